This design comes from an exercise in tuning for small area on the open sky130 flow, not from production work.
Only simulation tests tie the RTL to the original design; equivalence was not proved.
Runs are listed by start time; runs that overlapped did not see each other's results, and the first one shown may already differ from the original design.
Not every run is shown, and edits may drop behaviour that the tests do not exercise.
Power is estimated from default activity; no workload was simulated.

## config.mk

```make
export PLATFORM = sky130hd
export DESIGN_NAME = PE
export DESIGN_NICKNAME = PE
export VERILOG_FILES = /design/flow/design.v
export SDC_FILE = /design/flow/constraint.sdc
export NUM_CORES = 4
export LEC_CHECK = 0
export CAP_MARGIN = 20
export CORE_MARGIN = 2
export CORE_UTILIZATION = 60
export SETUP_SLACK_MARGIN = 0.5
export SLEW_MARGIN = 20
```

## constraint.sdc

```tcl
create_clock -name core_clock -period 16.0 [get_ports {clock}]
set_input_delay 3.2000 -clock core_clock [delete_from_list [all_inputs] [get_ports {clock}]]
set_output_delay 3.2000 -clock core_clock [all_outputs]
set_load 0.01 [all_outputs]
```

## design.v

```verilog
module RAdd #(parameter W = 8) (
  input  [W-1:0] a,
  input  [W-1:0] b,
  input          ci,
  output [W-1:0] s,
  output         co
);
  wire [W:0] c;
  assign c[0] = ci;
  genvar i;
  generate
    for (i = 0; i < W; i = i + 1) begin : bit_
      assign s[i] = a[i] ^ b[i] ^ c[i];
      assign c[i+1] = (a[i] & b[i]) | (c[i] & (a[i] ^ b[i]));
    end
  endgenerate
  assign co = c[W];
endmodule
module FRoundPack(
  input         sign,
  input  [8:0]  E,
  input  [23:0] M,
  input         g,
  input         s,
  input  [2:0]  rm,
  output [31:0] out
);
  wire rne = rm == 3'h0;
  wire rdn = rm == 3'h2;
  wire rup = rm == 3'h3;
  wire rmm = rm == 3'h4;
  wire rod = rm == 3'h6;
  wire inexact = g | s;
  wire inc = (rne & g & (s | M[0])) | (rdn & sign & inexact) | (rup & ~sign & inexact) | (rmm & g);
  wire [23:0] Mo = {M[23:1], M[0] | (rod & inexact)};
  wire [23:0] Mi;
  wire        Mc;
  RAdd #(24) inc_ (.a(Mo), .b(24'd0), .ci(inc), .s(Mi), .co(Mc));
  wire [1:0]  v = {Mc, Mi[23]};
  wire [9:0]  adj = (v == 2'd0) ? 10'h3ff : (v == 2'd1) ? 10'h000 : 10'h001;
  wire [9:0]  top;
  wire        tc;
  RAdd #(10) exp_ (.a({1'b0, E}), .b(adj), .ci(1'b0), .s(top), .co(tc));
  wire ovf = top[9] | top[8] | (&top[7:0]);
  wire toInf = rne | rmm | (rdn & sign) | (rup & ~sign);
  assign out = ovf ? (toInf ? {sign, 8'hff, 23'd0} : {sign, 8'hfe, 23'h7fffff}) : {sign, top[7:0], Mi[22:0]};
endmodule
module FAddRaw(
  input  [31:0] a,
  input  [31:0] b,
  input         op,
  input  [2:0]  rm,
  output [37:0] raw
);
  wire sa = a[31];
  wire sb = b[31] ^ op;
  wire [7:0] ea = a[30:23];
  wire [7:0] eb = b[30:23];
  wire fa_nz = |a[22:0];
  wire fb_nz = |b[22:0];
  wire a_nan = (&ea) & fa_nz;
  wire b_nan = (&eb) & fb_nz;
  wire a_inf = (&ea) & ~fa_nz;
  wire b_inf = (&eb) & ~fb_nz;
  wire nan = a_nan | b_nan | (a_inf & b_inf & (sa ^ sb));
  wire inf = a_inf | b_inf;
  wire inf_sign = a_inf ? sa : sb;
  wire swap = b[30:0] > a[30:0];
  wire        sL = swap ? sb : sa;
  wire        sS = swap ? sa : sb;
  wire [30:0] xL = swap ? b[30:0] : a[30:0];
  wire [30:0] xS = swap ? a[30:0] : b[30:0];
  wire        nL = |xL[30:23];
  wire        nS = |xS[30:23];
  wire [7:0]  EL = {xL[30:24], xL[23] | ~nL};
  wire [7:0]  ES = {xS[30:24], xS[23] | ~nS};
  wire [23:0] mL = {nL, xL[22:0]};
  wire [23:0] mS = {nS, xS[22:0]};
  wire [7:0]  d = EL - ES;
  wire        far = d > 8'd26;
  wire [26:0] sh = far ? 27'd0 : ({mS, 3'b000} >> d[4:0]);
  reg  [4:0]  tz;
  integer i;
  always @(*) begin
    tz = 5'd0;
    for (i = 23; i >= 0; i = i - 1)
      if (mS[i]) tz = i[4:0];
  end
  wire        sticky = (|mS) & ({3'd0, tz} + 8'd3 < d);
  wire        effSub = sL ^ sS;
  wire [27:0] L = {1'b0, mL, 3'b000};
  wire [27:0] S = {1'b0, sh[26:1], sh[0] | sticky};
  wire [27:0] sum = L + (S ^ {28{effSub}}) + {27'd0, effSub};
  wire        zero = sum == 28'd0;
  reg  [4:0]  lz;
  always @(*) begin
    lz = 5'd27;
    for (i = 0; i <= 26; i = i + 1)
      if (sum[i]) lz = 5'd26 - i[4:0];
  end
  wire [7:0]  ELm1 = EL - 8'd1;
  wire [4:0]  nsh = ({3'd0, lz} > ELm1) ? ELm1[4:0] : lz;
  wire [26:0] nrm = sum[26:0] << nsh;
  wire        carry = sum[27];
  wire [23:0] M = carry ? sum[27:4] : nrm[26:3];
  wire        g = carry ? sum[3] : nrm[2];
  wire        s = carry ? (|sum[2:0]) : (|nrm[1:0]);
  wire [8:0]  E = zero ? 9'd1 : carry ? {1'b0, EL} + 9'd1 : {1'b0, EL} - {4'd0, nsh};
  wire        sign = inf ? inf_sign : zero ? (effSub ? (rm == 3'h2) : sL) : sL;
  assign raw = {nan, inf, sign, E, M, g, s};
endmodule
module FAddRound(
  input  [37:0] raw,
  input  [2:0]  rm,
  output [31:0] out
);
  wire [31:0] fin;
  FRoundPack rp (.sign(raw[35]), .E(raw[34:26]), .M(raw[25:2]), .g(raw[1]), .s(raw[0]), .rm(rm), .out(fin));
  assign out = raw[37] ? 32'h7fc00000 : raw[36] ? {raw[35], 8'hff, 23'd0} : fin;
endmodule
module FUnpackNorm(
  input  [31:0] a,
  output [23:0] m,
  output [9:0]  e
);
  wire [7:0] ea = a[30:23];
  wire       sub = ea == 8'd0;
  reg  [4:0] lz;
  integer i;
  always @(*) begin
    lz = 5'd0;
    for (i = 0; i <= 22; i = i + 1)
      if (a[i]) lz = 5'd22 - i[4:0];
  end
  wire [22:0] fs = a[22:0] << lz;
  assign m = sub ? {fs, 1'b0} : {1'b1, a[22:0]};
  assign e = sub ? -{5'd0, lz} : {2'd0, ea};
endmodule
module FMulRaw(
  input  [31:0] a,
  input  [31:0] b,
  input  [9:0]  ea_n,
  input  [9:0]  eb_n,
  input  [47:0] p,
  output [40:0] raw
);
  wire [7:0] ea = a[30:23];
  wire [7:0] eb = b[30:23];
  wire fa_nz = |a[22:0];
  wire fb_nz = |b[22:0];
  wire a_nan = (&ea) & fa_nz;
  wire b_nan = (&eb) & fb_nz;
  wire a_inf = (&ea) & ~fa_nz;
  wire b_inf = (&eb) & ~fb_nz;
  wire a_zero = (ea == 8'd0) & ~fa_nz;
  wire b_zero = (eb == 8'd0) & ~fb_nz;
  wire nan = a_nan | b_nan | (a_inf & b_zero) | (a_zero & b_inf);
  wire inf = a_inf | b_inf;
  wire zero = a_zero | b_zero;
  wire sign = a[31] ^ b[31];
  wire [9:0] es, E0;
  wire c0, c1;
  RAdd #(10) e1_ (.a(ea_n), .b(eb_n), .ci(1'b0), .s(es), .co(c0));
  RAdd #(10) e2_ (.a(es), .b(10'h381), .ci(1'b0), .s(E0), .co(c1));
  assign raw = {nan, inf, zero, sign, E0, p[47:22], |p[21:0]};
endmodule
module FMulRound(
  input  [40:0] raw,
  input  [2:0]  rm,
  output [31:0] out
);
  wire        sign = raw[37];
  wire [9:0]  E0 = raw[36:27];
  wire [25:0] pt = raw[26:1];
  wire        st = raw[0];
  wire        hi = pt[25];
  wire [9:0]  E;
  wire        ec;
  RAdd #(10) eh_ (.a(E0), .b(10'd0), .ci(hi), .s(E), .co(ec));
  wire [23:0] M = hi ? pt[25:2] : pt[24:1];
  wire        g = hi ? pt[1] : pt[0];
  wire        s = st | (hi & pt[0]);
  wire        tiny = E[9] | (E == 10'd0);
  wire [9:0]  sd;
  wire        sc;
  RAdd #(10) sd_ (.a(~E), .b(10'd1), .ci(1'b1), .s(sd), .co(sc));
  wire [4:0]  sdc = (sd[9:5] != 5'd0 || sd[4:0] > 5'd26) ? 5'd26 : sd[4:0];
  wire [24:0] X = {M, g};
  wire [24:0] Xs = X >> sdc;
  reg  [4:0]  tz;
  integer i;
  always @(*) begin
    tz = 5'd0;
    for (i = 24; i >= 0; i = i - 1)
      if (X[i]) tz = i[4:0];
  end
  wire        lost = (|X) & (tz < sdc);
  wire [23:0] Md = tiny ? Xs[24:1] : M;
  wire        gd = tiny ? Xs[0] : g;
  wire        sdn = tiny ? (s | lost) : s;
  wire [8:0]  Ed = tiny ? 9'd1 : (E[8] ? 9'h1ff : E[8:0]);
  wire [31:0] fin;
  FRoundPack rp (.sign(sign), .E(Ed), .M(Md), .g(gd), .s(sdn), .rm(rm), .out(fin));
  assign out = raw[40] ? 32'h7fc00000 : raw[39] ? {sign, 8'hff, 23'd0} : raw[38] ? {sign, 31'd0} : fin;
endmodule
module MulUnit(
  input         clock,
  input         reset,
  input         rs1,
  input         rs2,
  input         use_in,
  input         u1,
  input  [2:0]  r1,
  input  [31:0] pre_a,
  input  [31:0] pre_b,
  output [31:0] res
);
  reg [31:0] oa, ob, aa, ab;
  reg [40:0] R;
  reg [31:0] N, Y, Mr;
  wire [23:0] ma, mb;
  wire [9:0]  ea, eb;
  FUnpackNorm una (.a(aa), .m(ma), .e(ea));
  FUnpackNorm unb (.a(ab), .m(mb), .e(eb));
  wire [23:0] xl = use_in ? oa[23:0] : ma;
  wire [23:0] yl = use_in ? ob[23:0] : mb;
  wire [7:0]  ex = oa[31:24] * ob[7:0] + oa[7:0] * ob[31:24];
  wire [47:0] p = xl * yl + {16'd0, use_in ? ex : 8'd0, 24'd0};
  wire [31:0] pint = p[31:0];
  wire [40:0] fr;
  FMulRaw fmr (.a(aa), .b(ab), .ea_n(ea), .eb_n(eb), .p(p), .raw(fr));
  wire zf = rs1 | rs2;
  wire zi = reset | rs1;
  wire [40:0] fraw = zf ? {3'b001, 38'd0} : fr;
  wire [31:0] iraw = zi ? 32'd0 : pint;
  wire [31:0] mo = reset ? 32'd0 : N;
  wire [31:0] fres;
  FMulRound rr (.raw(R), .rm(r1), .out(fres));
  always @(posedge clock) begin
    oa <= pre_a;
    ob <= pre_b;
    aa <= oa;
    ab <= ob;
    R  <= use_in ? {9'd0, iraw} : fraw;
    N  <= u1 ? R[31:0] : mo;
    Y  <= u1 ? mo : fres;
    Mr <= Y;
  end
  assign res = rs1 ? 32'd0 : Mr;
endmodule
module AddUnit(
  input         clock,
  input         reset,
  input         rs1,
  input         rs2,
  input         use_in,
  input         u1,
  input  [2:0]  rm_in,
  input  [2:0]  r1,
  input         op_in,
  input  [31:0] pre_a,
  input  [31:0] pre_b,
  output [31:0] res
);
  reg [31:0] oa, ob, aa, ab;
  reg [37:0] R;
  reg [31:0] N, Y, Mr;
  wire [37:0] fr;
  FAddRaw far (.a(aa), .b(ab), .op(op_in), .rm(rm_in), .raw(fr));
  wire [31:0] isum = oa + (ob ^ {32{op_in}}) + {31'd0, op_in};
  wire zf = rs1 | rs2;
  wire zi = reset | rs1;
  wire zsign = op_in & (rm_in == 3'h2);
  wire [37:0] fraw = zf ? {2'b00, zsign, 9'd1, 26'd0} : fr;
  wire [31:0] iraw = zi ? 32'd0 : isum;
  wire [31:0] mo = reset ? 32'd0 : N;
  wire [31:0] fres;
  FAddRound rr (.raw(R), .rm(r1), .out(fres));
  always @(posedge clock) begin
    oa <= pre_a;
    ob <= pre_b;
    aa <= oa;
    ab <= ob;
    R  <= use_in ? {6'd0, iraw} : fraw;
    N  <= u1 ? R[31:0] : mo;
    Y  <= u1 ? mo : fres;
    Mr <= Y;
  end
  assign res = rs1 ? 32'd0 : Mr;
endmodule
module PE(
  input         clock,
  input         reset,
  input  [31:0] io_Xi_0,
  input  [31:0] io_Yi_0,
  input  [31:0] io_Xi_1,
  input  [31:0] io_Yi_1,
  input  [31:0] io_aggr_0,
  input  [31:0] io_aggr_1,
  input  [31:0] io_aggr_2,
  input  [31:0] io_aggr_3,
  input  [1:0]  io_m_0_sel,
  input  [1:0]  io_m_1_sel,
  input  [1:0]  io_m_2_sel,
  input  [1:0]  io_m_3_sel,
  input  [1:0]  io_m_4_sel,
  input  [1:0]  io_m_5_sel,
  input  [1:0]  io_m_6_sel,
  input  [1:0]  io_m_7_sel,
  input  [1:0]  io_m_8_sel,
  input  [1:0]  io_m_9_sel,
  input         io_addsub_0_op,
  input         io_addsub_1_op,
  input  [2:0]  io_rounding,
  input         io_tininess,
  input         io_use_int,
  output [31:0] io_out_0,
  output [31:0] io_out_1
);
  reg [31:0] Xi_0, Yi_0, Xi_1, Yi_1, aggr_0, aggr_1, aggr_2, aggr_3;
  reg        rs1, rs2, u1;
  reg [2:0]  r1;
  reg [31:0] pre_0, pre_1, pre_2, pre_3, pre_4, pre_5, pre_6, pre_7, pre_8, pre_9;
  reg [31:0] o_8, o_9, q_8, q_9;
  wire [31:0] A0, A1, M0, M1;
  function [31:0] mux3;
    input [1:0]  sel;
    input [31:0] in0;
    input [31:0] in1;
    input [31:0] in2;
    begin
      case (sel)
        2'd0: mux3 = in0;
        2'd1: mux3 = in1;
        2'd2: mux3 = in2;
        default: mux3 = 32'd0;
      endcase
    end
  endfunction
  always @(posedge clock) begin
    Xi_0 <= io_Xi_0;
    Yi_0 <= io_Yi_0;
    Xi_1 <= io_Xi_1;
    Yi_1 <= io_Yi_1;
    aggr_0 <= io_aggr_0;
    aggr_1 <= io_aggr_1;
    aggr_2 <= io_aggr_2;
    aggr_3 <= io_aggr_3;
    rs1 <= reset;
    rs2 <= rs1;
    u1 <= io_use_int;
    r1 <= io_rounding;
    pre_0 <= mux3(io_m_0_sel, Xi_0, A0, 32'd0);
    pre_1 <= mux3(io_m_1_sel, Yi_0, A0, 32'd0);
    pre_2 <= mux3(io_m_2_sel, Xi_1, A1, 32'd0);
    pre_3 <= mux3(io_m_3_sel, Yi_1, A1, 32'd0);
    pre_4 <= mux3(io_m_4_sel, Xi_0, M0, aggr_0);
    pre_5 <= mux3(io_m_5_sel, Yi_0, M1, aggr_1);
    pre_6 <= mux3(io_m_6_sel, Xi_1, M1, aggr_2);
    pre_7 <= mux3(io_m_7_sel, Yi_1, 32'd0, aggr_3);
    pre_8 <= mux3(io_m_8_sel, A0, M0, 32'd0);
    pre_9 <= mux3(io_m_9_sel, A1, M1, 32'd0);
    o_8 <= pre_8;
    o_9 <= pre_9;
    q_8 <= o_8;
    q_9 <= o_9;
  end
  MulUnit mul0 (.clock(clock), .reset(reset), .rs1(rs1), .rs2(rs2), .use_in(io_use_int), .u1(u1),
    .r1(r1), .pre_a(pre_0), .pre_b(pre_1), .res(M0));
  MulUnit mul1 (.clock(clock), .reset(reset), .rs1(rs1), .rs2(rs2), .use_in(io_use_int), .u1(u1),
    .r1(r1), .pre_a(pre_2), .pre_b(pre_3), .res(M1));
  AddUnit add0 (.clock(clock), .reset(reset), .rs1(rs1), .rs2(rs2), .use_in(io_use_int), .u1(u1),
    .rm_in(io_rounding), .r1(r1), .op_in(io_addsub_0_op), .pre_a(pre_4), .pre_b(pre_5), .res(A0));
  AddUnit add1 (.clock(clock), .reset(reset), .rs1(rs1), .rs2(rs2), .use_in(io_use_int), .u1(u1),
    .rm_in(io_rounding), .r1(r1), .op_in(io_addsub_1_op), .pre_a(pre_6), .pre_b(pre_7), .res(A1));
  wire zo = rs1 | rs2;
  assign io_out_0 = zo ? 32'd0 : q_8;
  assign io_out_1 = zo ? 32'd0 : q_9;
endmodule
```

## run.sh

```bash
#!/bin/bash
# synth_recipe.tcl (not shown) runs the flow's synth.tcl, then flattens the netlist and writes it again
# the make line also repeats each setting of config.mk as NAME=value (left out here)
make -C /OpenROAD-flow-scripts/flow DESIGN_CONFIG=/design/flow/config.mk WORK_HOME=/design/flow/orfs CLKGATE_MAP_FILE= SYNTH_SCRIPT=/design/flow/synth_recipe.tcl finish
```

==> results of run 1 <==
## through the flow
step / instances / instance area, µm²
2_1_floorplan: 13700 / 122000
3_3_place_gp: 16300 / 129000
3_5_place_dp: 16300 / 129000
4_1_cts: 16600 / 135000
5_1_grt: 16700 / 136000
6_report: 16700 / 136000
## worst paths after layout
| check | endpoint | slack [ps] | depth (start not counted) |
|---|---|---|---|
| setup / recovery | add1.R[34] | 1230 | 71 |
| hold reg to reg | o_8[9] | 280 | 0 |
| setup reg to reg | add1.R[34] | 1230 | 71 |
| hold / removal | o_8[9] | 280 | 0 |
## sequential cells by signal, summed over array words and instances (netlist names), 38 cells and up
name	cells
mul0.R	41
add0.R	38
mul1.R	41
add1.R	38
## critical path, delay by kind of cell, from the launching register on
kind | cells | cell delay, ps
AND/OR/NAND/NOR | 17 | 3100
XOR/XNOR | 2 | 340
AO/OA/AOI/OAI | 38 | 7480
adder cells (fa/ha/maj) | 9 | 2700
buffers and inverters | 5 | 570
flip-flops | 1 | 390
## area by class of cell
class                   instances  area share
multi-input cells            9775       0.586
inverters                    1475      0.0409
clock inverters               109      0.0110
well taps                    2672      0.0246
clock buffers                 204      0.0334
repair buffers                669      0.0434
diodes                         13    0.000240
repair inverters                1   0.0000369
flip-flops and latches       1764       0.260
## kinds of logic after synthesis
| family | after synthesis | synth area share |
|---|---|---|
| simple gates | 4234 | 0.155 |
| compound gates | 2334 | 0.121 |
| buf+inv | 2133 | 0.0668 |
| fa+ha+maj | 1938 | 0.265 |
| flops | 1764 | 0.288 |
| mux | 867 | 0.0739 |
| xor+xnor | 399 | 0.0288 |
| other cells | 1 | 0.0000306 |
## power groups by stage
stage,clock (µW),combinational (µW),sequential (µW)
after global routing,4480,15300,5870
after floorplan,0,9320,5460
after global placement,0,13400,5890
after detailed placement,0,13600,5900
final,4280,14300,5850
after CTS,4300,13700,5820
## repair_timing
action                                  in CTS  in global routing
gates resized for setup                      0                 35
buffers inserted                             0                 15
endpoints found under the setup margin       0                 83
## per-layer routing
layer  GRT usage  part of all wire  vias up
li1            -                 -    45700
met5           0           0.00020        -
met1       0.521              0.38    50300
met2       0.628              0.44     6070
met4       0.251             0.074       14
met3      0.0975              0.11     1405
## layout by cell type (no fill, tap or decap), drive strengths merged, types with 38 or more instances in the layout
master	count
or3	51
mux2i	763
nand4	74
nor3	217
fa	1094
nor2b	161
o22ai	85
o21a	60
a22oi	57
o31ai	45
o211ai	70
or2	38
inv	1483
a21o	69
nor4	73
o21bai	53
dfxtp	1764
a31oi	56
and3	73
xnor2	268
clkinv	64
clkbuf	205
a22o	112
nand2	1639
and2	339
ha	844
o21ai	719
xor2	130
nor2	1242
nand2b	112
a21oi	578
mux2	83
nand3	140
a211oi	115
clkdlybuf4s50	331
buf	337
==> results.cfg, run 1 <==
[timing]
setup_viol = 0
final.setup.tns_ps = 0
worst_clock_skew_ps = 58.7
grt_setup_unrepaired = true
holdWs_ps = 279
setup_slack_ps = 1230
post-route-period-util = 0.923
period_minus_slack_ps = 14770
maxSlewHeadroom = 0.210
timing.fmax_mhz = 67.7
worst_pin_slew_ps = 1170
drv_slew = 0
hold_viol = 0

[synthesis]
ys_seq_area_frac = 0.288
synth.most_common_cell = dfxtp_1
synthTopCellsByArea = dfxtp_1 (29%), fa_1 (18%), ha_1 (8.6%)
syn_inst = 13700
yosysTopAreaCellShare = 0.288
synth_area_per_cell_um2 = 8.95
synth_enable_flop_cells = 0
async_reset_ff_frac = 0
yosysUniqueCellTypes = 115
synthesis.area_um2 = 122000
yosysWarnings = 6
synth_flop_cell = dfxtp_1
synth.top_cells.by_count = dfxtp_1 (1764), nand2_1 (1637), inv_1 (1455)
ys_seq_elements = 1764
synth_top_area_cell = dfxtp_1

[worst_setup_path]
worstReg2RegStart = add1.aa[26]
cp-start-kind = flop
startpoint = add1.aa[26]
max_stage_delay_ps = 510
crit_fanout = 14
path_class = flop to flop
end_kind = flop
slowest_stage = ha_1
cp.arrival_ps = 15460
crit_required_ps = 16690

[floorplan]
die_y_um = 456
die_area_um2 = 208000
core_area_um2 = 203000
die_w_um = 456
ioPinCount = 349
initial_core_util = 0.604
std_cell_rows = 165

[cells_and_area]
fin_util = 0.670
fillers = 16200
syn2layout_area_growth_pct = 10.9
multi_input_area_um2 = 79500
drive_gt1_frac = 0.0678
final_nets = 16100
seqCellArea_um2 = 35300

[global_route]
grtUsageTotal = 0.409
antenna_found_initial = 23
grt_start_max_net_pins = 99
grt_pass1_wl_um = 642000
grt-ovfl-total = 0
grt_pass1_vias = 103000

[clock_network]
clk_pin_slew_ps = 70
cts.htree.levels = 4
cts_root_buf = clkbuf_16
ctsHoldBuffers = 0
numCtsBuffers = 168
clk-insertion-delay-late_ps = 840
cts.path.max_buffers = 3
cts_tree = done
clock_sinks = 1764

[drt]
drtIter0Drc = 11700
vias = 104000
vias_per_cell = 6.21
firstDrtPassIters = 9
drc = 0
avgRoutedWirePerCell_um = 26.0
postRouteAntennaNets = 0
routed_wirelength_um = 434000

[power_and_ir_drop]
finalPower_uw = 24400
ir_drop_mv = 0.182
switching_share = 0.477
p_sw_uw = 11600
pwr-share-clk = 0.176
power_frac_comb = 0.585
p_per_area_nw_per_um2 = 180
power.internal_uw = 12700
power_frac_seq = 0.240
p_leak_uw = 0.0605

[place]
gp_congestion = 1.03
dp_hpwl_um = 339000
portBuffers = 347
pre_cts_slack_ps = 992

[worst_hold_path]
holdCritStartpoint = pre_8[9]
min_path_type = flop to flop

[job]
cap_violations = 0

[outcome]
status = finished clean
==> inputs of run 2 (changes only) <==
--- a/design.v
+++ b/design.v
@@ -47,11 +47,7 @@
 endmodule
-module FAddRaw(
+module FAddPrep(
   input  [31:0] a,
   input  [31:0] b,
-  input         op,
-  input  [2:0]  rm,
-  output [37:0] raw
+  output [64:0] prep
 );
-  wire sa = a[31];
-  wire sb = b[31] ^ op;
   wire [7:0] ea = a[30:23];
@@ -64,8 +60,6 @@
   wire b_inf = (&eb) & ~fb_nz;
-  wire nan = a_nan | b_nan | (a_inf & b_inf & (sa ^ sb));
-  wire inf = a_inf | b_inf;
-  wire inf_sign = a_inf ? sa : sb;
-  wire swap = b[30:0] > a[30:0];
-  wire        sL = swap ? sb : sa;
-  wire        sS = swap ? sa : sb;
+  wire [30:0] df;
+  wire        ge;
+  RAdd #(31) cmp_ (.a(a[30:0]), .b(~b[30:0]), .ci(1'b1), .s(df), .co(ge));
+  wire        swap = ~ge;
   wire [30:0] xL = swap ? b[30:0] : a[30:0];
@@ -78,3 +72,5 @@
   wire [23:0] mS = {nS, xS[22:0]};
-  wire [7:0]  d = EL - ES;
+  wire [7:0]  d;
+  wire        dc;
+  RAdd #(8) dif_ (.a(EL), .b(~ES), .ci(1'b1), .s(d), .co(dc));
   wire        far = d > 8'd26;
@@ -89,8 +85,27 @@
   wire        sticky = (|mS) & ({3'd0, tz} + 8'd3 < d);
-  wire        effSub = sL ^ sS;
-  wire [27:0] L = {1'b0, mL, 3'b000};
-  wire [27:0] S = {1'b0, sh[26:1], sh[0] | sticky};
-  wire [27:0] sum = L + (S ^ {28{effSub}}) + {27'd0, effSub};
+  wire [26:0] S = {sh[26:1], sh[0] | sticky};
+  assign prep = {a_nan | b_nan, a_inf, b_inf, a[31], b[31], swap, EL, mL, S};
+endmodule
+module FAddRaw(
+  input  [64:0] prep,
+  input         op,
+  input  [2:0]  rm,
+  input  [27:0] sum,
+  output        effSub,
+  output [38:0] raw
+);
+  wire        sa = prep[61];
+  wire        sb = prep[60] ^ op;
+  wire        swap = prep[59];
+  wire [7:0]  EL = prep[58:51];
+  wire        a_inf = prep[63];
+  wire        b_inf = prep[62];
+  assign effSub = sa ^ sb;
+  wire        sL = swap ? sb : sa;
+  wire        nan = prep[64] | (a_inf & b_inf & effSub);
+  wire        inf = a_inf | b_inf;
+  wire        inf_sign = a_inf ? sa : sb;
   wire        zero = sum == 28'd0;
   reg  [4:0]  lz;
+  integer i;
   always @(*) begin
@@ -109,6 +124,6 @@
   wire        sign = inf ? inf_sign : zero ? (effSub ? (rm == 3'h2) : sL) : sL;
-  assign raw = {nan, inf, sign, E, M, g, s};
+  assign raw = {nan, inf, 1'b0, sign, E, M, g, s};
 endmodule
 module FAddRound(
-  input  [37:0] raw,
+  input  [38:0] raw,
   input  [2:0]  rm,
@@ -118,29 +133,8 @@
   FRoundPack rp (.sign(raw[35]), .E(raw[34:26]), .M(raw[25:2]), .g(raw[1]), .s(raw[0]), .rm(rm), .out(fin));
-  assign out = raw[37] ? 32'h7fc00000 : raw[36] ? {raw[35], 8'hff, 23'd0} : fin;
+  assign out = raw[38] ? 32'h7fc00000 : raw[37] ? {raw[35], 8'hff, 23'd0} : raw[36] ? {raw[35], 31'd0} : fin;
 endmodule
-module FUnpackNorm(
-  input  [31:0] a,
-  output [23:0] m,
-  output [9:0]  e
-);
-  wire [7:0] ea = a[30:23];
-  wire       sub = ea == 8'd0;
-  reg  [4:0] lz;
-  integer i;
-  always @(*) begin
-    lz = 5'd0;
-    for (i = 0; i <= 22; i = i + 1)
-      if (a[i]) lz = 5'd22 - i[4:0];
-  end
-  wire [22:0] fs = a[22:0] << lz;
-  assign m = sub ? {fs, 1'b0} : {1'b1, a[22:0]};
-  assign e = sub ? -{5'd0, lz} : {2'd0, ea};
-endmodule
-module FMulRaw(
+module FMulPrep(
   input  [31:0] a,
   input  [31:0] b,
-  input  [9:0]  ea_n,
-  input  [9:0]  eb_n,
-  input  [47:0] p,
-  output [40:0] raw
+  output [60:0] prep
 );
@@ -150,2 +144,4 @@
   wire fb_nz = |b[22:0];
+  wire a_sub = ea == 8'd0;
+  wire b_sub = eb == 8'd0;
   wire a_nan = (&ea) & fa_nz;
@@ -154,4 +150,4 @@
   wire b_inf = (&eb) & ~fb_nz;
-  wire a_zero = (ea == 8'd0) & ~fa_nz;
-  wire b_zero = (eb == 8'd0) & ~fb_nz;
+  wire a_zero = a_sub & ~fa_nz;
+  wire b_zero = b_sub & ~fb_nz;
   wire nan = a_nan | b_nan | (a_inf & b_zero) | (a_zero & b_inf);
@@ -159,8 +155,25 @@
   wire zero = a_zero | b_zero;
+  wire tiny = a_sub & b_sub;
   wire sign = a[31] ^ b[31];
-  wire [9:0] es, E0;
+  wire sel = b_sub & ~a_sub;
+  wire [22:0] nf = sel ? b[22:0] : a[22:0];
+  wire [7:0]  ne = sel ? eb : ea;
+  wire        nsub = sel ? b_sub : a_sub;
+  wire [22:0] fo = sel ? a[22:0] : b[22:0];
+  wire [7:0]  oe = sel ? ea : eb;
+  reg  [4:0]  lz;
+  integer i;
+  always @(*) begin
+    lz = 5'd0;
+    for (i = 0; i <= 22; i = i + 1)
+      if (nf[i]) lz = 5'd22 - i[4:0];
+  end
+  wire [22:0] fs = nf << lz;
+  wire [22:0] fn = nsub ? {fs[21:0], 1'b0} : nf;
+  wire [9:0]  en = nsub ? -{5'd0, lz} : {2'd0, ne};
+  wire [9:0]  es, E0;
   wire c0, c1;
-  RAdd #(10) e1_ (.a(ea_n), .b(eb_n), .ci(1'b0), .s(es), .co(c0));
+  RAdd #(10) e1_ (.a(en), .b({2'd0, oe}), .ci(1'b0), .s(es), .co(c0));
   RAdd #(10) e2_ (.a(es), .b(10'h381), .ci(1'b0), .s(E0), .co(c1));
-  assign raw = {nan, inf, zero, sign, E0, p[47:22], |p[21:0]};
+  assign prep = {nan, inf, zero, tiny, sign, tiny ? 10'h300 : E0, fn, fo};
 endmodule
@@ -176,5 +189,5 @@
   wire        hi = pt[25];
-  wire [9:0]  E;
-  wire        ec;
-  RAdd #(10) eh_ (.a(E0), .b(10'd0), .ci(hi), .s(E), .co(ec));
+  wire [9:0]  E = hi ? E0 + 10'd1 : E0;
+  wire        tiny = E[9] | (E == 10'd0);
+  wire [9:0]  sd = hi ? -E0 : 10'd1 - E0;
   wire [23:0] M = hi ? pt[25:2] : pt[24:1];
@@ -182,6 +195,2 @@
   wire        s = st | (hi & pt[0]);
-  wire        tiny = E[9] | (E == 10'd0);
-  wire [9:0]  sd;
-  wire        sc;
-  RAdd #(10) sd_ (.a(~E), .b(10'd1), .ci(1'b1), .s(sd), .co(sc));
   wire [4:0]  sdc = (sd[9:5] != 5'd0 || sd[4:0] > 5'd26) ? 5'd26 : sd[4:0];
@@ -217,19 +226,19 @@
 );
-  reg [31:0] oa, ob, aa, ab;
+  reg [31:0] oa, ob;
+  reg [60:0] A;
   reg [40:0] R;
   reg [31:0] N, Y, Mr;
-  wire [23:0] ma, mb;
-  wire [9:0]  ea, eb;
-  FUnpackNorm una (.a(aa), .m(ma), .e(ea));
-  FUnpackNorm unb (.a(ab), .m(mb), .e(eb));
-  wire [23:0] xl = use_in ? oa[23:0] : ma;
-  wire [23:0] yl = use_in ? ob[23:0] : mb;
-  wire [7:0]  ex = oa[31:24] * ob[7:0] + oa[7:0] * ob[31:24];
-  wire [47:0] p = xl * yl + {16'd0, use_in ? ex : 8'd0, 24'd0};
+  wire [60:0] prep;
+  FMulPrep fmp (.a(oa), .b(ob), .prep(prep));
+  wire [23:0] xl = use_in ? oa[23:0] : {1'b1, A[45:23]};
+  wire [23:0] yl = use_in ? ob[23:0] : {1'b1, A[22:0]};
+  wire [7:0]  xh = use_in ? oa[31:24] : 8'd0;
+  wire [7:0]  yh = use_in ? ob[31:24] : 8'd0;
+  wire [47:0] p;
+  MulTree mt (.x(xl), .y(yl), .xh(xh), .yh(yh), .p(p));
   wire [31:0] pint = p[31:0];
-  wire [40:0] fr;
-  FMulRaw fmr (.a(aa), .b(ab), .ea_n(ea), .eb_n(eb), .p(p), .raw(fr));
+  wire [40:0] fr = {A[60:58], A[56:46], p[47:22], (|p[21:0]) | A[57]};
   wire zf = rs1 | rs2;
   wire zi = reset | rs1;
-  wire [40:0] fraw = zf ? {3'b001, 38'd0} : fr;
+  wire [40:0] fraw = zf ? {4'b0010, fr[36:0]} : fr;
   wire [31:0] iraw = zi ? 32'd0 : pint;
@@ -241,4 +250,3 @@
     ob <= pre_b;
-    aa <= oa;
-    ab <= ob;
+    A  <= prep;
     R  <= use_in ? {9'd0, iraw} : fraw;
@@ -264,8 +272,15 @@
 );
-  reg [31:0] oa, ob, aa, ab;
-  reg [37:0] R;
+  reg [31:0] oa, ob;
+  reg [64:0] A;
+  reg [38:0] R;
   reg [31:0] N, Y, Mr;
-  wire [37:0] fr;
-  FAddRaw far (.a(aa), .b(ab), .op(op_in), .rm(rm_in), .raw(fr));
-  wire [31:0] isum = oa + (ob ^ {32{op_in}}) + {31'd0, op_in};
+  wire [64:0] prep;
+  FAddPrep fap (.a(oa), .b(ob), .prep(prep));
+  wire        effSub;
+  wire [38:0] fr;
+  wire [31:0] x = use_in ? oa : {4'd0, A[50:27], 3'd0};
+  wire [31:0] y = use_in ? ob : {5'd0, A[26:0]};
+  wire        inv = use_in ? op_in : effSub;
+  wire [31:0] sum = x + (y ^ {32{inv}}) + {31'd0, inv};
+  FAddRaw far (.prep(A), .op(op_in), .rm(rm_in), .sum(sum[27:0]), .effSub(effSub), .raw(fr));
   wire zf = rs1 | rs2;
@@ -273,4 +288,4 @@
   wire zsign = op_in & (rm_in == 3'h2);
-  wire [37:0] fraw = zf ? {2'b00, zsign, 9'd1, 26'd0} : fr;
-  wire [31:0] iraw = zi ? 32'd0 : isum;
+  wire [38:0] fraw = zf ? {3'b001, zsign, fr[34:0]} : fr;
+  wire [31:0] iraw = zi ? 32'd0 : sum;
   wire [31:0] mo = reset ? 32'd0 : N;
@@ -281,5 +296,4 @@
     ob <= pre_b;
-    aa <= oa;
-    ab <= ob;
-    R  <= use_in ? {6'd0, iraw} : fraw;
+    A  <= prep;
+    R  <= use_in ? {7'd0, iraw} : fraw;
     N  <= u1 ? R[31:0] : mo;
@@ -379 +393,811 @@
 endmodule
+module MulTree(
+  input  [23:0] x,
+  input  [23:0] y,
+  input  [7:0]  xh,
+  input  [7:0]  yh,
+  output [47:0] p
+);
+  wire [26:0] yy = {2'b00, y, 1'b0};
+  wire [25:0] x1 = {2'b00, x};
+  wire [25:0] x2 = {1'b0, x, 1'b0};
+  wire one0 = yy[0] ^ yy[1];
+  wire two0 = (yy[2] & ~yy[1] & ~yy[0]) | (~yy[2] & yy[1] & yy[0]);
+  wire neg0 = yy[2];
+  wire [25:0] r0 = (({26{one0}} & x1) | ({26{two0}} & x2)) ^ {26{neg0}};
+  wire one1 = yy[2] ^ yy[3];
+  wire two1 = (yy[4] & ~yy[3] & ~yy[2]) | (~yy[4] & yy[3] & yy[2]);
+  wire neg1 = yy[4];
+  wire [25:0] r1 = (({26{one1}} & x1) | ({26{two1}} & x2)) ^ {26{neg1}};
+  wire one2 = yy[4] ^ yy[5];
+  wire two2 = (yy[6] & ~yy[5] & ~yy[4]) | (~yy[6] & yy[5] & yy[4]);
+  wire neg2 = yy[6];
+  wire [25:0] r2 = (({26{one2}} & x1) | ({26{two2}} & x2)) ^ {26{neg2}};
+  wire one3 = yy[6] ^ yy[7];
+  wire two3 = (yy[8] & ~yy[7] & ~yy[6]) | (~yy[8] & yy[7] & yy[6]);
+  wire neg3 = yy[8];
+  wire [25:0] r3 = (({26{one3}} & x1) | ({26{two3}} & x2)) ^ {26{neg3}};
+  wire one4 = yy[8] ^ yy[9];
+  wire two4 = (yy[10] & ~yy[9] & ~yy[8]) | (~yy[10] & yy[9] & yy[8]);
+  wire neg4 = yy[10];
+  wire [25:0] r4 = (({26{one4}} & x1) | ({26{two4}} & x2)) ^ {26{neg4}};
+  wire one5 = yy[10] ^ yy[11];
+  wire two5 = (yy[12] & ~yy[11] & ~yy[10]) | (~yy[12] & yy[11] & yy[10]);
+  wire neg5 = yy[12];
+  wire [25:0] r5 = (({26{one5}} & x1) | ({26{two5}} & x2)) ^ {26{neg5}};
+  wire one6 = yy[12] ^ yy[13];
+  wire two6 = (yy[14] & ~yy[13] & ~yy[12]) | (~yy[14] & yy[13] & yy[12]);
+  wire neg6 = yy[14];
+  wire [25:0] r6 = (({26{one6}} & x1) | ({26{two6}} & x2)) ^ {26{neg6}};
+  wire one7 = yy[14] ^ yy[15];
+  wire two7 = (yy[16] & ~yy[15] & ~yy[14]) | (~yy[16] & yy[15] & yy[14]);
+  wire neg7 = yy[16];
+  wire [25:0] r7 = (({26{one7}} & x1) | ({26{two7}} & x2)) ^ {26{neg7}};
+  wire one8 = yy[16] ^ yy[17];
+  wire two8 = (yy[18] & ~yy[17] & ~yy[16]) | (~yy[18] & yy[17] & yy[16]);
+  wire neg8 = yy[18];
+  wire [25:0] r8 = (({26{one8}} & x1) | ({26{two8}} & x2)) ^ {26{neg8}};
+  wire one9 = yy[18] ^ yy[19];
+  wire two9 = (yy[20] & ~yy[19] & ~yy[18]) | (~yy[20] & yy[19] & yy[18]);
+  wire neg9 = yy[20];
+  wire [25:0] r9 = (({26{one9}} & x1) | ({26{two9}} & x2)) ^ {26{neg9}};
+  wire one10 = yy[20] ^ yy[21];
+  wire two10 = (yy[22] & ~yy[21] & ~yy[20]) | (~yy[22] & yy[21] & yy[20]);
+  wire neg10 = yy[22];
+  wire [25:0] r10 = (({26{one10}} & x1) | ({26{two10}} & x2)) ^ {26{neg10}};
+  wire one11 = yy[22] ^ yy[23];
+  wire two11 = (yy[24] & ~yy[23] & ~yy[22]) | (~yy[24] & yy[23] & yy[22]);
+  wire neg11 = yy[24];
+  wire [25:0] r11 = (({26{one11}} & x1) | ({26{two11}} & x2)) ^ {26{neg11}};
+  wire one12 = yy[24] ^ yy[25];
+  wire two12 = (yy[26] & ~yy[25] & ~yy[24]) | (~yy[26] & yy[25] & yy[24]);
+  wire neg12 = yy[26];
+  wire [25:0] r12 = (({26{one12}} & x1) | ({26{two12}} & x2)) ^ {26{neg12}};
+  wire t1 = ~r1[25] ^ r2[23];
+  wire t2 = ~r1[25] & r2[23];
+  wire t3 = r2[24] ^ r3[22] ^ r4[20];
+  wire t4 = (r2[24] & r3[22]) | (r4[20] & (r2[24] ^ r3[22]));
+  wire t5 = r5[18] ^ r6[16] ^ r7[14];
+  wire t6 = (r5[18] & r6[16]) | (r7[14] & (r5[18] ^ r6[16]));
+  wire t7 = ~r2[25] ^ r3[23] ^ r4[21];
+  wire t8 = (~r2[25] & r3[23]) | (r4[21] & (~r2[25] ^ r3[23]));
+  wire t9 = r5[19] ^ r6[17] ^ r7[15];
+  wire t10 = (r5[19] & r6[17]) | (r7[15] & (r5[19] ^ r6[17]));
+  wire t11 = r8[13] ^ r9[11] ^ r10[9];
+  wire t12 = (r8[13] & r9[11]) | (r10[9] & (r8[13] ^ r9[11]));
+  wire t13 = r3[24] ^ r4[22] ^ r5[20];
+  wire t14 = (r3[24] & r4[22]) | (r5[20] & (r3[24] ^ r4[22]));
+  wire t15 = r6[18] ^ r7[16] ^ r8[14];
+  wire t16 = (r6[18] & r7[16]) | (r8[14] & (r6[18] ^ r7[16]));
+  wire t17 = r9[12] ^ r10[10] ^ r11[8];
+  wire t18 = (r9[12] & r10[10]) | (r11[8] & (r9[12] ^ r10[10]));
+  wire t19 = r12[6] ^ (xh[0] & y[6]) ^ (x[6] & yh[0]);
+  wire t20 = (r12[6] & (xh[0] & y[6])) | ((x[6] & yh[0]) & (r12[6] ^ (xh[0] & y[6])));
+  wire t21 = (xh[1] & y[5]) ^ (x[5] & yh[1]);
+  wire t22 = (xh[1] & y[5]) & (x[5] & yh[1]);
+  wire t23 = ~r3[25] ^ r4[23] ^ r5[21];
+  wire t24 = (~r3[25] & r4[23]) | (r5[21] & (~r3[25] ^ r4[23]));
+  wire t25 = r6[19] ^ r7[17] ^ r8[15];
+  wire t26 = (r6[19] & r7[17]) | (r8[15] & (r6[19] ^ r7[17]));
+  wire t27 = r9[13] ^ r10[11] ^ r11[9];
+  wire t28 = (r9[13] & r10[11]) | (r11[9] & (r9[13] ^ r10[11]));
+  wire t29 = r12[7] ^ (xh[0] & y[7]) ^ (x[7] & yh[0]);
+  wire t30 = (r12[7] & (xh[0] & y[7])) | ((x[7] & yh[0]) & (r12[7] ^ (xh[0] & y[7])));
+  wire t31 = (xh[1] & y[6]) ^ (x[6] & yh[1]) ^ (xh[2] & y[5]);
+  wire t32 = ((xh[1] & y[6]) & (x[6] & yh[1])) | ((xh[2] & y[5]) & ((xh[1] & y[6]) ^ (x[6] & yh[1])));
+  wire t33 = (x[5] & yh[2]) ^ (xh[3] & y[4]) ^ (x[4] & yh[3]);
+  wire t34 = ((x[5] & yh[2]) & (xh[3] & y[4])) | ((x[4] & yh[3]) & ((x[5] & yh[2]) ^ (xh[3] & y[4])));
+  wire t35 = r0[24] ^ r1[22] ^ r2[20];
+  wire t36 = (r0[24] & r1[22]) | (r2[20] & (r0[24] ^ r1[22]));
+  wire t37 = r3[18] ^ r4[16];
+  wire t38 = r3[18] & r4[16];
+  wire t39 = ~r0[25] ^ r1[23] ^ r2[21];
+  wire t40 = (~r0[25] & r1[23]) | (r2[21] & (~r0[25] ^ r1[23]));
+  wire t41 = r3[19] ^ r4[17] ^ r5[15];
+  wire t42 = (r3[19] & r4[17]) | (r5[15] & (r3[19] ^ r4[17]));
+  wire t43 = r6[13] ^ r7[11] ^ r8[9];
+  wire t44 = (r6[13] & r7[11]) | (r8[9] & (r6[13] ^ r7[11]));
+  wire t45 = r9[7] ^ r10[5];
+  wire t46 = r9[7] & r10[5];
+  wire t47 = r1[24] ^ r2[22] ^ r3[20];
+  wire t48 = (r1[24] & r2[22]) | (r3[20] & (r1[24] ^ r2[22]));
+  wire t49 = r4[18] ^ r5[16] ^ r6[14];
+  wire t50 = (r4[18] & r5[16]) | (r6[14] & (r4[18] ^ r5[16]));
+  wire t51 = r7[12] ^ r8[10] ^ r9[8];
+  wire t52 = (r7[12] & r8[10]) | (r9[8] & (r7[12] ^ r8[10]));
+  wire t53 = r10[6] ^ r11[4] ^ r12[2];
+  wire t54 = (r10[6] & r11[4]) | (r12[2] & (r10[6] ^ r11[4]));
+  wire t55 = (xh[0] & y[2]) ^ (x[2] & yh[0]) ^ (xh[1] & y[1]);
+  wire t56 = ((xh[0] & y[2]) & (x[2] & yh[0])) | ((xh[1] & y[1]) & ((xh[0] & y[2]) ^ (x[2] & yh[0])));
+  wire t57 = r3[21] ^ r4[19] ^ r5[17];
+  wire t58 = (r3[21] & r4[19]) | (r5[17] & (r3[21] ^ r4[19]));
+  wire t59 = r6[15] ^ r7[13] ^ r8[11];
+  wire t60 = (r6[15] & r7[13]) | (r8[11] & (r6[15] ^ r7[13]));
+  wire t61 = r9[9] ^ r10[7] ^ r11[5];
+  wire t62 = (r9[9] & r10[7]) | (r11[5] & (r9[9] ^ r10[7]));
+  wire t63 = r12[3] ^ (xh[0] & y[3]) ^ (x[3] & yh[0]);
+  wire t64 = (r12[3] & (xh[0] & y[3])) | ((x[3] & yh[0]) & (r12[3] ^ (xh[0] & y[3])));
+  wire t65 = (xh[1] & y[2]) ^ (x[2] & yh[1]) ^ (xh[2] & y[1]);
+  wire t66 = ((xh[1] & y[2]) & (x[2] & yh[1])) | ((xh[2] & y[1]) & ((xh[1] & y[2]) ^ (x[2] & yh[1])));
+  wire t67 = (x[1] & yh[2]) ^ (xh[3] & y[0]);
+  wire t68 = (x[1] & yh[2]) & (xh[3] & y[0]);
+  wire t69 = r8[12] ^ r9[10] ^ r10[8];
+  wire t70 = (r8[12] & r9[10]) | (r10[8] & (r8[12] ^ r9[10]));
+  wire t71 = r11[6] ^ r12[4] ^ (xh[0] & y[4]);
+  wire t72 = (r11[6] & r12[4]) | ((xh[0] & y[4]) & (r11[6] ^ r12[4]));
+  wire t73 = (x[4] & yh[0]) ^ (xh[1] & y[3]) ^ (x[3] & yh[1]);
+  wire t74 = ((x[4] & yh[0]) & (xh[1] & y[3])) | ((x[3] & yh[1]) & ((x[4] & yh[0]) ^ (xh[1] & y[3])));
+  wire t75 = (xh[2] & y[2]) ^ (x[2] & yh[2]) ^ (xh[3] & y[1]);
+  wire t76 = ((xh[2] & y[2]) & (x[2] & yh[2])) | ((xh[3] & y[1]) & ((xh[2] & y[2]) ^ (x[2] & yh[2])));
+  wire t77 = (x[1] & yh[3]) ^ (xh[4] & y[0]) ^ (x[0] & yh[4]);
+  wire t78 = ((x[1] & yh[3]) & (xh[4] & y[0])) | ((x[0] & yh[4]) & ((x[1] & yh[3]) ^ (xh[4] & y[0])));
+  wire t79 = 1'b1 ^ t2 ^ t3;
+  wire t80 = (1'b1 & t2) | (t3 & (1'b1 ^ t2));
+  wire t81 = r11[7] ^ r12[5] ^ (xh[0] & y[5]);
+  wire t82 = (r11[7] & r12[5]) | ((xh[0] & y[5]) & (r11[7] ^ r12[5]));
+  wire t83 = (x[5] & yh[0]) ^ (xh[1] & y[4]) ^ (x[4] & yh[1]);
+  wire t84 = ((x[5] & yh[0]) & (xh[1] & y[4])) | ((x[4] & yh[1]) & ((x[5] & yh[0]) ^ (xh[1] & y[4])));
+  wire t85 = (xh[2] & y[3]) ^ (x[3] & yh[2]) ^ (xh[3] & y[2]);
+  wire t86 = ((xh[2] & y[3]) & (x[3] & yh[2])) | ((xh[3] & y[2]) & ((xh[2] & y[3]) ^ (x[3] & yh[2])));
+  wire t87 = (x[2] & yh[3]) ^ (xh[4] & y[1]) ^ (x[1] & yh[4]);
+  wire t88 = ((x[2] & yh[3]) & (xh[4] & y[1])) | ((x[1] & yh[4]) & ((x[2] & yh[3]) ^ (xh[4] & y[1])));
+  wire t89 = (xh[5] & y[0]) ^ (x[0] & yh[5]) ^ t4;
+  wire t90 = ((xh[5] & y[0]) & (x[0] & yh[5])) | (t4 & ((xh[5] & y[0]) ^ (x[0] & yh[5])));
+  wire t91 = t6 ^ t7 ^ t9;
+  wire t92 = (t6 & t7) | (t9 & (t6 ^ t7));
+  wire t93 = (xh[2] & y[4]) ^ (x[4] & yh[2]) ^ (xh[3] & y[3]);
+  wire t94 = ((xh[2] & y[4]) & (x[4] & yh[2])) | ((xh[3] & y[3]) & ((xh[2] & y[4]) ^ (x[4] & yh[2])));
+  wire t95 = (x[3] & yh[3]) ^ (xh[4] & y[2]) ^ (x[2] & yh[4]);
+  wire t96 = ((x[3] & yh[3]) & (xh[4] & y[2])) | ((x[2] & yh[4]) & ((x[3] & yh[3]) ^ (xh[4] & y[2])));
+  wire t97 = (xh[5] & y[1]) ^ (x[1] & yh[5]) ^ (xh[6] & y[0]);
+  wire t98 = ((xh[5] & y[1]) & (x[1] & yh[5])) | ((xh[6] & y[0]) & ((xh[5] & y[1]) ^ (x[1] & yh[5])));
+  wire t99 = (x[0] & yh[6]) ^ 1'b1 ^ t8;
+  wire t100 = ((x[0] & yh[6]) & 1'b1) | (t8 & ((x[0] & yh[6]) ^ 1'b1));
+  wire t101 = t10 ^ t12 ^ t13;
+  wire t102 = (t10 & t12) | (t13 & (t10 ^ t12));
+  wire t103 = t15 ^ t17 ^ t19;
+  wire t104 = (t15 & t17) | (t19 & (t15 ^ t17));
+  wire t105 = (xh[4] & y[3]) ^ (x[3] & yh[4]) ^ (xh[5] & y[2]);
+  wire t106 = ((xh[4] & y[3]) & (x[3] & yh[4])) | ((xh[5] & y[2]) & ((xh[4] & y[3]) ^ (x[3] & yh[4])));
+  wire t107 = (x[2] & yh[5]) ^ (xh[6] & y[1]) ^ (x[1] & yh[6]);
+  wire t108 = ((x[2] & yh[5]) & (xh[6] & y[1])) | ((x[1] & yh[6]) & ((x[2] & yh[5]) ^ (xh[6] & y[1])));
+  wire t109 = (xh[7] & y[0]) ^ (x[0] & yh[7]) ^ t14;
+  wire t110 = ((xh[7] & y[0]) & (x[0] & yh[7])) | (t14 & ((xh[7] & y[0]) ^ (x[0] & yh[7])));
+  wire t111 = t16 ^ t18 ^ t20;
+  wire t112 = (t16 & t18) | (t20 & (t16 ^ t18));
+  wire t113 = t22 ^ t23 ^ t25;
+  wire t114 = (t22 & t23) | (t25 & (t22 ^ t23));
+  wire t115 = t27 ^ t29 ^ t31;
+  wire t116 = (t27 & t29) | (t31 & (t27 ^ t29));
+  wire t117 = r4[24] ^ r5[22] ^ r6[20];
+  wire t118 = (r4[24] & r5[22]) | (r6[20] & (r4[24] ^ r5[22]));
+  wire t119 = r7[18] ^ r8[16] ^ r9[14];
+  wire t120 = (r7[18] & r8[16]) | (r9[14] & (r7[18] ^ r8[16]));
+  wire t121 = r10[12] ^ r11[10] ^ r12[8];
+  wire t122 = (r10[12] & r11[10]) | (r12[8] & (r10[12] ^ r11[10]));
+  wire t123 = 1'b1 ^ t24 ^ t26;
+  wire t124 = (1'b1 & t24) | (t26 & (1'b1 ^ t24));
+  wire t125 = t28 ^ t30;
+  wire t126 = t28 & t30;
+  wire t127 = ~r4[25] ^ r5[23];
+  wire t128 = ~r4[25] & r5[23];
+  wire t129 = r0[16] ^ r1[14];
+  wire t130 = r0[16] & r1[14];
+  wire t131 = r0[17] ^ r1[15];
+  wire t132 = r0[17] & r1[15];
+  wire t133 = r0[18] ^ r1[16] ^ r2[14];
+  wire t134 = (r0[18] & r1[16]) | (r2[14] & (r0[18] ^ r1[16]));
+  wire t135 = r3[12] ^ r4[10];
+  wire t136 = r3[12] & r4[10];
+  wire t137 = r0[19] ^ r1[17] ^ r2[15];
+  wire t138 = (r0[19] & r1[17]) | (r2[15] & (r0[19] ^ r1[17]));
+  wire t139 = r3[13] ^ r4[11];
+  wire t140 = r3[13] & r4[11];
+  wire t141 = r0[20] ^ r1[18] ^ r2[16];
+  wire t142 = (r0[20] & r1[18]) | (r2[16] & (r0[20] ^ r1[18]));
+  wire t143 = r3[14] ^ r4[12] ^ r5[10];
+  wire t144 = (r3[14] & r4[12]) | (r5[10] & (r3[14] ^ r4[12]));
+  wire t145 = r6[8] ^ r7[6];
+  wire t146 = r6[8] & r7[6];
+  wire t147 = r0[21] ^ r1[19] ^ r2[17];
+  wire t148 = (r0[21] & r1[19]) | (r2[17] & (r0[21] ^ r1[19]));
+  wire t149 = r3[15] ^ r4[13] ^ r5[11];
+  wire t150 = (r3[15] & r4[13]) | (r5[11] & (r3[15] ^ r4[13]));
+  wire t151 = r6[9] ^ r7[7];
+  wire t152 = r6[9] & r7[7];
+  wire t153 = r0[22] ^ r1[20] ^ r2[18];
+  wire t154 = (r0[22] & r1[20]) | (r2[18] & (r0[22] ^ r1[20]));
+  wire t155 = r3[16] ^ r4[14] ^ r5[12];
+  wire t156 = (r3[16] & r4[14]) | (r5[12] & (r3[16] ^ r4[14]));
+  wire t157 = r6[10] ^ r7[8] ^ r8[6];
+  wire t158 = (r6[10] & r7[8]) | (r8[6] & (r6[10] ^ r7[8]));
+  wire t159 = r9[4] ^ r10[2];
+  wire t160 = r9[4] & r10[2];
+  wire t161 = r0[23] ^ r1[21] ^ r2[19];
+  wire t162 = (r0[23] & r1[21]) | (r2[19] & (r0[23] ^ r1[21]));
+  wire t163 = r3[17] ^ r4[15] ^ r5[13];
+  wire t164 = (r3[17] & r4[15]) | (r5[13] & (r3[17] ^ r4[15]));
+  wire t165 = r6[11] ^ r7[9] ^ r8[7];
+  wire t166 = (r6[11] & r7[9]) | (r8[7] & (r6[11] ^ r7[9]));
+  wire t167 = r9[5] ^ r10[3];
+  wire t168 = r9[5] & r10[3];
+  wire t169 = r5[14] ^ r6[12] ^ r7[10];
+  wire t170 = (r5[14] & r6[12]) | (r7[10] & (r5[14] ^ r6[12]));
+  wire t171 = r8[8] ^ r9[6] ^ r10[4];
+  wire t172 = (r8[8] & r9[6]) | (r10[4] & (r8[8] ^ r9[6]));
+  wire t173 = r11[2] ^ r12[0] ^ neg12;
+  wire t174 = (r11[2] & r12[0]) | (neg12 & (r11[2] ^ r12[0]));
+  wire t175 = (xh[0] & y[0]) ^ (x[0] & yh[0]) ^ t35;
+  wire t176 = ((xh[0] & y[0]) & (x[0] & yh[0])) | (t35 & ((xh[0] & y[0]) ^ (x[0] & yh[0])));
+  wire t177 = r11[3] ^ r12[1] ^ (xh[0] & y[1]);
+  wire t178 = (r11[3] & r12[1]) | ((xh[0] & y[1]) & (r11[3] ^ r12[1]));
+  wire t179 = (x[1] & yh[0]) ^ (xh[1] & y[0]) ^ (x[0] & yh[1]);
+  wire t180 = ((x[1] & yh[0]) & (xh[1] & y[0])) | ((x[0] & yh[1]) & ((x[1] & yh[0]) ^ (xh[1] & y[0])));
+  wire t181 = 1'b1 ^ t36 ^ t38;
+  wire t182 = (1'b1 & t36) | (t38 & (1'b1 ^ t36));
+  wire t183 = t39 ^ t41 ^ t43;
+  wire t184 = (t39 & t41) | (t43 & (t39 ^ t41));
+  wire t185 = (x[1] & yh[1]) ^ (xh[2] & y[0]) ^ (x[0] & yh[2]);
+  wire t186 = ((x[1] & yh[1]) & (xh[2] & y[0])) | ((x[0] & yh[2]) & ((x[1] & yh[1]) ^ (xh[2] & y[0])));
+  wire t187 = 1'b1 ^ t40 ^ t42;
+  wire t188 = (1'b1 & t40) | (t42 & (1'b1 ^ t40));
+  wire t189 = t44 ^ t46 ^ t47;
+  wire t190 = (t44 & t46) | (t47 & (t44 ^ t46));
+  wire t191 = t49 ^ t51 ^ t53;
+  wire t192 = (t49 & t51) | (t53 & (t49 ^ t51));
+  wire t193 = (x[0] & yh[3]) ^ t1 ^ t48;
+  wire t194 = ((x[0] & yh[3]) & t1) | (t48 & ((x[0] & yh[3]) ^ t1));
+  wire t195 = t50 ^ t52 ^ t54;
+  wire t196 = (t50 & t52) | (t54 & (t50 ^ t52));
+  wire t197 = t56 ^ t57 ^ t59;
+  wire t198 = (t56 & t57) | (t59 & (t56 ^ t57));
+  wire t199 = t61 ^ t63 ^ t65;
+  wire t200 = (t61 & t63) | (t65 & (t61 ^ t63));
+  wire t201 = t5 ^ t58 ^ t60;
+  wire t202 = (t5 & t58) | (t60 & (t5 ^ t58));
+  wire t203 = t62 ^ t64 ^ t66;
+  wire t204 = (t62 & t64) | (t66 & (t62 ^ t64));
+  wire t205 = t68 ^ t69 ^ t71;
+  wire t206 = (t68 & t69) | (t71 & (t68 ^ t69));
+  wire t207 = t73 ^ t75 ^ t77;
+  wire t208 = (t73 & t75) | (t77 & (t73 ^ t75));
+  wire t209 = t11 ^ t70 ^ t72;
+  wire t210 = (t11 & t70) | (t72 & (t11 ^ t70));
+  wire t211 = t74 ^ t76 ^ t78;
+  wire t212 = (t74 & t76) | (t78 & (t74 ^ t76));
+  wire t213 = t80 ^ t81 ^ t83;
+  wire t214 = (t80 & t81) | (t83 & (t80 ^ t81));
+  wire t215 = t85 ^ t87 ^ t89;
+  wire t216 = (t85 & t87) | (t89 & (t85 ^ t87));
+  wire t217 = t21 ^ t82 ^ t84;
+  wire t218 = (t21 & t82) | (t84 & (t21 ^ t82));
+  wire t219 = t86 ^ t88 ^ t90;
+  wire t220 = (t86 & t88) | (t90 & (t86 ^ t88));
+  wire t221 = t92 ^ t93 ^ t95;
+  wire t222 = (t92 & t93) | (t95 & (t92 ^ t93));
+  wire t223 = t97 ^ t99 ^ t101;
+  wire t224 = (t97 & t99) | (t101 & (t97 ^ t99));
+  wire t225 = t33 ^ t94 ^ t96;
+  wire t226 = (t33 & t94) | (t96 & (t33 ^ t94));
+  wire t227 = t98 ^ t100 ^ t102;
+  wire t228 = (t98 & t100) | (t102 & (t98 ^ t100));
+  wire t229 = t104 ^ t105 ^ t107;
+  wire t230 = (t104 & t105) | (t107 & (t104 ^ t105));
+  wire t231 = t109 ^ t111 ^ t113;
+  wire t232 = (t109 & t111) | (t113 & (t109 ^ t111));
+  wire t233 = t32 ^ t34 ^ t106;
+  wire t234 = (t32 & t34) | (t106 & (t32 ^ t34));
+  wire t235 = t108 ^ t110 ^ t112;
+  wire t236 = (t108 & t110) | (t112 & (t108 ^ t110));
+  wire t237 = t114 ^ t116 ^ t117;
+  wire t238 = (t114 & t116) | (t117 & (t114 ^ t116));
+  wire t239 = t119 ^ t121 ^ t123;
+  wire t240 = (t119 & t121) | (t123 & (t119 ^ t121));
+  wire t241 = r6[21] ^ r7[19] ^ r8[17];
+  wire t242 = (r6[21] & r7[19]) | (r8[17] & (r6[21] ^ r7[19]));
+  wire t243 = r9[15] ^ r10[13] ^ r11[11];
+  wire t244 = (r9[15] & r10[13]) | (r11[11] & (r9[15] ^ r10[13]));
+  wire t245 = r12[9] ^ t118 ^ t120;
+  wire t246 = (r12[9] & t118) | (t120 & (r12[9] ^ t118));
+  wire t247 = t122 ^ t124 ^ t126;
+  wire t248 = (t122 & t124) | (t126 & (t122 ^ t124));
+  wire t249 = r5[24] ^ r6[22] ^ r7[20];
+  wire t250 = (r5[24] & r6[22]) | (r7[20] & (r5[24] ^ r6[22]));
+  wire t251 = r8[18] ^ r9[16] ^ r10[14];
+  wire t252 = (r8[18] & r9[16]) | (r10[14] & (r8[18] ^ r9[16]));
+  wire t253 = r11[12] ^ r12[10];
+  wire t254 = r11[12] & r12[10];
+  wire t255 = ~r5[25] ^ r6[23] ^ r7[21];
+  wire t256 = (~r5[25] & r6[23]) | (r7[21] & (~r5[25] ^ r6[23]));
+  wire t257 = r0[10] ^ r1[8];
+  wire t258 = r0[10] & r1[8];
+  wire t259 = r0[11] ^ r1[9];
+  wire t260 = r0[11] & r1[9];
+  wire t261 = r0[12] ^ r1[10] ^ r2[8];
+  wire t262 = (r0[12] & r1[10]) | (r2[8] & (r0[12] ^ r1[10]));
+  wire t263 = r3[6] ^ r4[4];
+  wire t264 = r3[6] & r4[4];
+  wire t265 = r0[13] ^ r1[11] ^ r2[9];
+  wire t266 = (r0[13] & r1[11]) | (r2[9] & (r0[13] ^ r1[11]));
+  wire t267 = r3[7] ^ r4[5];
+  wire t268 = r3[7] & r4[5];
+  wire t269 = r0[14] ^ r1[12] ^ r2[10];
+  wire t270 = (r0[14] & r1[12]) | (r2[10] & (r0[14] ^ r1[12]));
+  wire t271 = r3[8] ^ r4[6] ^ r5[4];
+  wire t272 = (r3[8] & r4[6]) | (r5[4] & (r3[8] ^ r4[6]));
+  wire t273 = r6[2] ^ r7[0];
+  wire t274 = r6[2] & r7[0];
+  wire t275 = r0[15] ^ r1[13] ^ r2[11];
+  wire t276 = (r0[15] & r1[13]) | (r2[11] & (r0[15] ^ r1[13]));
+  wire t277 = r3[9] ^ r4[7] ^ r5[5];
+  wire t278 = (r3[9] & r4[7]) | (r5[5] & (r3[9] ^ r4[7]));
+  wire t279 = r6[3] ^ r7[1];
+  wire t280 = r6[3] & r7[1];
+  wire t281 = r2[12] ^ r3[10] ^ r4[8];
+  wire t282 = (r2[12] & r3[10]) | (r4[8] & (r2[12] ^ r3[10]));
+  wire t283 = r5[6] ^ r6[4] ^ r7[2];
+  wire t284 = (r5[6] & r6[4]) | (r7[2] & (r5[6] ^ r6[4]));
+  wire t285 = r8[0] ^ neg8 ^ t129;
+  wire t286 = (r8[0] & neg8) | (t129 & (r8[0] ^ neg8));
+  wire t287 = r2[13] ^ r3[11] ^ r4[9];
+  wire t288 = (r2[13] & r3[11]) | (r4[9] & (r2[13] ^ r3[11]));
+  wire t289 = r5[7] ^ r6[5] ^ r7[3];
+  wire t290 = (r5[7] & r6[5]) | (r7[3] & (r5[7] ^ r6[5]));
+  wire t291 = r8[1] ^ t130 ^ t131;
+  wire t292 = (r8[1] & t130) | (t131 & (r8[1] ^ t130));
+  wire t293 = r5[8] ^ r6[6] ^ r7[4];
+  wire t294 = (r5[8] & r6[6]) | (r7[4] & (r5[8] ^ r6[6]));
+  wire t295 = r8[2] ^ r9[0] ^ neg9;
+  wire t296 = (r8[2] & r9[0]) | (neg9 & (r8[2] ^ r9[0]));
+  wire t297 = t132 ^ t133 ^ t135;
+  wire t298 = (t132 & t133) | (t135 & (t132 ^ t133));
+  wire t299 = r5[9] ^ r6[7] ^ r7[5];
+  wire t300 = (r5[9] & r6[7]) | (r7[5] & (r5[9] ^ r6[7]));
+  wire t301 = r8[3] ^ r9[1] ^ t134;
+  wire t302 = (r8[3] & r9[1]) | (t134 & (r8[3] ^ r9[1]));
+  wire t303 = t136 ^ t137 ^ t139;
+  wire t304 = (t136 & t137) | (t139 & (t136 ^ t137));
+  wire t305 = r8[4] ^ r9[2] ^ r10[0];
+  wire t306 = (r8[4] & r9[2]) | (r10[0] & (r8[4] ^ r9[2]));
+  wire t307 = neg10 ^ t138 ^ t140;
+  wire t308 = (neg10 & t138) | (t140 & (neg10 ^ t138));
+  wire t309 = t141 ^ t143 ^ t145;
+  wire t310 = (t141 & t143) | (t145 & (t141 ^ t143));
+  wire t311 = r8[5] ^ r9[3] ^ r10[1];
+  wire t312 = (r8[5] & r9[3]) | (r10[1] & (r8[5] ^ r9[3]));
+  wire t313 = t142 ^ t144 ^ t146;
+  wire t314 = (t142 & t144) | (t146 & (t142 ^ t144));
+  wire t315 = t147 ^ t149 ^ t151;
+  wire t316 = (t147 & t149) | (t151 & (t147 ^ t149));
+  wire t317 = r11[0] ^ neg11 ^ t148;
+  wire t318 = (r11[0] & neg11) | (t148 & (r11[0] ^ neg11));
+  wire t319 = t150 ^ t152 ^ t153;
+  wire t320 = (t150 & t152) | (t153 & (t150 ^ t152));
+  wire t321 = t155 ^ t157 ^ t159;
+  wire t322 = (t155 & t157) | (t159 & (t155 ^ t157));
+  wire t323 = r11[1] ^ t154 ^ t156;
+  wire t324 = (r11[1] & t154) | (t156 & (r11[1] ^ t154));
+  wire t325 = t158 ^ t160 ^ t161;
+  wire t326 = (t158 & t160) | (t161 & (t158 ^ t160));
+  wire t327 = t163 ^ t165 ^ t167;
+  wire t328 = (t163 & t165) | (t167 & (t163 ^ t165));
+  wire t329 = t37 ^ t162 ^ t164;
+  wire t330 = (t37 & t162) | (t164 & (t37 ^ t162));
+  wire t331 = t166 ^ t168 ^ t169;
+  wire t332 = (t166 & t168) | (t169 & (t166 ^ t168));
+  wire t333 = t171 ^ t173 ^ t175;
+  wire t334 = (t171 & t173) | (t175 & (t171 ^ t173));
+  wire t335 = t45 ^ t170 ^ t172;
+  wire t336 = (t45 & t170) | (t172 & (t45 ^ t170));
+  wire t337 = t174 ^ t176 ^ t177;
+  wire t338 = (t174 & t176) | (t177 & (t174 ^ t176));
+  wire t339 = t179 ^ t181 ^ t183;
+  wire t340 = (t179 & t181) | (t183 & (t179 ^ t181));
+  wire t341 = t55 ^ t178 ^ t180;
+  wire t342 = (t55 & t178) | (t180 & (t55 ^ t178));
+  wire t343 = t182 ^ t184 ^ t185;
+  wire t344 = (t182 & t184) | (t185 & (t182 ^ t184));
+  wire t345 = t187 ^ t189 ^ t191;
+  wire t346 = (t187 & t189) | (t191 & (t187 ^ t189));
+  wire t347 = t67 ^ t186 ^ t188;
+  wire t348 = (t67 & t186) | (t188 & (t67 ^ t186));
+  wire t349 = t190 ^ t192 ^ t193;
+  wire t350 = (t190 & t192) | (t193 & (t190 ^ t192));
+  wire t351 = t195 ^ t197 ^ t199;
+  wire t352 = (t195 & t197) | (t199 & (t195 ^ t197));
+  wire t353 = t79 ^ t194 ^ t196;
+  wire t354 = (t79 & t194) | (t196 & (t79 ^ t194));
+  wire t355 = t198 ^ t200 ^ t201;
+  wire t356 = (t198 & t200) | (t201 & (t198 ^ t200));
+  wire t357 = t203 ^ t205 ^ t207;
+  wire t358 = (t203 & t205) | (t207 & (t203 ^ t205));
+  wire t359 = t91 ^ t202 ^ t204;
+  wire t360 = (t91 & t202) | (t204 & (t91 ^ t202));
+  wire t361 = t206 ^ t208 ^ t209;
+  wire t362 = (t206 & t208) | (t209 & (t206 ^ t208));
+  wire t363 = t211 ^ t213 ^ t215;
+  wire t364 = (t211 & t213) | (t215 & (t211 ^ t213));
+  wire t365 = t103 ^ t210 ^ t212;
+  wire t366 = (t103 & t210) | (t212 & (t103 ^ t210));
+  wire t367 = t214 ^ t216 ^ t217;
+  wire t368 = (t214 & t216) | (t217 & (t214 ^ t216));
+  wire t369 = t219 ^ t221 ^ t223;
+  wire t370 = (t219 & t221) | (t223 & (t219 ^ t221));
+  wire t371 = t115 ^ t218 ^ t220;
+  wire t372 = (t115 & t218) | (t220 & (t115 ^ t218));
+  wire t373 = t222 ^ t224 ^ t225;
+  wire t374 = (t222 & t224) | (t225 & (t222 ^ t224));
+  wire t375 = t227 ^ t229 ^ t231;
+  wire t376 = (t227 & t229) | (t231 & (t227 ^ t229));
+  wire t377 = t125 ^ t226 ^ t228;
+  wire t378 = (t125 & t226) | (t228 & (t125 ^ t226));
+  wire t379 = t230 ^ t232 ^ t233;
+  wire t380 = (t230 & t232) | (t233 & (t230 ^ t232));
+  wire t381 = t235 ^ t237 ^ t239;
+  wire t382 = (t235 & t237) | (t239 & (t235 ^ t237));
+  wire t383 = t127 ^ t234 ^ t236;
+  wire t384 = (t127 & t234) | (t236 & (t127 ^ t234));
+  wire t385 = t238 ^ t240 ^ t241;
+  wire t386 = (t238 & t240) | (t241 & (t238 ^ t240));
+  wire t387 = t243 ^ t245 ^ t247;
+  wire t388 = (t243 & t245) | (t247 & (t243 ^ t245));
+  wire t389 = 1'b1 ^ t128 ^ t242;
+  wire t390 = (1'b1 & t128) | (t242 & (1'b1 ^ t128));
+  wire t391 = t244 ^ t246 ^ t248;
+  wire t392 = (t244 & t246) | (t248 & (t244 ^ t246));
+  wire t393 = t249 ^ t251 ^ t253;
+  wire t394 = (t249 & t251) | (t253 & (t249 ^ t251));
+  wire t395 = r8[19] ^ r9[17] ^ r10[15];
+  wire t396 = (r8[19] & r9[17]) | (r10[15] & (r8[19] ^ r9[17]));
+  wire t397 = r11[13] ^ r12[11] ^ t250;
+  wire t398 = (r11[13] & r12[11]) | (t250 & (r11[13] ^ r12[11]));
+  wire t399 = t252 ^ t254 ^ t255;
+  wire t400 = (t252 & t254) | (t255 & (t252 ^ t254));
+  wire t401 = r6[24] ^ r7[22] ^ r8[20];
+  wire t402 = (r6[24] & r7[22]) | (r8[20] & (r6[24] ^ r7[22]));
+  wire t403 = r9[18] ^ r10[16] ^ r11[14];
+  wire t404 = (r9[18] & r10[16]) | (r11[14] & (r9[18] ^ r10[16]));
+  wire t405 = r12[12] ^ 1'b1 ^ t256;
+  wire t406 = (r12[12] & 1'b1) | (t256 & (r12[12] ^ 1'b1));
+  wire t407 = ~r6[25] ^ r7[23] ^ r8[21];
+  wire t408 = (~r6[25] & r7[23]) | (r8[21] & (~r6[25] ^ r7[23]));
+  wire t409 = r9[19] ^ r10[17] ^ r11[15];
+  wire t410 = (r9[19] & r10[17]) | (r11[15] & (r9[19] ^ r10[17]));
+  wire t411 = r7[24] ^ r8[22] ^ r9[20];
+  wire t412 = (r7[24] & r8[22]) | (r9[20] & (r7[24] ^ r8[22]));
+  wire t413 = r10[18] ^ r11[16];
+  wire t414 = r10[18] & r11[16];
+  wire t415 = ~r7[25] ^ r8[23] ^ r9[21];
+  wire t416 = (~r7[25] & r8[23]) | (r9[21] & (~r7[25] ^ r8[23]));
+  wire t417 = r8[24] ^ r9[22];
+  wire t418 = r8[24] & r9[22];
+  wire t419 = r0[6] ^ r1[4];
+  wire t420 = r0[6] & r1[4];
+  wire t421 = r0[7] ^ r1[5];
+  wire t422 = r0[7] & r1[5];
+  wire t423 = r0[8] ^ r1[6] ^ r2[4];
+  wire t424 = (r0[8] & r1[6]) | (r2[4] & (r0[8] ^ r1[6]));
+  wire t425 = r3[2] ^ r4[0];
+  wire t426 = r3[2] & r4[0];
+  wire t427 = r0[9] ^ r1[7] ^ r2[5];
+  wire t428 = (r0[9] & r1[7]) | (r2[5] & (r0[9] ^ r1[7]));
+  wire t429 = r3[3] ^ r4[1];
+  wire t430 = r3[3] & r4[1];
+  wire t431 = r2[6] ^ r3[4] ^ r4[2];
+  wire t432 = (r2[6] & r3[4]) | (r4[2] & (r2[6] ^ r3[4]));
+  wire t433 = r5[0] ^ neg5 ^ t257;
+  wire t434 = (r5[0] & neg5) | (t257 & (r5[0] ^ neg5));
+  wire t435 = r2[7] ^ r3[5] ^ r4[3];
+  wire t436 = (r2[7] & r3[5]) | (r4[3] & (r2[7] ^ r3[5]));
+  wire t437 = r5[1] ^ t258 ^ t259;
+  wire t438 = (r5[1] & t258) | (t259 & (r5[1] ^ t258));
+  wire t439 = r5[2] ^ r6[0] ^ neg6;
+  wire t440 = (r5[2] & r6[0]) | (neg6 & (r5[2] ^ r6[0]));
+  wire t441 = t260 ^ t261 ^ t263;
+  wire t442 = (t260 & t261) | (t263 & (t260 ^ t261));
+  wire t443 = r5[3] ^ r6[1] ^ t262;
+  wire t444 = (r5[3] & r6[1]) | (t262 & (r5[3] ^ r6[1]));
+  wire t445 = t264 ^ t265 ^ t267;
+  wire t446 = (t264 & t265) | (t267 & (t264 ^ t265));
+  wire t447 = neg7 ^ t266 ^ t268;
+  wire t448 = (neg7 & t266) | (t268 & (neg7 ^ t266));
+  wire t449 = t269 ^ t271 ^ t273;
+  wire t450 = (t269 & t271) | (t273 & (t269 ^ t271));
+  wire t451 = t270 ^ t272 ^ t274;
+  wire t452 = (t270 & t272) | (t274 & (t270 ^ t272));
+  wire t453 = t275 ^ t277 ^ t279;
+  wire t454 = (t275 & t277) | (t279 & (t275 ^ t277));
+  wire t455 = t276 ^ t278 ^ t280;
+  wire t456 = (t276 & t278) | (t280 & (t276 ^ t278));
+  wire t457 = t281 ^ t283 ^ t285;
+  wire t458 = (t281 & t283) | (t285 & (t281 ^ t283));
+  wire t459 = t282 ^ t284 ^ t286;
+  wire t460 = (t282 & t284) | (t286 & (t282 ^ t284));
+  wire t461 = t287 ^ t289 ^ t291;
+  wire t462 = (t287 & t289) | (t291 & (t287 ^ t289));
+  wire t463 = t288 ^ t290 ^ t292;
+  wire t464 = (t288 & t290) | (t292 & (t288 ^ t290));
+  wire t465 = t293 ^ t295 ^ t297;
+  wire t466 = (t293 & t295) | (t297 & (t293 ^ t295));
+  wire t467 = t294 ^ t296 ^ t298;
+  wire t468 = (t294 & t296) | (t298 & (t294 ^ t296));
+  wire t469 = t299 ^ t301 ^ t303;
+  wire t470 = (t299 & t301) | (t303 & (t299 ^ t301));
+  wire t471 = t300 ^ t302 ^ t304;
+  wire t472 = (t300 & t302) | (t304 & (t300 ^ t302));
+  wire t473 = t305 ^ t307 ^ t309;
+  wire t474 = (t305 & t307) | (t309 & (t305 ^ t307));
+  wire t475 = t306 ^ t308 ^ t310;
+  wire t476 = (t306 & t308) | (t310 & (t306 ^ t308));
+  wire t477 = t311 ^ t313 ^ t315;
+  wire t478 = (t311 & t313) | (t315 & (t311 ^ t313));
+  wire t479 = t312 ^ t314 ^ t316;
+  wire t480 = (t312 & t314) | (t316 & (t312 ^ t314));
+  wire t481 = t317 ^ t319 ^ t321;
+  wire t482 = (t317 & t319) | (t321 & (t317 ^ t319));
+  wire t483 = t318 ^ t320 ^ t322;
+  wire t484 = (t318 & t320) | (t322 & (t318 ^ t320));
+  wire t485 = t323 ^ t325 ^ t327;
+  wire t486 = (t323 & t325) | (t327 & (t323 ^ t325));
+  wire t487 = t324 ^ t326 ^ t328;
+  wire t488 = (t324 & t326) | (t328 & (t324 ^ t326));
+  wire t489 = t329 ^ t331 ^ t333;
+  wire t490 = (t329 & t331) | (t333 & (t329 ^ t331));
+  wire t491 = t330 ^ t332 ^ t334;
+  wire t492 = (t330 & t332) | (t334 & (t330 ^ t332));
+  wire t493 = t335 ^ t337 ^ t339;
+  wire t494 = (t335 & t337) | (t339 & (t335 ^ t337));
+  wire t495 = t336 ^ t338 ^ t340;
+  wire t496 = (t336 & t338) | (t340 & (t336 ^ t338));
+  wire t497 = t341 ^ t343 ^ t345;
+  wire t498 = (t341 & t343) | (t345 & (t341 ^ t343));
+  wire t499 = t342 ^ t344 ^ t346;
+  wire t500 = (t342 & t344) | (t346 & (t342 ^ t344));
+  wire t501 = t347 ^ t349 ^ t351;
+  wire t502 = (t347 & t349) | (t351 & (t347 ^ t349));
+  wire t503 = t348 ^ t350 ^ t352;
+  wire t504 = (t348 & t350) | (t352 & (t348 ^ t350));
+  wire t505 = t353 ^ t355 ^ t357;
+  wire t506 = (t353 & t355) | (t357 & (t353 ^ t355));
+  wire t507 = t354 ^ t356 ^ t358;
+  wire t508 = (t354 & t356) | (t358 & (t354 ^ t356));
+  wire t509 = t359 ^ t361 ^ t363;
+  wire t510 = (t359 & t361) | (t363 & (t359 ^ t361));
+  wire t511 = t360 ^ t362 ^ t364;
+  wire t512 = (t360 & t362) | (t364 & (t360 ^ t362));
+  wire t513 = t365 ^ t367 ^ t369;
+  wire t514 = (t365 & t367) | (t369 & (t365 ^ t367));
+  wire t515 = t366 ^ t368 ^ t370;
+  wire t516 = (t366 & t368) | (t370 & (t366 ^ t368));
+  wire t517 = t371 ^ t373 ^ t375;
+  wire t518 = (t371 & t373) | (t375 & (t371 ^ t373));
+  wire t519 = t372 ^ t374 ^ t376;
+  wire t520 = (t372 & t374) | (t376 & (t372 ^ t374));
+  wire t521 = t377 ^ t379 ^ t381;
+  wire t522 = (t377 & t379) | (t381 & (t377 ^ t379));
+  wire t523 = t378 ^ t380 ^ t382;
+  wire t524 = (t378 & t380) | (t382 & (t378 ^ t380));
+  wire t525 = t383 ^ t385 ^ t387;
+  wire t526 = (t383 & t385) | (t387 & (t383 ^ t385));
+  wire t527 = t384 ^ t386 ^ t388;
+  wire t528 = (t384 & t386) | (t388 & (t384 ^ t386));
+  wire t529 = t389 ^ t391 ^ t393;
+  wire t530 = (t389 & t391) | (t393 & (t389 ^ t391));
+  wire t531 = t390 ^ t392 ^ t394;
+  wire t532 = (t390 & t392) | (t394 & (t390 ^ t392));
+  wire t533 = t395 ^ t397 ^ t399;
+  wire t534 = (t395 & t397) | (t399 & (t395 ^ t397));
+  wire t535 = t396 ^ t398 ^ t400;
+  wire t536 = (t396 & t398) | (t400 & (t396 ^ t398));
+  wire t537 = t401 ^ t403 ^ t405;
+  wire t538 = (t401 & t403) | (t405 & (t401 ^ t403));
+  wire t539 = r12[13] ^ t402 ^ t404;
+  wire t540 = (r12[13] & t402) | (t404 & (r12[13] ^ t402));
+  wire t541 = t406 ^ t407 ^ t409;
+  wire t542 = (t406 & t407) | (t409 & (t406 ^ t407));
+  wire t543 = r12[14] ^ 1'b1 ^ t408;
+  wire t544 = (r12[14] & 1'b1) | (t408 & (r12[14] ^ 1'b1));
+  wire t545 = t410 ^ t411 ^ t413;
+  wire t546 = (t410 & t411) | (t413 & (t410 ^ t411));
+  wire t547 = r10[19] ^ r11[17] ^ r12[15];
+  wire t548 = (r10[19] & r11[17]) | (r12[15] & (r10[19] ^ r11[17]));
+  wire t549 = t412 ^ t414 ^ t415;
+  wire t550 = (t412 & t414) | (t415 & (t412 ^ t414));
+  wire t551 = r10[20] ^ r11[18] ^ r12[16];
+  wire t552 = (r10[20] & r11[18]) | (r12[16] & (r10[20] ^ r11[18]));
+  wire t553 = 1'b1 ^ t416 ^ t417;
+  wire t554 = (1'b1 & t416) | (t417 & (1'b1 ^ t416));
+  wire t555 = ~r8[25] ^ r9[23] ^ r10[21];
+  wire t556 = (~r8[25] & r9[23]) | (r10[21] & (~r8[25] ^ r9[23]));
+  wire t557 = r11[19] ^ r12[17] ^ t418;
+  wire t558 = (r11[19] & r12[17]) | (t418 & (r11[19] ^ r12[17]));
+  wire t559 = r9[24] ^ r10[22] ^ r11[20];
+  wire t560 = (r9[24] & r10[22]) | (r11[20] & (r9[24] ^ r10[22]));
+  wire t561 = r12[18] ^ 1'b1;
+  wire t562 = r12[18] & 1'b1;
+  wire t563 = ~r9[25] ^ r10[23] ^ r11[21];
+  wire t564 = (~r9[25] & r10[23]) | (r11[21] & (~r9[25] ^ r10[23]));
+  wire t565 = r10[24] ^ r11[22];
+  wire t566 = r10[24] & r11[22];
+  wire t567 = r0[4] ^ r1[2];
+  wire t568 = r0[4] & r1[2];
+  wire t569 = r0[5] ^ r1[3];
+  wire t570 = r0[5] & r1[3];
+  wire t571 = r2[2] ^ r3[0] ^ neg3;
+  wire t572 = (r2[2] & r3[0]) | (neg3 & (r2[2] ^ r3[0]));
+  wire t573 = r2[3] ^ r3[1] ^ t420;
+  wire t574 = (r2[3] & r3[1]) | (t420 & (r2[3] ^ r3[1]));
+  wire t575 = neg4 ^ t422 ^ t423;
+  wire t576 = (neg4 & t422) | (t423 & (neg4 ^ t422));
+  wire t577 = t424 ^ t426 ^ t427;
+  wire t578 = (t424 & t426) | (t427 & (t424 ^ t426));
+  wire t579 = t428 ^ t430 ^ t431;
+  wire t580 = (t428 & t430) | (t431 & (t428 ^ t430));
+  wire t581 = t432 ^ t434 ^ t435;
+  wire t582 = (t432 & t434) | (t435 & (t432 ^ t434));
+  wire t583 = t436 ^ t438 ^ t439;
+  wire t584 = (t436 & t438) | (t439 & (t436 ^ t438));
+  wire t585 = t440 ^ t442 ^ t443;
+  wire t586 = (t440 & t442) | (t443 & (t440 ^ t442));
+  wire t587 = t444 ^ t446 ^ t447;
+  wire t588 = (t444 & t446) | (t447 & (t444 ^ t446));
+  wire t589 = t448 ^ t450 ^ t451;
+  wire t590 = (t448 & t450) | (t451 & (t448 ^ t450));
+  wire t591 = t452 ^ t454 ^ t455;
+  wire t592 = (t452 & t454) | (t455 & (t452 ^ t454));
+  wire t593 = t456 ^ t458 ^ t459;
+  wire t594 = (t456 & t458) | (t459 & (t456 ^ t458));
+  wire t595 = t460 ^ t462 ^ t463;
+  wire t596 = (t460 & t462) | (t463 & (t460 ^ t462));
+  wire t597 = t464 ^ t466 ^ t467;
+  wire t598 = (t464 & t466) | (t467 & (t464 ^ t466));
+  wire t599 = t468 ^ t470 ^ t471;
+  wire t600 = (t468 & t470) | (t471 & (t468 ^ t470));
+  wire t601 = t472 ^ t474 ^ t475;
+  wire t602 = (t472 & t474) | (t475 & (t472 ^ t474));
+  wire t603 = t476 ^ t478 ^ t479;
+  wire t604 = (t476 & t478) | (t479 & (t476 ^ t478));
+  wire t605 = t480 ^ t482 ^ t483;
+  wire t606 = (t480 & t482) | (t483 & (t480 ^ t482));
+  wire t607 = t484 ^ t486 ^ t487;
+  wire t608 = (t484 & t486) | (t487 & (t484 ^ t486));
+  wire t609 = t488 ^ t490 ^ t491;
+  wire t610 = (t488 & t490) | (t491 & (t488 ^ t490));
+  wire t611 = t492 ^ t494 ^ t495;
+  wire t612 = (t492 & t494) | (t495 & (t492 ^ t494));
+  wire t613 = t496 ^ t498 ^ t499;
+  wire t614 = (t496 & t498) | (t499 & (t496 ^ t498));
+  wire t615 = t500 ^ t502 ^ t503;
+  wire t616 = (t500 & t502) | (t503 & (t500 ^ t502));
+  wire t617 = t504 ^ t506 ^ t507;
+  wire t618 = (t504 & t506) | (t507 & (t504 ^ t506));
+  wire t619 = t508 ^ t510 ^ t511;
+  wire t620 = (t508 & t510) | (t511 & (t508 ^ t510));
+  wire t621 = t512 ^ t514 ^ t515;
+  wire t622 = (t512 & t514) | (t515 & (t512 ^ t514));
+  wire t623 = t516 ^ t518 ^ t519;
+  wire t624 = (t516 & t518) | (t519 & (t516 ^ t518));
+  wire t625 = t520 ^ t522 ^ t523;
+  wire t626 = (t520 & t522) | (t523 & (t520 ^ t522));
+  wire t627 = t524 ^ t526 ^ t527;
+  wire t628 = (t524 & t526) | (t527 & (t524 ^ t526));
+  wire t629 = t528 ^ t530 ^ t531;
+  wire t630 = (t528 & t530) | (t531 & (t528 ^ t530));
+  wire t631 = t532 ^ t534 ^ t535;
+  wire t632 = (t532 & t534) | (t535 & (t532 ^ t534));
+  wire t633 = t536 ^ t538 ^ t539;
+  wire t634 = (t536 & t538) | (t539 & (t536 ^ t538));
+  wire t635 = t540 ^ t542 ^ t543;
+  wire t636 = (t540 & t542) | (t543 & (t540 ^ t542));
+  wire t637 = t544 ^ t546 ^ t547;
+  wire t638 = (t544 & t546) | (t547 & (t544 ^ t546));
+  wire t639 = t548 ^ t550 ^ t551;
+  wire t640 = (t548 & t550) | (t551 & (t548 ^ t550));
+  wire t641 = t552 ^ t554 ^ t555;
+  wire t642 = (t552 & t554) | (t555 & (t552 ^ t554));
+  wire t643 = t556 ^ t558 ^ t559;
+  wire t644 = (t556 & t558) | (t559 & (t556 ^ t558));
+  wire t645 = r12[19] ^ t560 ^ t562;
+  wire t646 = (r12[19] & t560) | (t562 & (r12[19] ^ t560));
+  wire t647 = r12[20] ^ 1'b1 ^ t564;
+  wire t648 = (r12[20] & 1'b1) | (t564 & (r12[20] ^ 1'b1));
+  wire t649 = ~r10[25] ^ r11[23] ^ r12[21];
+  wire t650 = (~r10[25] & r11[23]) | (r12[21] & (~r10[25] ^ r11[23]));
+  wire t651 = r11[24] ^ r12[22];
+  wire t652 = r11[24] & r12[22];
+  wire t653 = r0[2] ^ r1[0];
+  wire t654 = r0[2] & r1[0];
+  wire t655 = r0[3] ^ r1[1];
+  wire t656 = r0[3] & r1[1];
+  wire t657 = r2[0] ^ neg2 ^ t567;
+  wire t658 = (r2[0] & neg2) | (t567 & (r2[0] ^ neg2));
+  wire t659 = r2[1] ^ t568 ^ t569;
+  wire t660 = (r2[1] & t568) | (t569 & (r2[1] ^ t568));
+  wire t661 = t419 ^ t570 ^ t571;
+  wire t662 = (t419 & t570) | (t571 & (t419 ^ t570));
+  wire t663 = t421 ^ t572 ^ t573;
+  wire t664 = (t421 & t572) | (t573 & (t421 ^ t572));
+  wire t665 = t425 ^ t574 ^ t575;
+  wire t666 = (t425 & t574) | (t575 & (t425 ^ t574));
+  wire t667 = t429 ^ t576 ^ t577;
+  wire t668 = (t429 & t576) | (t577 & (t429 ^ t576));
+  wire t669 = t433 ^ t578 ^ t579;
+  wire t670 = (t433 & t578) | (t579 & (t433 ^ t578));
+  wire t671 = t437 ^ t580 ^ t581;
+  wire t672 = (t437 & t580) | (t581 & (t437 ^ t580));
+  wire t673 = t441 ^ t582 ^ t583;
+  wire t674 = (t441 & t582) | (t583 & (t441 ^ t582));
+  wire t675 = t445 ^ t584 ^ t585;
+  wire t676 = (t445 & t584) | (t585 & (t445 ^ t584));
+  wire t677 = t449 ^ t586 ^ t587;
+  wire t678 = (t449 & t586) | (t587 & (t449 ^ t586));
+  wire t679 = t453 ^ t588 ^ t589;
+  wire t680 = (t453 & t588) | (t589 & (t453 ^ t588));
+  wire t681 = t457 ^ t590 ^ t591;
+  wire t682 = (t457 & t590) | (t591 & (t457 ^ t590));
+  wire t683 = t461 ^ t592 ^ t593;
+  wire t684 = (t461 & t592) | (t593 & (t461 ^ t592));
+  wire t685 = t465 ^ t594 ^ t595;
+  wire t686 = (t465 & t594) | (t595 & (t465 ^ t594));
+  wire t687 = t469 ^ t596 ^ t597;
+  wire t688 = (t469 & t596) | (t597 & (t469 ^ t596));
+  wire t689 = t473 ^ t598 ^ t599;
+  wire t690 = (t473 & t598) | (t599 & (t473 ^ t598));
+  wire t691 = t477 ^ t600 ^ t601;
+  wire t692 = (t477 & t600) | (t601 & (t477 ^ t600));
+  wire t693 = t481 ^ t602 ^ t603;
+  wire t694 = (t481 & t602) | (t603 & (t481 ^ t602));
+  wire t695 = t485 ^ t604 ^ t605;
+  wire t696 = (t485 & t604) | (t605 & (t485 ^ t604));
+  wire t697 = t489 ^ t606 ^ t607;
+  wire t698 = (t489 & t606) | (t607 & (t489 ^ t606));
+  wire t699 = t493 ^ t608 ^ t609;
+  wire t700 = (t493 & t608) | (t609 & (t493 ^ t608));
+  wire t701 = t497 ^ t610 ^ t611;
+  wire t702 = (t497 & t610) | (t611 & (t497 ^ t610));
+  wire t703 = t501 ^ t612 ^ t613;
+  wire t704 = (t501 & t612) | (t613 & (t501 ^ t612));
+  wire t705 = t505 ^ t614 ^ t615;
+  wire t706 = (t505 & t614) | (t615 & (t505 ^ t614));
+  wire t707 = t509 ^ t616 ^ t617;
+  wire t708 = (t509 & t616) | (t617 & (t509 ^ t616));
+  wire t709 = t513 ^ t618 ^ t619;
+  wire t710 = (t513 & t618) | (t619 & (t513 ^ t618));
+  wire t711 = t517 ^ t620 ^ t621;
+  wire t712 = (t517 & t620) | (t621 & (t517 ^ t620));
+  wire t713 = t521 ^ t622 ^ t623;
+  wire t714 = (t521 & t622) | (t623 & (t521 ^ t622));
+  wire t715 = t525 ^ t624 ^ t625;
+  wire t716 = (t525 & t624) | (t625 & (t525 ^ t624));
+  wire t717 = t529 ^ t626 ^ t627;
+  wire t718 = (t529 & t626) | (t627 & (t529 ^ t626));
+  wire t719 = t533 ^ t628 ^ t629;
+  wire t720 = (t533 & t628) | (t629 & (t533 ^ t628));
+  wire t721 = t537 ^ t630 ^ t631;
+  wire t722 = (t537 & t630) | (t631 & (t537 ^ t630));
+  wire t723 = t541 ^ t632 ^ t633;
+  wire t724 = (t541 & t632) | (t633 & (t541 ^ t632));
+  wire t725 = t545 ^ t634 ^ t635;
+  wire t726 = (t545 & t634) | (t635 & (t545 ^ t634));
+  wire t727 = t549 ^ t636 ^ t637;
+  wire t728 = (t549 & t636) | (t637 & (t549 ^ t636));
+  wire t729 = t553 ^ t638 ^ t639;
+  wire t730 = (t553 & t638) | (t639 & (t553 ^ t638));
+  wire t731 = t557 ^ t640 ^ t641;
+  wire t732 = (t557 & t640) | (t641 & (t557 ^ t640));
+  wire t733 = t561 ^ t642 ^ t643;
+  wire t734 = (t561 & t642) | (t643 & (t561 ^ t642));
+  wire t735 = t563 ^ t644 ^ t645;
+  wire t736 = (t563 & t644) | (t645 & (t563 ^ t644));
+  wire t737 = t565 ^ t646 ^ t647;
+  wire t738 = (t565 & t646) | (t647 & (t565 ^ t646));
+  wire t739 = t566 ^ t648 ^ t649;
+  wire t740 = (t566 & t648) | (t649 & (t566 ^ t648));
+  wire t741 = 1'b1 ^ t650 ^ t651;
+  wire t742 = (1'b1 & t650) | (t651 & (1'b1 ^ t650));
+  wire t743 = ~r11[25] ^ r12[23] ^ t652;
+  wire t744 = (~r11[25] & r12[23]) | (t652 & (~r11[25] ^ r12[23]));
+  wire [47:0] s0 = {t742, t740, t738, t736, t734, t732, t730, t728, t726, t724, t722, t720, t718, t716, t714, t712, t710, t708, t706, t704, t702, t700, t698, t696, t694, t692, t690, t688, t686, t684, t682, t680, t678, t676, t674, t672, t670, t668, t666, t664, t662, t660, t658, t656, t654, neg1, r0[1], r0[0]};
+  wire [47:0] s1 = {t743, t741, t739, t737, t735, t733, t731, t729, t727, t725, t723, t721, t719, t717, t715, t713, t711, t709, t707, t705, t703, t701, t699, t697, t695, t693, t691, t689, t687, t685, t683, t681, t679, t677, t675, t673, t671, t669, t667, t665, t663, t661, t659, t657, t655, t653, 1'b0, neg0};
+  assign p = s0 + s1;
+endmodule
--- a/config.mk
+++ b/config.mk
@@ -7,6 +7,7 @@
 export LEC_CHECK = 0
+export ABC_AREA = 1
 export CAP_MARGIN = 20
 export CORE_MARGIN = 2
-export CORE_UTILIZATION = 60
-export SETUP_SLACK_MARGIN = 0.5
+export CORE_UTILIZATION = 65
+export SETUP_SLACK_MARGIN = 0.3
 export SLEW_MARGIN = 20
==> run 2 against run 1 <==
Critical path depth down 6. Utilization increased by 5.2 points. Global-route usage increased by 6.2 points. Non-clock buffer count down 125.
==> results.cfg, run 2 <==
[synthesis]
synth.most_common_cell = nand2_1
yosysWarnings = 7
yosysTopAreaCellShare = 0.331
synthesis.area_um2 = 107000
synth.top_cells.by_count = nand2_1 (2448), inv_1 (1883), dfxtp_1 (1761)
synth_top_area_cell = dfxtp_1
ys_seq_area_frac = 0.331
synthTopCellsByArea = dfxtp_1 (33%), fa_1 (13%), nand2_1 (8.6%)
yosysUniqueCellTypes = 75
ys_seq_elements = 1761
synth_enable_flop_cells = 0
async_reset_ff_frac = 0
synth_flop_cell = dfxtp_1
synth_area_per_cell_um2 = 7.94
syn_inst = 13400

[clock_network]
cts.repair.resized = 0
clock_sinks = 1761
cts.htree.levels = 4
cts_tree = done
numCtsBuffers = 164
ctsHoldBuffers = 0
cts_setup_buffers = 0
cts.path.max_buffers = 3
cts_root_buf = clkbuf_16
clk_pin_slew_ps = 70
clk-insertion-delay-late_ps = 850

[drt]
avgRoutedWirePerCell_um = 25.7
firstDrtPassIters = 17
routed_wirelength_um = 405000
vias_per_cell = 6.41
postRouteAntennaNets = 0
drtIter0Drc = 16300
vias = 101000
drc = 0

[timing]
grt_setup_unrepaired = false
maxSlewHeadroom = 0.217
timing.fmax_mhz = 68.1
final.setup.tns_ps = 0
setup_viol = 0
drv_slew = 0
post-route-period-util = 0.918
hold_viol = 0
worst_clock_skew_ps = 30.0
period_minus_slack_ps = 14680
worst_pin_slew_ps = 1170

[place]
portBuffers = 347
numPlacedInstances = 15400
dp_hpwl_um = 299000
gp_congestion = 1.05

[floorplan]
die_y_um = 409
core_area_um2 = 163000
std_cell_rows = 148
die_w_um = 409
ioPinCount = 349
initial_core_util = 0.655
die_area_um2 = 167000

[worst_setup_path]
max_stage_delay_ps = 1030
end_kind = flop
crit_fanout = 33
cp.arrival_ps = 15390
path_common_cell = ha_1
rrSetupSlack_ps = 1320
rr_endpoint = mul0.Y[7]
worstRegToRegCells = 65
worstReg2RegStart = mul0.R[26]
cp-start-kind = flop
slowest_stage = dfxtp_1
path_class = flop to flop
crit_required_ps = 16710

[cells_and_area]
final_cells = 15700
reg_top3 = add0.A: 65 flops, add1.A: 65 flops
drive_gt1_frac = 0.0569
final_nets = 14900
layout_common_cells = nand2_1 (2444), inv_1 (1878), dfxtp_1 (1759)
syn2layout_area_growth_pct = 10.2
final_common_cell = nand2_1

[global_route]
antenna_found_initial = 57
grt_pass1_wl_um = 598000
grt_pass1_vias = 98700
grtUsageTotal = 0.471
grt_start_max_net_pins = 134
grt-ovfl-total = 0

[outcome]
status = finished clean

[job]
cap_violations = 0

[worst_hold_path]
min_path_type = flop to flop
holdCritStartpoint = add1.Y[10]
min_to = add1.Mr[10]
hold_depth = 0
## run 2: changes by cell type in the layout (fill, tap and decap cells not counted), sizes merged, moves of 336 or more
| cell | previous run | this run |
|---|---|---|
| ha | 844 | 508 |
| o22ai | 85 | 960 |
| mux2i | 763 | 43 |
| nand2 | 1639 | 2466 |
| nor2 | 1242 | 846 |
| o21ai | 719 | 1345 |
| inv | 1483 | 1949 |
| xor2 | 130 | 723 |
| fa | 1094 | 684 |
## run 2: routing by layer
metal	global-route usage	up-vias	wire length, µm
li1	-	43800	-
met1	0.587	46900	146000
met2	0.697	7858	170000
met3	0.152	2350	54600
met4	0.315	34	34300
met5	0.00230	-	283
## run 2: area by class of cell
class	count	area (µm²)
sequential	1761	35300
clock buffer	226	4660
timing repair buffer	544	4990
inverter	1945	7310
clock inverter	76	991
fill	12100	45300
tap	2175	2720
multi-input combinational	8991	61500
antenna	27	67.6
## run 2: logic make-up (layout without fill, tap and decap cells)
logic type / count (synthesis) / count (layout) / share of synthesized area
DFF: 1761 / 1761 / 0.331
xor gates and xnor gates: 815 / 815 / 0.0671
other: 1 / 29 / 0.0000352
muxes: 43 / 43 / 0.00404
and+or+nand+nor: 3886 / 3886 / 0.148
adders and majority gates: 1192 / 1192 / 0.188
AOI/OAI and AO/OA: 3053 / 3053 / 0.167
buffers and inverters: 2669 / 2791 / 0.0953
## run 2: how the worst max path moves through the flow
stage	endpoint	from	cells after the start	slack, ps
6_report	mul0.Y[7]	mul0.R[26]	65	1320
2_1_floorplan	add1.R[34]	io_use_int	67	3480
5_1_grt	mul0.Y[7]	mul0.R[26]	65	450
3_3_place_gp	mul0.Y[7]	mul0.R[26]	65	1880
4_1_cts	mul0.Y[2]	mul0.R[26]	65	1590
3_5_place_dp	mul0.Y[7]	mul0.R[26]	65	1620
## run 2: worst max-delay path: cells and delay by family, from the launching register on
kind / cells / cell delay, ps
AOI/OAI and AO/OA: 16 / 3060
xor gates and xnor gates: 1 / 170
adders and majority gates: 33 / 7510
buffers and inverters: 8 / 1120
DFF: 1 / 1030
and+or+nand+nor: 7 / 1660
## run 2: stage by stage
step           area [µm²]  hold WS, ps  setup WS, ps   util
2_1_floorplan      107000          310          3480      -
3_3_place_gp       112000          310          1880  0.687
3_5_place_dp       112000          312          1620  0.687
4_1_cts            117000          314          1590  0.721
5_1_grt            117000          319           454  0.721
6_report           117000          316          1320  0.722
Power of run 2 is left out: the tool's default activity adds up to more than one toggle a clock period on the data nets, which glitch-free logic cannot reach.
==> inputs of run 3 (changes only) <==
==> flow/run.sh (new file) <==
#!/bin/bash
# The standard layout, with clock tree synthesis told to use larger sink
# clusters and not to add dummy loads.
set -euo pipefail
bash standard.sh \
  "CTS_ARGS=-sink_clustering_enable -repair_clock_nets -dont_use_dummy_load -sink_clustering_size 20 -sink_clustering_max_diameter 60" \
  finish > orfs_flow.log 2>&1
==> standard.sh (new file) <==
#!/bin/bash
# synth_recipe.tcl (not shown) runs the flow's synth.tcl, then flattens the netlist and writes it again
# the make line also repeats each setting of config.mk as NAME=value (left out here)
make -C /OpenROAD-flow-scripts/flow DESIGN_CONFIG=/design/flow/config.mk WORK_HOME=/design/flow/orfs CLKGATE_MAP_FILE= SYNTH_SCRIPT=/design/flow/synth_recipe.tcl "${@:-finish}"
removed: run.sh
==> run 3 against run 2 <==
First-iteration DRC count fell by 8.9%. Still clean. Critical path depth unchanged. Synthesized cell count stayed put. Register-to-register slack improved by 100 ps. Sequential share of layout area increased by 0.70 points. Clock skew increased by 76 ps.
==> results.cfg, run 3 <==
[clock_network]
clk_pin_slew_ps = 80
ctsHoldBuffers = 0
cts.path.max_buffers = 3
cts.repair.resized = 0
clock_sinks = 1761
clk-insertion-delay-late_ps = 800
cts_tree = done
cts_root_buf = clkbuf_16
cts_setup_buffers = 0
cts.htree.levels = 3
numCtsBuffers = 119

[timing]
holdWs_ps = 270
grt_setup_unrepaired = false
worst_pin_slew_ps = 1150
drv_slew = 0
final.setup.tns_ps = 0
worst_clock_skew_ps = 106
period_minus_slack_ps = 14580
post-route-period-util = 0.911
setup_viol = 0
hold_viol = 0
timing.fmax_mhz = 68.6
maxSlewHeadroom = 0.231

[floorplan]
die_w_um = 409
die_area_um2 = 167000
initial_core_util = 0.655
die_y_um = 409
core_area_um2 = 163000
ioPinCount = 349
std_cell_rows = 148

[drt]
postRouteAntennaNets = 0
drc = 0
drtIter0Drc = 14800
avgRoutedWirePerCell_um = 25.4
routed_wirelength_um = 396000
vias_per_cell = 6.38
vias = 99300
firstDrtPassIters = 22

[worst_setup_path]
path_common_cell = ha_1
cp.arrival_ps = 15230
end_kind = flop
critPathTopFamily = adder cells
slowest_stage = dfxtp_1
path_class = flop to flop
crit_fanout = 33
path_buf_inv = 8
max_stage_delay_ps = 1000
cp-start-kind = flop
crit_required_ps = 16650

[cells_and_area]
drive_gt1_frac = 0.0464
final_nets = 14800
final_common_cell = nand2_1
layout_common_cells = nand2_1 (2444), inv_1 (1878), dfxtp_1 (1759)
syn2layout_area_growth_pct = 7.69
reg_top3 = add0.A: 65 flops, add1.A: 65 flops

[synthesis]
yosysUniqueCellTypes = 75
synth_top_area_cell = dfxtp_1
syn_inst = 13400
synth-xor-area-share = 0.0671
synth_top_family_by_area = adder cells
synth.top_cells.by_count = nand2_1 (2448), inv_1 (1883), dfxtp_1 (1761)
synth_enable_flop_cells = 0
synth_adder_area_share = 0.188
ys_seq_elements = 1761
yosysTopAreaCellShare = 0.331
synth_area_per_cell_um2 = 7.94
async_reset_ff_frac = 0
synth_compound_area_frac = 0.167
synthSimpleGateAreaFrac = 0.148
synth_flop_cell = dfxtp_1
ys_seq_area_frac = 0.331
synthesis.area_um2 = 107000
synthTopCellsByArea = dfxtp_1 (33%), fa_1 (13%), nand2_1 (8.6%)
yosysWarnings = 7
synth.most_common_cell = nand2_1
muxShareOfSynthArea = 0.00404

[outcome]
status = finished clean

[global_route]
grt-ovfl-total = 0
grtUsageTotal = 0.460
grt_pass1_wl_um = 585000
grt_pass1_vias = 96800
grt_start_max_net_pins = 134
antenna_found_initial = 43

[place]
portBuffers = 347
gp_congestion = 1.05
dp_hpwl_um = 299000

[job]
cap_violations = 0

[worst_hold_path]
min_path_type = flop to flop
-- run 3: logic make-up (layout without fill, tap and decap cells) --
logic type                 count (synthesis)  after routing
and+or+nand+nor                         3886           3886
adders and majority gates               1192           1192
buffers and inverters                   2669           2609
muxes                                     43             43
other                                      1             27
xor gates and xnor gates                 815            815
DFF                                     1761           1761
AOI/OAI and AO/OA                       3053           3053
-- run 3: metal layers --
| layer | wire length [µm] | track usage |
|---|---|---|
| met3 | 52000 | 0.139 |
| met1 | 145000 | 0.579 |
| met4 | 31600 | 0.296 |
| met2 | 167000 | 0.687 |
| met5 | 189 | 0.00115 |
-- run 3: stage by stage --
step,area (µm²),instances,setup WS [ps],util
6_report,115000,15600,1420,0.705
5_1_grt,115000,15500,424,0.705
4_1_cts,115000,15500,1580,0.705
3_5_place_dp,112000,15400,1620,0.687
3_3_place_gp,112000,15400,1880,0.687
2_1_floorplan,107000,13400,3480,-
-- run 3: worst reg2reg max path: cells and delay by family, from the launching register on --
kind                     cells  cell delay [ps]
AO/OA/AOI/OAI               16             3020
XOR/XNOR                     1              170
adder cells (fa/ha/maj)     33             7490
buffers and inverters        8             1080
flip-flops                   1             1000
AND/OR/NAND/NOR              7             1690
-- run 3: path summary, 6_finish.rpt --
| path | start | end | slack (ps) | cells past startpoint |
|---|---|---|---|---|
| worst min register to register | pre_4[11] | add0.oa[11] | 270 | 0 |
| worst min-delay path | pre_4[11] | add0.oa[11] | 270 | 0 |
| worst max-delay path | mul0.R[26] | mul0.Y[7] | 1420 | 65 |
| worst max register to register | mul0.R[26] | mul0.Y[7] | 1420 | 65 |
-- run 3: layout make-up --
class                           instances  area [µm²]
Multi-Input combinational cell       8991       61500
Fill cell                           12500       48000
Sequential cell                      1761       35300
Inverter                             1945        7310
Timing Repair Buffer                  545        4990
Clock buffer                          119        2980
Tap cell                             2175        2720
Antenna cell                           25        62.6
Power of run 3 is left out for the same reason.
==> inputs of run 4 (changes only) <==
==> flow/run.sh (replaced) <==
#!/bin/bash
# The standard layout, with clock tree synthesis told to use larger sink
# clusters and not to add dummy loads.
set -euo pipefail
bash standard.sh \
  "CTS_ARGS=-sink_clustering_enable -repair_clock_nets -dont_use_dummy_load -sink_clustering_size 25 -sink_clustering_max_diameter 80" \
  finish > orfs_flow.log 2>&1
==> run 4 against run 3 <==
Wire length down 0.16%. Non-clock buffer count up 1. Die area unchanged. First-iteration DRC count up 5.3%. Synthesized cell count unchanged. Via count down 0.11%.
==> results.cfg, run 4 <==
[outcome]
status = finished clean

[drt]
avgRoutedWirePerCell_um = 25.5
drtIter0Drc = 15600
vias = 99100
firstDrtPassIters = 20
vias_per_cell = 6.38
postRouteAntennaNets = 0
drc = 0
routed_wirelength_um = 395000

[timing]
hold_viol = 0
timing.fmax_mhz = 68.5
worst_pin_slew_ps = 1170
setup_viol = 0
worst_clock_skew_ps = 99.9
final.setup.tns_ps = 0
grt_setup_unrepaired = false
post-route-period-util = 0.912
period_minus_slack_ps = 14590
drv_slew = 0
maxSlewHeadroom = 0.213
holdWs_ps = 275

[cells_and_area]
final_common_cell = nand2_1
multi_input_area_um2 = 61500
syn2layout_area_growth_pct = 7.04
drive_gt1_frac = 0.0445
seqCellArea_um2 = 35300
fin_util = 0.701
reg_top3 = add0.A: 65 flops, add1.A: 65 flops
final_nets = 14800
layout_common_cells = nand2_1 (2444), inv_1 (1878), dfxtp_1 (1759)
fillers = 12600

[worst_setup_path]
crit_fanout = 33
startpoint = mul0.R[26]
crit_required_ps = 16600
critPathTopFamily = adder cells
worstRegToRegCells = 65
rrSetupSlack_ps = 1410
path_buf_inv = 8
rr_endpoint = mul0.Y[20]
worstReg2RegStart = mul0.R[26]
end_kind = flop
path_class = flop to flop
critPathCapture = mul0.Y[20]
path_common_cell = ha_1
slowest_stage = dfxtp_1
cp.arrival_ps = 15190
max_stage_delay_ps = 1010
path_depth = 65
cp-start-kind = flop

[synthesis]
synthesis.area_um2 = 107000
synth_flop_cell = dfxtp_1
synth.top_cells.by_count = nand2_1 (2448), inv_1 (1883), dfxtp_1 (1761)
synth_area_per_cell_um2 = 7.94
yosysTopAreaCellShare = 0.331
synth.most_common_cell = nand2_1
yosysWarnings = 7
synthTopCellsByArea = dfxtp_1 (33%), fa_1 (13%), nand2_1 (8.6%)
yosysUniqueCellTypes = 75
ys_seq_area_frac = 0.331
async_reset_ff_frac = 0
synth_enable_flop_cells = 0
ys_seq_elements = 1761
synth_top_area_cell = dfxtp_1
syn_inst = 13400

[place]
gp_congestion = 1.05
dp_hpwl_um = 299000
portBuffers = 347

[clock_network]
cts.repair.resized = 0
cts.htree.levels = 3
cts_setup_buffers = 0
cts_tree = done
cts_root_buf = clkbuf_16
numCtsBuffers = 91
clock_sinks = 1761
cts.path.max_buffers = 3
clk-insertion-delay-late_ps = 770
clk_pin_slew_ps = 100
ctsHoldBuffers = 0

[global_route]
grt_start_max_net_pins = 134
grtUsageTotal = 0.458
grt-ovfl-total = 0
grt_pass1_wl_um = 582000
grt_pass1_vias = 96300
antenna_found_initial = 41

[floorplan]
ioPinCount = 349
die_w_um = 409
initial_core_util = 0.655
std_cell_rows = 148
die_y_um = 409
die_area_um2 = 167000
core_area_um2 = 163000

[worst_hold_path]
hold_depth = 0
min_path_type = flop to flop

[job]
cap_violations = 0
==> run 4: cell count changes in the layout (fill, tap and decap cells not counted), sizes merged <==
cell / delta
buf: +1
diode: -5
clkbuf: -28
==> run 4: layout make-up <==
type / count / share of cell area
Timing Repair Buffer: 546 / 0.0440
Inverter: 1945 / 0.0641
Sequential cell: 1761 / 0.309
Multi-Input combinational cell: 8991 / 0.539
Tap cell: 2175 / 0.0238
Antenna cell: 20 / 0.000439
Clock buffer: 91 / 0.0200
==> run 4: cell families (layout without fill, tap and decap cells) <==
logic type                 count (synthesis)  count (layout)  synth area share
buffers and inverters                   2669            2582            0.0953
and+or+nand+nor                         3886            3886             0.148
muxes                                     43              43           0.00404
other                                      1              22         0.0000352
AOI/OAI and AO/OA                       3053            3053             0.167
adders and majority gates               1192            1192             0.188
DFF                                     1761            1761             0.331
xor gates and xnor gates                 815             815            0.0671
==> run 4: layer usage <==
layer  track usage  up-vias  wire (µm)
met5             0        -        145
met4         0.288       22      31700
met3         0.132     2051      51500
met2         0.686     7295     166000
met1         0.582    46300     145000
li1              -    43400          -
==> run 4: worst min-delay path by stage <==
stage,from,to,slack (ps)
2_1_floorplan,add0.Y[0],add0.Mr[0],310
3_3_place_gp,add1.Y[19],add1.Mr[19],310
3_5_place_dp,pre_6[29],add1.oa[29],310
4_1_cts,o_9[0],q_9[0],270
5_1_grt,o_9[0],q_9[0],270
6_report,o_9[0],q_9[0],270
==> run 4: per-stage QoR <==
| step | cells | setup slack (ps) | cell area, µm² |
|---|---|---|---|
| after detailed placement | 15400 | 1620 | 112000 |
| after global placement | 15400 | 1880 | 112000 |
| final | 15500 | 1410 | 114000 |
| after global routing | 15500 | 434 | 114000 |
| after floorplan | 13400 | 3480 | 107000 |
| after CTS | 15500 | 1550 | 114000 |
==> run 4: worst register-to-register path: cells and delay by family, from the launching register on <==
family	cells	cell delay [ps]
fa+ha+maj	33	7530
flops	1	1010
xor+xnor	1	170
simple gates	7	1670
compound gates	16	2960
buf+inv	8	1120
Power of run 4 is left out for the same reason.

## static timing again, ports no longer ideal
The flow's constraints put no driver on any port. The routed layouts listed below were extracted and timed again, unchanged, in two steps. Step 1 sets driving cells, clkbuf_16 on the clock port and buf_2 on the other inputs (assumed; they add their load-dependent delay and slew). Step 2 also shifts input and output timing later by t, the mid clock arrival at the registers, as if the neighbouring blocks saw the same clock. a / b / c = ideal / step 1 / step 2; a / b = the first two.
run | t, ns | slack for setup (ns) | worst hold slack (ns) | clock arrival spread, ns | worst slew at a driven data input, ns
run 1 | 0.903 | 1.234 / 1.234 / 1.234 | 0.279 / 0.279 / 0.279 | 0.059 / 0.059 | 0.16
run 2 | 0.931 | 1.319 / 1.319 / 1.319 | 0.316 / 0.316 / 0.316 | 0.034 / 0.034 | 0.18
run 3 | 0.842 | 1.421 / 1.421 / 1.421 | 0.270 / 0.270 / 0.270 | 0.109 / 0.109 | 0.13
run 4 | 0.809 | 1.406 / 1.406 / 1.406 | 0.275 / 0.275 / 0.275 | 0.109 / 0.108 | 0.14
After both steps every run listed still meets setup and hold.
